This is an optimization exercise on Yosys and OpenROAD, whose aim is small area and a short achievable clock period, not a production implementation. At most, simulation tests tie the RTL to the original design; equivalence was not proved. The runs stand in the order in which they began. Some may have run side by side, so a run need not build on the results above it, and the first need not be the original design. The series may have gaps, and a smaller design here may also do less where the tests do not look. No functional check of the RTL was part of runs 2 and 3. Power and IR drop assume default switching activity.

$ cat config.mk
export PLATFORM = sky130hd
export DESIGN_NAME = vga_unit
export DESIGN_NICKNAME = vga_unit
export VERILOG_FILES = /design/flow/design.v
export SDC_FILE = /design/flow/constraint.sdc
export NUM_CORES = 4
export LEC_CHECK = 0
export CAP_MARGIN = 20
export CORE_MARGIN = 2
export CORE_UTILIZATION = 45
export PLACE_DENSITY = 0.6
export SLEW_MARGIN = 20
$ cat constraint.sdc
create_clock -name core_clock -period 7.0 [get_ports {clk}]
set_input_delay 1.4000 -clock core_clock [delete_from_list [all_inputs] [get_ports {clk}]]
set_output_delay 1.4000 -clock core_clock [all_outputs]
set_load 0.01 [all_outputs]
$ cat design.v
module vga_core( 
   Hsync, Vsync, vgaRed, vgaGreen, vgaBlue, vg__stall,
   clk, rst_b, vg__color
   );
   parameter HOR_BITS = 11;
   parameter VER_BITS = 10;
   parameter HOR_ADDR = 800;
   parameter HOR_BLANK = 240;
   parameter HOR_TOTAL = HOR_ADDR + HOR_BLANK;
   parameter VER_ADDR = 600;
   parameter VER_BLANK = 66;
   parameter VER_TOTAL = VER_ADDR + VER_BLANK;
   parameter HSYNC_START = 856;
   parameter HSYNC_LENGTH = 120;
   parameter VSYNC_START = 637;
   parameter VSYNC_LENGTH = 6;
   output reg 	     Hsync;
   output reg 	     Vsync; 
   output [1:3]      vgaRed;
   output [1:3]      vgaGreen;
   output [2:3]      vgaBlue;
   output 	     vg__stall;
   input 	     clk;
   input 	     rst_b;
   input [7:0] 	     vg__color;
   reg [HOR_BITS-1:0] h_addr;
   reg [VER_BITS-1:0] v_addr;
   assign vg__stall = (h_addr >= HOR_ADDR || v_addr >= VER_ADDR);
   assign { vgaRed, vgaGreen, vgaBlue } = vg__stall ? 8'b0 : vg__color;
   always @(posedge clk or negedge rst_b) begin
      if (!rst_b) begin
	 Hsync <= 1'h0;
	 Vsync <= 1'h0;
	 h_addr <= {HOR_BITS{1'b0}};
	 v_addr <= {VER_BITS{1'b0}};
      end else begin
	 if (h_addr == (HOR_TOTAL - 1)) begin
	    h_addr <= {HOR_BITS{1'b0}};
	    if (v_addr == (VER_TOTAL - 1))
	      v_addr <= {VER_BITS{1'b0}};
	    else
	      v_addr <= v_addr + 1;
	 end else begin
	    h_addr <= h_addr + 1;
	 end
	 Hsync <= (HSYNC_START <= h_addr && h_addr < (HSYNC_START + HSYNC_LENGTH));
	 Vsync <= (VSYNC_START <= v_addr && v_addr < (VSYNC_START + VSYNC_LENGTH));
      end
   end
endmodule
module vga_stage_rectangle( 
   st__color_1a, st__x_1a, st__y_1a,
   clk, rst_b, st__color_0a, st__x_0a, st__y_0a, st__conf_multi_index,
   st__a0, st__data, vg__rect_write, vg__stall
   );
   parameter WIDTHBITS = 10;
   parameter HEIGHTBITS = 10;
   parameter COLORBITS = 8;
   parameter MULTIBITS = 5;
   output reg [COLORBITS-1:0]  st__color_1a;
   output reg [WIDTHBITS-1:0]  st__x_1a;
   output reg [HEIGHTBITS-1:0] st__y_1a;
   input 		       clk;
   input 		       rst_b;
   input [COLORBITS-1:0]       st__color_0a;
   input [WIDTHBITS-1:0]       st__x_0a;
   input [HEIGHTBITS-1:0]      st__y_0a;
   input [MULTIBITS-1:0]       st__conf_multi_index;
   input                       st__a0;
   input [31:0]                st__data;
   input 		       vg__rect_write;
   input 		       vg__stall;
   reg [COLORBITS-1:0] 	       color [0:2**MULTIBITS-1];
   reg 			       enabled[0:2**MULTIBITS-1];
   reg [WIDTHBITS-1:0] 	       rect_x1[0:2**MULTIBITS-1];
   reg [WIDTHBITS-1:0] 	       rect_x2[0:2**MULTIBITS-1];
   reg [HEIGHTBITS-1:0]        rect_y1[0:2**MULTIBITS-1];
   reg [HEIGHTBITS-1:0]        rect_y2[0:2**MULTIBITS-1];
   wire [0:2**MULTIBITS-1]     valid_bus;
   wire [COLORBITS-1:0]        color_bus[0:2**MULTIBITS];
   always @(posedge clk or negedge rst_b) begin
      if (!rst_b) begin
	 st__color_1a <= {COLORBITS{1'b0}};
	 st__x_1a <= {WIDTHBITS{1'b0}};
	 st__y_1a <= {HEIGHTBITS{1'b0}};
      end else begin
	 if (!vg__stall) begin
	    st__color_1a <= (|valid_bus) ? color_bus[2**MULTIBITS] : st__color_0a;
	    st__x_1a <= st__x_0a;
	    st__y_1a <= st__y_0a;
	 end
      end
   end
   assign color_bus[0] = {COLORBITS{1'b0}};
   generate
      genvar 		       i;
      for (i = 1; i <= 2**MULTIBITS; i = i + 1) begin : buses
	 assign valid_bus[i-1] = enabled[i-1] &&
				 rect_x1[i-1] <= st__x_0a && st__x_0a <= rect_x2[i-1] &&
				 rect_y1[i-1] <= st__y_0a && st__y_0a <= rect_y2[i-1];
	 assign color_bus[i] = valid_bus[i-1] ? (color[i-1] | color_bus[i-1]) : color_bus[i-1];
      end
      for (i = 0; i < 2**MULTIBITS; i = i + 1) begin : registers
	 always @(posedge clk or negedge rst_b) begin
	    if (!rst_b) begin
	       enabled[i] <= 1'h0;
	    end else begin
	       if (vg__rect_write && st__conf_multi_index == i) begin
                  if (st__a0 == 1'b0) begin
		     rect_x1[i] <= st__data[9:0];
		     rect_y1[i] <= st__data[19:10];
		     color[i] <= st__data[27:20];
		     enabled[i] <= st__data[28];
                  end else begin
		     rect_x2[i] <= st__data[9:0];
		     rect_y2[i] <= st__data[19:10];
                  end
	       end
	    end
	 end
      end
   endgenerate
endmodule
module vga_pipeline( 
   vg__color,
   clk, rst_b, st__data, vg__addr, vg__rect_write, vg__stall
   );
   parameter WIDTH = 800;
   parameter HEIGHT = 600;
   parameter WIDTHBITS = 10;
   parameter HEIGHTBITS = 10;
   parameter COLORBITS = 8;
   parameter RECTBITS = 6;
   output [COLORBITS-1:0] vg__color;
   input 		  clk, rst_b;
   input [31:0]           st__data;
   input [RECTBITS:0]     vg__addr;
   input 		  vg__rect_write;
   input 		  vg__stall;
   wire [COLORBITS-1:0]   color[0:1];
   wire [WIDTHBITS-1:0]   x[0:1];
   wire [HEIGHTBITS-1:0]  y[0:1];
   reg [WIDTHBITS-1:0] 	  x_counter;
   reg [HEIGHTBITS-1:0]   y_counter;
   assign color[0] = 8'h00;
   assign vg__color = color[1];
   assign x[0] = x_counter;
   assign y[0] = y_counter;
   always @(posedge clk or negedge rst_b) begin
      if (!rst_b) begin
	 x_counter <= {WIDTHBITS{1'b0}};
	 y_counter <= {HEIGHTBITS{1'b0}};
      end else begin
	 if (!vg__stall) begin
	    if (x_counter == (WIDTH - 1)) begin
	       x_counter <= 0;
	       if (y_counter == (HEIGHT - 1))
		 y_counter <= 0;
	       else
		 y_counter <= y_counter + 1;
	    end else begin
	       x_counter <= x_counter + 1;
	    end
	 end
      end
   end
   vga_stage_rectangle #(WIDTHBITS,HEIGHTBITS,COLORBITS,RECTBITS)
   RectangleStage(.st__conf_multi_index(vg__addr[RECTBITS:1]),
		  .st__a0		(vg__addr[0]),
		  .st__color_0a(color[0]),
		  .st__color_1a(color[1]),
		  .st__x_0a(x[0]),
		  .st__x_1a(x[1]),
		  .st__y_0a(y[0]),
		  .st__y_1a(y[1]),
		  .clk			(clk),
		  .rst_b		(rst_b),
		  .st__data		(st__data[31:0]),
		  .vg__rect_write	(vg__rect_write),
		  .vg__stall		(vg__stall));
endmodule
module vga_unit( 
   Hsync, Vsync, vgaRed, vgaGreen, vgaBlue,
   clk, rst_b, vg__data, vg__addr, vg__write
   );
   parameter WIDTH = 800;
   parameter HEIGHT = 600;
   parameter WIDTHBITS = 10;
   parameter HEIGHTBITS = 10;
   parameter COLORBITS = 8;
   parameter RECTBITS = 6;
   output 		Hsync;
   output 		Vsync; 
   output [1:3] 	vgaRed;
   output [1:3] 	vgaGreen;
   output [2:3] 	vgaBlue;
   input 		clk;
   input                rst_b;
   input [31:0]         vg__data;
   input [RECTBITS:0]   vg__addr;
   input                vg__write;
   wire [COLORBITS-1:0]	vg__color;		 
   wire			vg__stall;		 
   vga_core VGA( 
		.Hsync			(Hsync),
		.Vsync			(Vsync),
		.vgaRed			(vgaRed[1:3]),
		.vgaGreen		(vgaGreen[1:3]),
		.vgaBlue		(vgaBlue[2:3]),
		.vg__stall		(vg__stall),
		.clk			(clk),
		.rst_b			(rst_b),
		.vg__color		(vg__color[7:0]));
   vga_pipeline #(WIDTH, HEIGHT, WIDTHBITS, HEIGHTBITS, COLORBITS, RECTBITS)
   Video(.vg__rect_write		(vg__write),
	 .st__data			(vg__data),
	 .vg__color			(vg__color[COLORBITS-1:0]),
	 .clk				(clk),
	 .rst_b				(rst_b),
	 .vg__addr			(vg__addr[RECTBITS:0]),
	 .vg__stall			(vg__stall));
endmodule
$ cat run.sh
#!/bin/bash
# synth_recipe.tcl (not shown) runs the flow's synth.tcl, then flattens the netlist and writes it again
# the make line also repeats each setting of config.mk as NAME=value (left out here)
make -C /OpenROAD-flow-scripts/flow DESIGN_CONFIG=/design/flow/config.mk WORK_HOME=/design/flow/orfs CLKGATE_MAP_FILE= SYNTH_SCRIPT=/design/flow/synth_recipe.tcl finish
==> impl_metrics.json, run 1 <==
{
  "critPathMaxStageDelay_ps": 970,
  "fillers": 29400,
  "crit_cells": 14,
  "ioPinCount": 52,
  "syn_area_sq_um": 161000,
  "synth_enable_flop_cells": 3072,
  "gr-usage-all-layers_pct": 28.4,
  "cts_hold_buffers": 0,
  "hpwl_mm": 321,
  "cts_root_buffer": "clkbuf_16",
  "power_density_nw_per_um2": 221,
  "coreArea_sq_um": 356000,
  "r2r.worst_path.cells": 14,
  "avgSynthCellArea_sq_um": 13.4,
  "cts_tree": "yes",
  "synth.top_cell.area_share_pct": 57.1,
  "grt_max_degree": 92,
  "tightest_slew_ps": 1250,
  "synth-main-ff-cell": "edfxtp_1",
  "drt_first_pass_iters": 6,
  "critPathTopFamily": "compound AO/OA/AOI/OAI gates",
  "vdd_drop_max_uv": 191,
  "fin_nets": 15400,
  "r2r_slack_ps": 1520,
  "critPathKind": "reg2reg",
  "worstPathRequired_ps": 7840,
  "die_height_um": 603,
  "cts_resized": 0,
  "startpoint": "Video.y_counter[7]",
  "seqCellArea_sq_um": 95200,
  "drive_above_1_share_pct": 9.07,
  "core.rowCount": 219,
  "rsz0062_at_grt": "false",
  "post_drt_via_cell_ratio": 6.10,
  "grt_first_pass_wirelength_mm": 742,
  "slew_headroom_pct": 16.5,
  "synthArstFlopShare_pct": 3.61,
  "worstSetupEndpointType": "flop",
  "path_cells": "inv_4 -> ha_1 -> and3_1 -> nand3_1 -> a21o_1 -> a221oi_1 -> nor4_2 -> buf_4 -> a22o_1 -> a221oi_1 -> buf_4 -> nand4_1 -> or4_1 -> o32a_1",
  "cts_max_path_buffers": 4,
  "min_period_ps": 5480,
  "overflow": 0,
  "drt_iter0_drc": 13800,
  "route.final.wire_length_mm": 525,
  "cp-endpoint": "Video.RectangleStage.st__color_1a[5]",
  "detail-route-antenna-nets": 0,
  "placed_cells": 17200,
  "synth_cell_type_count": 77,
  "timing_hold_violations_final": 0,
  "final_cell_mix": "3072 x edfxtp_1, 2566 x ha_1, 1639 x inv_1, 584 x a21oi_1, 532 x nand4_1",
  "clk_pin_slew_worst_paths_ps": 60,
  "skew_ps": 60.4,
  "maxSlewViolCount": 0,
  "htree_levels": 5,
  "status": "no timing/DRC/antenna violations",
  "drc": 0,
  "period_share_pct": 78.3,
  "area_growth_pct": 13.6,
  "die_x_um": 603,
  "crit_arrival_ps": 6320,
  "cpMaxStageDelayCell": "dfrtp_4",
  "routabilityCongestion": 0.905,
  "post-cts-setup-buffers": 0,
  "netlist_top_cells_area": "edfxtp_1 57%, ha_1 20%, inv_1 3.9%",
  "max_freq_mhz": 182,
  "clkLatencyLatePin_ps": 960,
  "worstSetupStartpointType": "flop",
  "cts.sinks": 3187,
  "r2r_start": "Video.y_counter[7]",
  "ys.warnings.count": 9,
  "holdCritPathClass": "in2async",
  "post-synth-top-area-cell": "edfxtp_1",
  "wire_per_inst_um": 29.5,
  "multiInputGateArea_sq_um": 60800,
  "timing.critical_path.buf_inv": 3,
  "path_max_fanout": 29,
  "fin_tns_setup_ps": 0,
  "antenna_found_initial": 47,
  "dieArea_sq_um": 364000,
  "max_cap_viol_count": 0,
  "num_vias": 109000,
  "synth_cells": 12100,
  "r2r_end": "Video.RectangleStage.st__color_1a[5]",
  "synth-seq-cells": 3187,
  "numCtsBuffers": 352,
  "grt_pass1_vias": 107000,
  "power_leakage_nw": 73.4,
  "syn-num-nets": 14700,
  "layout_commonest_cell": "edfxtp_1",
  "ys_seq_area_share_pct": 58.9,
  "fin_cells": 17800,
  "portBuffers": 48,
  "start_util_pct": 45.3,
  "finalSetupViolations": 0
}
flip-flops by register name, indices dropped and copies added, names as in the netlist, 10 cells and up:
name	flops
Video.RectangleStage.color	512
VGA.v_addr	10
Video.y_counter	10
Video.RectangleStage.rect_x1	640
Video.RectangleStage.rect_x2	640
Video.RectangleStage.rect_y1	640
Video.x_counter	10
VGA.h_addr	11
Video.RectangleStage.rect_y2	640
Video.RectangleStage.enabled	64
cell families after synthesis:
logic type | count (synthesis) | synth area share (%)
and+or+nand+nor | 2136 | 6.86
DFF | 3187 | 58.9
xor gates and xnor gates | 28 | 0.152
muxes | 65 | 0.452
buffers and inverters | 1708 | 3.97
adders and majority gates | 2566 | 19.9
AOI/OAI and AO/OA | 2366 | 9.75
where the power goes:
part           internal (mW)  switching (mW)  leakage [nW]
Sequential              21.0          0.0448          29.1
Clock                   10.6            7.82          5.50
Combinational          0.203           0.947          38.7
Total                   31.8            8.81          73.4
synthesized netlist by cell type, drive strengths merged, types with 14 or more instances:
cell and count:
nor4 55, o211ai 61, o21a 81, a2111oi 108, nand3 173, a32oi 19
o31a 28, and2 23, nand4 532, a2bb2oi 17, nor2b 117, a22o 27
mux2 63, dfrtp 115, o32a 14, clkbuf 48, nor2 530, and3 26
a22oi 160, edfxtp 3072, o31ai 28, o311ai 25, o22ai 31, a31oi 58
o32ai 19, nand2b 146, ha 2566, o2111ai 17, a21oi 585, nor3 113
a211oi 340, xnor2 23, and4 51, o21ai 423, a221oi 43, inv 1659
a21o 183, o221ai 23, nand2 325
through the flow:
stage	hold WS (ps)	power, mW	setup slack [ps]	utilization (%)	instance area [sq um]
finish	422	40.6	1520	51.4	183000
global route	451	41.5	1340	51.4	183000
CTS	401	40.8	1460	51.4	183000
detailed placement	496	22.6	1580	48.2	172000
global placement	490	22.5	1440	48.2	172000
floorplan	465	21.6	876	-	161000
final cells by class:
type | count | area share [%]
Sequential cell | 3187 | 51.9
Multi-Input combinational cell | 7161 | 33.1
Clock buffer | 466 | 5.22
Inverter | 1659 | 3.42
Tap cell | 4751 | 3.24
Timing Repair Buffer | 412 | 2.12
Clock inverter | 178 | 0.943
Antenna cell | 14 | 0.0191
per-layer routing:
metal,wire [um],GRT usage (%),vias to the layer above
met1,212000,38.3,54700
li1,-,-,47700
met2,238000,45.7,5228
met5,81,0,-
met4,22700,11.0,12
met3,52200,5.02,1075
worst reg2reg max path: cells and delay by family (launching register included):
kind	cells	cell delay [ps]
AOI/OAI and AO/OA	5	1700
and+or+nand+nor	5	1230
DFF	1	970
buffers and inverters	3	910
adders and majority gates	1	540
how the worst min path moves through the flow:
stage	slack, ps	start	end	cells past startpoint
3_3_place_gp	490	VGA.h_addr[0]	VGA.h_addr[0]	1
3_5_place_dp	500	Video.RectangleStage.enabled[37]	Video.RectangleStage.enabled[37]	1
5_1_grt	450	rst_b	VGA.Hsync	1
2_1_floorplan	460	Video.RectangleStage.st__color_1a[1]	Video.RectangleStage.st__color_1a[1]	1
4_1_cts	400	rst_b	VGA.Hsync	1
6_report	420	rst_b	VGA.Hsync	1
==> run 2: changes to the inputs <==
==> design.v (replaced) <==
module vga_unit(
   Hsync, Vsync, vgaRed, vgaGreen, vgaBlue,
   clk, rst_b, vg__data, vg__addr, vg__write
   );
   output reg           Hsync;
   output reg           Vsync;
   output [1:3]         vgaRed;
   output [1:3]         vgaGreen;
   output [2:3]         vgaBlue;
   input                clk;
   input                rst_b;
   input [31:0]         vg__data;
   input [6:0]          vg__addr;
   input                vg__write;
   reg [10:0] h;
   reg [9:0]  v;
   reg        blank;             
   wire       h_end = (h == 11'd1039);
   wire       v_end = (v == 10'd665);
   wire [10:0] h_nx = h_end ? 11'd0 : h + 11'd1;
   wire [9:0]  v_nx = h_end ? (v_end ? 10'd0 : v + 10'd1) : v;
   wire        blank_nx = (h_nx >= 11'd800) || (v_nx >= 10'd600);
   always @(posedge clk or negedge rst_b) begin
      if (!rst_b) begin
         h <= 11'd0;
         v <= 10'd0;
         blank <= 1'b0;
         Hsync <= 1'b0;
         Vsync <= 1'b0;
      end else begin
         h <= h_nx;
         v <= v_nx;
         blank <= blank_nx;
         Hsync <= (h >= 11'd856) && (h < 11'd976);
         Vsync <= (v >= 10'd637) && (v < 10'd643);
      end
   end
   reg [9:0] x1 [0:63];
   reg [9:0] y1 [0:63];
   reg [9:0] x2 [0:63];
   reg [9:0] y2 [0:63];
   reg [7:0] col [0:63];
   reg       en [0:63];
   wire [9:0] px = h[9:0];
   wire [9:0] py = v;
   function le10(input [9:0] a, input [9:0] b);
      integer j;
      reg r;
      begin
         r = 1'b1;
         for (j = 0; j < 10; j = j + 1)
           r = (a[j] ^ b[j]) ? b[j] : r;
         le10 = r;
      end
   endfunction
   reg [7:0] newcol;
   integer k;
   always @(*) begin
      newcol = 8'd0;
      for (k = 0; k < 64; k = k + 1)
        if (en[k] && le10(x1[k], px) && le10(px, x2[k]) && le10(y1[k], py) && le10(py, y2[k]))
          newcol = newcol | col[k];
   end
   genvar i;
   generate
      for (i = 0; i < 64; i = i + 1) begin : rect
         always @(posedge clk or negedge rst_b) begin
            if (!rst_b) begin
               en[i] <= 1'b0;
            end else if (vg__write && vg__addr[6:1] == i && !vg__addr[0]) begin
               en[i] <= vg__data[28];
            end
         end
         always @(posedge clk) begin
            if (vg__write && vg__addr[6:1] == i) begin
               if (!vg__addr[0]) begin
                  x1[i]  <= vg__data[9:0];
                  y1[i]  <= vg__data[19:10];
                  col[i] <= vg__data[27:20];
               end else begin
                  x2[i] <= vg__data[9:0];
                  y2[i] <= vg__data[19:10];
               end
            end
         end
      end
   endgenerate
   reg [7:0] held;
   reg [7:0] rgb;
   always @(posedge clk or negedge rst_b) begin
      if (!rst_b) begin
         held <= 8'd0;
         rgb <= 8'd0;
      end else begin
         if (!blank)
           held <= newcol;
         rgb <= blank_nx ? 8'd0 : (blank ? held : newcol);
      end
   end
   assign {vgaRed, vgaGreen, vgaBlue} = rgb;
endmodule
==> run 2 against run 1 <==
  * Register-to-register slack got worse by 150 ps
  * Design area is 15% lower
  * Clock skew shrank 14 ps
  * Wire length is 8.0% lower
  * Combinational power decreased by 32%
  * Critical path type unchanged
  * Critical endpoint is now rgb[3]
  * Largest cell class unchanged
==> impl_metrics.json, run 2 <==
{
  "numCtsBuffers": 338,
  "drt_first_pass_iters": 9,
  "post-cts-setup-buffers": 0,
  "syn-num-nets": 9833,
  "cts_max_path_buffers": 4,
  "synth_cells": 9786,
  "maxSlewViolCount": 0,
  "synth_xor_xnor_area_share_pct": 0.0949,
  "layout_commonest_cell": "edfxtp_1",
  "finalPower_mw": 39.7,
  "synth-seq-cells": 3176,
  "drt_iter0_drc": 14200,
  "drc": 0,
  "r2r_slack_ps": 1370,
  "avgSynthCellArea_sq_um": 14.1,
  "synth_compound_area_share_pct": 14.2,
  "clk_pin_slew_worst_paths_ps": 60,
  "synthMuxAreaShare_pct": 0.536,
  "fin_tns_setup_ps": 0,
  "syn_area_sq_um": 138000,
  "synth_enable_flop_cells": 3072,
  "synth-main-ff-cell": "edfxtp_1",
  "grt_max_degree": 93,
  "fin_area_sq_um": 157000,
  "cts.sinks": 3176,
  "die_x_um": 559,
  "start_util_pct": 45.2,
  "synth.top_cell.area_share_pct": 66.7,
  "core.rowCount": 203,
  "fin_nets": 10000,
  "vdd_drop_max_uv": 208,
  "period_share_pct": 80.4,
  "netlist_top_cells_area": "edfxtp_1 67%, maj3_1 3.6%, nor2b_1 2.6%",
  "finalSetupViolations": 0,
  "worstSetupStartpointType": "flop",
  "num_vias": 95300,
  "route.final.wire_length_mm": 483,
  "status": "no timing/DRC/antenna violations",
  "portBuffers": 48,
  "htree_levels": 5,
  "synth_top_family_by_area": "compound AO/OA/AOI/OAI gates",
  "synth_cell_type_count": 106,
  "drive_above_1_share_pct": 12.5,
  "r2r_start": "h[1]",
  "synthArstFlopShare_pct": 3.27,
  "rsz0062_at_grt": "false",
  "coreArea_sq_um": 306000,
  "power_density_nw_per_um2": 254,
  "synthAdderAreaFrac_pct": 3.82,
  "path_max_fanout": 66,
  "cts_hold_buffers": 0,
  "worstSetupEndpointType": "flop",
  "die_height_um": 559,
  "ys.warnings.count": 7,
  "post_dp_cell_area_sq_um": 145000,
  "crit_arrival_ps": 6450,
  "worstHoldStart": "en[0]",
  "power_leakage_nw": 49.7,
  "yosysMostFrequentCell": "edfxtp_1",
  "yosys-top-cells-count": "3072 x edfxtp_1, 586 x nor2b_1, 567 x nand2b_1",
  "r2r.worst_path.cells": 12,
  "cts_tree": "yes",
  "cts_resized": 0,
  "grt_pass1_vias": 90700,
  "gr-usage-all-layers_pct": 30.3,
  "overflow": 0,
  "tightest_slew_ps": 1160,
  "grt_first_pass_wirelength_mm": 671,
  "final_util_pct": 51.2,
  "clkLatencyLatePin_ps": 960,
  "ioPinCount": 52,
  "hpwl_mm": 281,
  "antenna_found_initial": 29,
  "dieArea_sq_um": 312000,
  "post-synth-top-area-cell": "edfxtp_1",
  "routabilityCongestion": 0.896,
  "max_cap_viol_count": 0,
  "final_cell_mix": "3072 x edfxtp_1, 586 x nor2b_1, 567 x nand2b_1, 491 x maj3_1, 379 x inv_1",
  "holdCritPathClass": "reg2reg",
  "wire_per_inst_um": 33.6,
  "detail-route-antenna-nets": 0,
  "slew_headroom_pct": 21.9,
  "min_path_cells": 1,
  "cts_root_buffer": "clkbuf_16",
  "synth_simple_gate_area_share_pct": 9.69,
  "hold-path-endpoint": "en[0]",
  "post_drt_via_cell_ratio": 6.62,
  "skew_ps": 46.4,
  "timing_hold_violations_final": 0,
  "ys_seq_area_share_pct": 68.5,
  "max_freq_mhz": 178,
  "critPathKind": "reg2reg",
  "area_growth_pct": 13.1,
  "worstPathRequired_ps": 7820,
  "min_period_ps": 5630,
  "r2r_end": "rgb[3]"
}
-- run 2: logic make-up (layout without fill, tap and decap cells) --
family,Yosys count,count (layout)
other,0,12
buffers and inverters,959,1453
adder cells (fa/ha/maj),524,524
AND/OR/NAND/NOR,2418,2418
multiplexers,66,66
flip-flops,3176,3176
XOR/XNOR,15,15
AO/OA/AOI/OAI,2628,2628
-- run 2: layout make-up --
type                       count  area [sq um]
clock buffer                 455          9230
tap                         4100          5130
multi-input combinational   5651         39900
timing repair buffer         430          3930
antenna                       12          30.0
inverter                     399          1630
sequential                  3176         94900
clock inverter               169          1730
fill                       25200        149000
-- run 2: per-stage QoR --
| step | hold slack, ps | worst slack [ps] | cells |
|---|---|---|---|
| detailed placement | 485 | 1500 | 13800 |
| floorplan | 443 | 3180 | 9786 |
| global placement | 463 | 1550 | 13800 |
| CTS | 484 | 1490 | 14400 |
| global route | 491 | 1280 | 14400 |
| finish | 503 | 1370 | 14400 |
-- run 2: power by group --
part	internal [mW]	switching, mW	total, mW
clock network	10.3	7.66	17.9
registers	20.9	0.0435	21.0
logic	0.106	0.674	0.780
total	31.3	8.38	39.7
-- run 2: worst max-delay path, cell delays in order, from the launching register on --
cell and delay, ps:
dfrtp_2 820, inv_8 390, maj3_2 450, maj3_2 320, maj3_2 320, o2bb2ai_2 140
o221ai_1 170, and4b_1 540, a221oi_2 400, o2111ai_1 430, or4_1 640, or4b_1 590
and3_1 180
-- run 2: worst max path at each step --
stage,startpoint,end,slack (ps)
after floorplan,vg__write,en[12],3180
after global placement,h[1],rgb[3],1550
after detailed placement,h[1],rgb[3],1500
after CTS,h[1],rgb[3],1490
after global routing,h[0],rgb[4],1280
final,h[1],rgb[3],1370
-- run 2: layer usage --
metal / GRT usage (%) / routed length (um) / up-vias
li1: - / - / 39300
met1: 41.0 / 188000 / 48800
met2: 48.5 / 222000 / 6089
met3: 4.72 / 50300 / 1146
met4: 13.3 / 23000 / 4
met5: 0 / 27 / -
==> run 3: changes to the inputs <==
--- a/design.v
+++ b/design.v
@@ -14,33 +14,2 @@
    input                vg__write;
-   reg [10:0] h;
-   reg [9:0]  v;
-   reg        blank;             
-   wire       h_end = (h == 11'd1039);
-   wire       v_end = (v == 10'd665);
-   wire [10:0] h_nx = h_end ? 11'd0 : h + 11'd1;
-   wire [9:0]  v_nx = h_end ? (v_end ? 10'd0 : v + 10'd1) : v;
-   wire        blank_nx = (h_nx >= 11'd800) || (v_nx >= 10'd600);
-   always @(posedge clk or negedge rst_b) begin
-      if (!rst_b) begin
-         h <= 11'd0;
-         v <= 10'd0;
-         blank <= 1'b0;
-         Hsync <= 1'b0;
-         Vsync <= 1'b0;
-      end else begin
-         h <= h_nx;
-         v <= v_nx;
-         blank <= blank_nx;
-         Hsync <= (h >= 11'd856) && (h < 11'd976);
-         Vsync <= (v >= 10'd637) && (v < 10'd643);
-      end
-   end
-   reg [9:0] x1 [0:63];
-   reg [9:0] y1 [0:63];
-   reg [9:0] x2 [0:63];
-   reg [9:0] y2 [0:63];
-   reg [7:0] col [0:63];
-   reg       en [0:63];
-   wire [9:0] px = h[9:0];
-   wire [9:0] py = v;
    function le10(input [9:0] a, input [9:0] b);
@@ -55,9 +24,51 @@
    endfunction
-   reg [7:0] newcol;
-   integer k;
-   always @(*) begin
-      newcol = 8'd0;
-      for (k = 0; k < 64; k = k + 1)
-        if (en[k] && le10(x1[k], px) && le10(px, x2[k]) && le10(y1[k], py) && le10(py, y2[k]))
-          newcol = newcol | col[k];
+   reg [10:0] hn;
+   reg [9:0]  vn;
+   reg        blank;             
+   wire       hn_end = (hn == 11'd1039);
+   wire       vn_end = (vn == 10'd665);
+   wire       blank_nx = (hn >= 11'd800) || (vn >= 10'd600);
+   always @(posedge clk or negedge rst_b) begin
+      if (!rst_b) begin
+         hn <= 11'd1;
+         vn <= 10'd0;
+         blank <= 1'b0;
+         Hsync <= 1'b0;
+         Vsync <= 1'b0;
+      end else begin
+         hn <= hn_end ? 11'd0 : hn + 11'd1;
+         if (hn_end)
+           vn <= vn_end ? 10'd0 : vn + 10'd1;
+         blank <= blank_nx;
+         Hsync <= (hn >= 11'd857) && (hn < 11'd977);
+         Vsync <= (hn == 11'd0) ? ((vn >= 10'd638) && (vn < 10'd644))
+                                : ((vn >= 10'd637) && (vn < 10'd643));
+      end
+   end
+   wire [9:0] pxn = hn[9:0];
+   wire [9:0] pyn = vn;
+   reg [9:0] x1 [0:63];
+   reg [9:0] y1 [0:63];
+   reg [9:0] x2 [0:63];
+   reg [9:0] y2 [0:63];
+   reg [7:0] col [0:63];
+   reg       en [0:63];
+   reg       f1 [0:63];          
+   reg       f2 [0:63];          
+   reg       wr_r;
+   reg [5:0] idx_r;
+   reg       half_r;
+   reg       gge;                
+   reg       gle;                
+   always @(posedge clk or negedge rst_b) begin
+      if (!rst_b)
+        wr_r <= 1'b0;
+      else
+        wr_r <= vg__write;
+   end
+   always @(posedge clk) begin
+      idx_r <= vg__addr[6:1];
+      half_r <= vg__addr[0];
+      gge <= le10(vg__data[9:0], pxn) && le10(vg__data[19:10], pyn);
+      gle <= le10(pxn, vg__data[9:0]) && le10(pyn, vg__data[19:10]);
    end
@@ -84,2 +95,4 @@
             end
+            f1[i] <= le10(x1[i], pxn) && le10(y1[i], pyn);
+            f2[i] <= le10(pxn, x2[i]) && le10(pyn, y2[i]);
          end
@@ -87,2 +100,15 @@
    endgenerate
+   reg [7:0] newcol;
+   reg       hit, a1, a2;
+   integer k;
+   always @(*) begin
+      newcol = 8'd0;
+      for (k = 0; k < 64; k = k + 1) begin
+         hit = wr_r && idx_r == k;
+         a1 = (hit && !half_r) ? gge : f1[k];
+         a2 = (hit && half_r) ? gle : f2[k];
+         if (en[k] && a1 && a2)
+           newcol = newcol | col[k];
+      end
+   end
    reg [7:0] held;
--- a/config.mk
+++ b/config.mk
@@ -11,2 +11,3 @@
 export PLACE_DENSITY = 0.6
+export SETUP_SLACK_MARGIN = 4.5
 export SLEW_MARGIN = 20
==> run 3 against run 2 <==
  * Sequential share of layout area decreased by 5.8 points
  * Combinational power increased by 51%
  * Sequential cell count increased by 138
  * Via count increased by 1.1%
  * Still clean on timing, DRC and antenna
  * Largest power group unchanged
  * Design area increased by 14%
  * Clock-buffer cell count increased by 40
  * Critical path type unchanged
  * Register-to-register slack improved by 2100 ps
  * Largest cell class unchanged
  * Power increased by 6.0%
  * Fmax increased by 59%
==> impl_metrics.json, run 3 <==
{
  "tightest_slew_ps": 1250,
  "avgSynthCellArea_sq_um": 15.0,
  "netlist_top_cells_area": "edfxtp_1 66%, maj3_1 8.8%, nand2b_1 2.9%",
  "start_util_pct": 45.3,
  "power_density_nw_per_um2": 236,
  "power_leakage_nw": 56.7,
  "holdCritPathClass": "in2async",
  "yosys-top-cells-count": "3072 x edfxtp_1, 1232 x maj3_1, 641 x nand2b_1",
  "r2r_start": "wr_r",
  "skew_ps": 50.2,
  "status": "no timing/DRC/antenna violations",
  "min_period_ps": 3530,
  "wire_per_inst_um": 37.1,
  "synth-seq-cells": 3314,
  "path_max_fanout": 6,
  "r2r_slack_ps": 3470,
  "synthMuxAreaShare_pct": 0.542,
  "dieArea_sq_um": 315000,
  "yosysMostFrequentCell": "edfxtp_1",
  "layout_commonest_cell": "edfxtp_1",
  "vdd_drop_max_uv": 212,
  "slew_headroom_pct": 15.7,
  "synthAdderAreaFrac_pct": 9.01,
  "drt_first_pass_iters": 8,
  "syn_area_sq_um": 140000,
  "ioPinCount": 52,
  "critPathKind": "reg2reg",
  "antenna_found_initial": 39,
  "timing_hold_violations_final": 0,
  "core.rowCount": 204,
  "num_vias": 96400,
  "clkLatencyLatePin_ps": 970,
  "drc": 0,
  "crit_arrival_ps": 4330,
  "fin_ws_ps": 3470,
  "hpwl_mm": 262,
  "startpoint": "wr_r",
  "final_util_pct": 57.7,
  "gr-usage-all-layers_pct": 33.5,
  "post_drt_via_cell_ratio": 6.55,
  "max_cap_viol_count": 0,
  "detail-route-antenna-nets": 0,
  "maxSlewViolCount": 0,
  "clk_pin_slew_worst_paths_ps": 60,
  "synth_cells": 9315,
  "htree_levels": 5,
  "fin_area_sq_um": 178000,
  "synth_cell_type_count": 94,
  "p_sw_mw": 8.96,
  "fin_nets": 10300,
  "post-synth-top-area-cell": "edfxtp_1",
  "period_share_pct": 50.4,
  "synthArstFlopShare_pct": 3.17,
  "cts_hold_buffers": 0,
  "cts_root_buffer": "clkbuf_16",
  "synth_top_family_by_area": "compound AO/OA/AOI/OAI gates",
  "routabilityCongestion": 0.958,
  "ys.warnings.count": 9,
  "grt_first_pass_wirelength_mm": 737,
  "final_cell_mix": "3072 x edfxtp_1, 864 x maj3_2, 587 x nand2b_1, 454 x nor2b_1, 445 x buf_4",
  "synth_enable_flop_cells": 3072,
  "synth_compound_area_share_pct": 10.2,
  "rsz0062_at_grt": "true",
  "p_comb_share_pct": 2.8,
  "numCtsBuffers": 353,
  "die_height_um": 561,
  "worstSetupStartpointType": "flop",
  "drt_iter0_drc": 13800,
  "grt_pass1_vias": 93100,
  "clock_power_share_pct": 45.4,
  "p_int_mw": 33.1,
  "synth_simple_gate_area_share_pct": 7.84,
  "coreArea_sq_um": 309000,
  "route.final.wire_length_mm": 546,
  "area_growth_pct": 27.4,
  "overflow": 0,
  "pre_cts_ws_ps": 2130,
  "cts_max_path_buffers": 4,
  "pwr-share-seq_pct": 51.8,
  "post_dp_cell_area_sq_um": 148000,
  "finalSetupViolations": 0,
  "fin_tns_setup_ps": 0,
  "grt_max_degree": 113,
  "synth_xor_xnor_area_share_pct": 0.0940,
  "ys_seq_area_share_pct": 69.8,
  "cts_tree": "yes",
  "drive_above_1_share_pct": 34.5,
  "cts.sinks": 3314,
  "worstSetupEndpointType": "flop",
  "worstPathRequired_ps": 7800,
  "r2r.worst_path.cells": 9,
  "synth-main-ff-cell": "edfxtp_1",
  "switching_share_pct": 21.3,
  "r2r_end": "rgb[7]",
  "portBuffers": 48,
  "max_freq_mhz": 283,
  "syn-num-nets": 9364,
  "die_x_um": 561,
  "synth.top_cell.area_share_pct": 66.0
}
-- run 3: critical path, cell delays in order (launching register included) --
cell and delay, ps:
dfrtp_4 460, or4b_4 610, buf_6 200, o21ai_4 140
a22oi_2 150, a222oi_1 960, nand4_1 280, nor4_4 330
buf_4 180, a211oi_1 50
-- run 3: logic make-up (layout without fill, tap and decap cells) --
kind of cell,Yosys count,in the layout
other,0,16
xor gates and xnor gates,15,15
buffers and inverters,888,2050
AOI/OAI and AO/OA,1913,1913
DFF,3314,3314
and+or+nand+nor,1864,1969
muxes,67,67
adders and majority gates,1254,1254
-- run 3: layer usage --
layer / track usage [%] / wire length [um] / vias to the layer above
li1: - / - / 38700
met5: 0 / 68 / -
met2: 52.1 / 246000 / 6216
met4: 17.5 / 34300 / 10
met1: 44.4 / 204000 / 50100
met3: 7.10 / 62000 / 1460
-- run 3: worst max-delay path by stage --
| stage | slack [ps] | end | cells past startpoint |
|---|---|---|---|
| 2_1_floorplan | 3650 | en[63] | 4 |
| 6_report | 3470 | rgb[7] | 9 |
| 5_1_grt | 3470 | held[7] | 9 |
| 4_1_cts | 3450 | held[7] | 10 |
| 3_5_place_dp | 2130 | en[53] | 5 |
| 3_3_place_gp | 2230 | en[27] | 5 |
-- run 3: area by class of cell --
type | count | area, sq um
fill | 23500 | 131000
sequential | 3314 | 97700
multi-input combinational | 5218 | 48000
timing repair buffer | 1011 | 13900
clock buffer | 495 | 9860
tap | 4120 | 5150
clock inverter | 155 | 1810
inverter | 384 | 1610
timing repair inverter | 5 | 68.8
antenna | 16 | 40.0
-- run 3: what timing repair did --
action | in CTS | in global routing
gates cloned | 157 | 19
setup endpoints to repair | 3342 | 1401
buffers inserted | 579 | 124
resized for setup | 1374 | 466
pin swaps | 1023 | 742
-- run 3: power by group through the flow --
stage	Clock (mW)	Sequential (mW)	Combinational (mW)
6_report	19.1	21.8	1.18
5_1_grt	20.0	21.8	1.18
4_1_cts	19.2	21.8	1.11
3_5_place_dp	0	22.2	0.918
3_3_place_gp	0	22.2	0.908
2_1_floorplan	0	22.2	0.240
-- run 3: metrics by stage --
| step | hold WS, ps | power [mW] | cells |
|---|---|---|---|
| 2_1_floorplan | 472 | 22.4 | 9315 |
| 3_3_place_gp | 491 | 23.1 | 13200 |
| 3_5_place_dp | 498 | 23.1 | 13200 |
| 4_1_cts | 272 | 42.1 | 14600 |
| 5_1_grt | 314 | 42.9 | 14700 |
| 6_report | 316 | 42.1 | 14700 |
==> run 4: changes to the inputs <==
==> design.v (replaced) <==
module vga_unit(
   Hsync, Vsync, vgaRed, vgaGreen, vgaBlue,
   clk, rst_b, vg__data, vg__addr, vg__write
   );
   output reg           Hsync;
   output reg           Vsync;
   output [1:3]         vgaRed;
   output [1:3]         vgaGreen;
   output [2:3]         vgaBlue;
   input                clk;
   input                rst_b;
   input [31:0]         vg__data;
   input [6:0]          vg__addr;
   input                vg__write;
   function le10(input [9:0] a, input [9:0] b);
      integer j;
      reg r;
      begin
         r = 1'b1;
         for (j = 0; j < 10; j = j + 1)
           r = (a[j] ^ b[j]) ? b[j] : r;
         le10 = r;
      end
   endfunction
   reg [10:0] hn;
   reg [9:0]  vn;
   reg        blank;             
   wire       hn_end = (hn == 11'd1039);
   wire       vn_end = (vn == 10'd665);
   wire [10:0] hn_nx = hn_end ? 11'd0 : hn + 11'd1;
   wire [9:0]  vn_nx = hn_end ? (vn_end ? 10'd0 : vn + 10'd1) : vn;
   wire       blank_nx = (hn >= 11'd800) || (vn >= 10'd600);
   reg [9:0]  pxa, pya, pxb, pyb;
   always @(posedge clk or negedge rst_b) begin
      if (!rst_b) begin
         hn <= 11'd1;
         vn <= 10'd0;
         pxa <= 10'd1;
         pya <= 10'd0;
         pxb <= ~10'd1;
         pyb <= ~10'd0;
         blank <= 1'b0;
         Hsync <= 1'b0;
         Vsync <= 1'b0;
      end else begin
         hn <= hn_nx;
         vn <= vn_nx;
         pxa <= hn_nx[9:0];
         pya <= vn_nx;
         pxb <= ~hn_nx[9:0];
         pyb <= ~vn_nx;
         blank <= blank_nx;
         Hsync <= (hn >= 11'd857) && (hn < 11'd977);
         Vsync <= (hn == 11'd0) ? ((vn >= 10'd638) && (vn < 10'd644))
                                : ((vn >= 10'd637) && (vn < 10'd643));
      end
   end
   wire [9:0] dx = vg__data[9:0];
   wire [9:0] dy = vg__data[19:10];
   wire       gge = le10(dx, pxa) && le10(dy, pya);
   wire       gle = le10(pxa, dx) && le10(pya, dy);
   reg [9:0] x1 [0:63];
   reg [9:0] y1 [0:63];
   reg [9:0] x2 [0:63];
   reg [9:0] y2 [0:63];
   reg [7:0] col [0:63];
   reg       en [0:63];
   reg       f1 [0:63];          
   reg       f2 [0:63];          
   genvar i;
   generate
      for (i = 0; i < 64; i = i + 1) begin : rect
         wire w1 = vg__write && vg__addr[6:1] == i && !vg__addr[0];
         wire w2 = vg__write && vg__addr[6:1] == i && vg__addr[0];
         wire [9:0] qx = (i % 2 == 0) ? pxa : ~pxb;
         wire [9:0] qy = (i % 2 == 0) ? pya : ~pyb;
         always @(posedge clk or negedge rst_b) begin
            if (!rst_b)
              en[i] <= 1'b0;
            else if (w1)
              en[i] <= vg__data[28];
         end
         always @(posedge clk) begin
            if (w1) begin
               x1[i]  <= dx;
               y1[i]  <= dy;
               col[i] <= vg__data[27:20];
            end
            if (w2) begin
               x2[i] <= dx;
               y2[i] <= dy;
            end
            f1[i] <= w1 ? gge : (le10(x1[i], qx) && le10(y1[i], qy));
            f2[i] <= w2 ? gle : (le10(qx, x2[i]) && le10(qy, y2[i]));
         end
      end
   endgenerate
   reg [7:0] newcol;
   integer k;
   always @(*) begin
      newcol = 8'd0;
      for (k = 0; k < 64; k = k + 1)
        if (en[k] && f1[k] && f2[k])
          newcol = newcol | col[k];
   end
   reg [7:0] held;
   reg [7:0] rgb;
   always @(posedge clk or negedge rst_b) begin
      if (!rst_b) begin
         held <= 8'd0;
         rgb <= 8'd0;
      end else begin
         if (!blank)
           held <= newcol;
         rgb <= blank_nx ? 8'd0 : (blank ? held : newcol);
      end
   end
   assign {vgaRed, vgaGreen, vgaBlue} = rgb;
endmodule
==> run 4 against run 3 <==
  * Still clean
  * Sequential power barely moved
  * Register-to-register slack better by 830 ps
  * Final cell count grew 0.89%
  * Clock-buffer cell count down 4
  * Utilization fell by 3.7 points
  * Wire length up 0.45%
  * Power hardly changed
  * Non-clock buffer count is 376 lower
  * Critical path type is now reg2out
  * Critical endpoint is now Vsync
  * Largest power group unchanged
  * Highest routed layer unchanged
==> impl_metrics.json, run 4 <==
{
  "max_cap_viol_count": 0,
  "slew_headroom_pct": 28.6,
  "maxSlewViolCount": 0,
  "power_leakage_nw": 53.8,
  "holdCritPathClass": "in2async",
  "cts_tree": "yes",
  "wire_per_inst_um": 37.0,
  "synth_cells": 10000,
  "tightest_slew_ps": 1070,
  "detail-route-antenna-nets": 0,
  "avgSynthCellArea_sq_um": 13.9,
  "timing_hold_violations_final": 0,
  "netlist_top_cells_area": "edfxtp_1 66%, a22oi_1 2.7%, o22ai_1 2.2%",
  "die_height_um": 561,
  "htree_levels": 5,
  "dieArea_sq_um": 315000,
  "grt_pass1_vias": 96400,
  "final_util_pct": 53.9,
  "synth_enable_flop_cells": 3072,
  "ys.warnings.count": 9,
  "drt_iter0_drc": 19200,
  "syn-num-nets": 10100,
  "finalSetupViolations": 0,
  "routabilityCongestion": 0.949,
  "worstSetupStartpointType": "flop",
  "critPathKind": "reg2out",
  "grt_first_pass_wirelength_mm": 735,
  "worstPathRequired_ps": 5600,
  "post_drt_via_cell_ratio": 7.00,
  "rsz0062_at_grt": "true",
  "syn_area_sq_um": 140000,
  "synth-seq-cells": 3324,
  "placed_cells": 13700,
  "start_util_pct": 45.2,
  "synthArstFlopShare_pct": 3.73,
  "synth_cell_type_count": 86,
  "drt_first_pass_iters": 13,
  "path_max_fanout": 1,
  "fin_tns_setup_ps": 0,
  "fin_nets": 10500,
  "critPathTopFamily": "flip-flops",
  "hpwl_mm": 270,
  "cts_hold_buffers": 0,
  "coreArea_sq_um": 309000,
  "antenna_found_initial": 38,
  "ioPinCount": 52,
  "final_cell_mix": "3072 x edfxtp_1, 512 x a21oi_1, 492 x o22ai_1, 483 x a22oi_1, 477 x nor2_1",
  "cts_max_path_buffers": 4,
  "critPathMaxStageDelay_ps": 500,
  "clkLatencyLatePin_ps": 1000,
  "clk_pin_slew_worst_paths_ps": 60,
  "gr-usage-all-layers_pct": 33.0,
  "period_share_pct": 42.7,
  "numCtsBuffers": 351,
  "drive_above_1_share_pct": 17.1,
  "vdd_drop_max_uv": 235,
  "power_density_nw_per_um2": 253,
  "overflow": 0,
  "cts.sinks": 3324,
  "timing.critical_path.buf_inv": 1,
  "post-synth-top-area-cell": "edfxtp_1",
  "path_cells": "buf_6",
  "route.final.wire_length_mm": 549,
  "status": "no timing/DRC/antenna violations",
  "layout_commonest_cell": "edfxtp_1",
  "drc": 0,
  "ys_seq_area_share_pct": 70.2,
  "yosys-top-cells-count": "3072 x edfxtp_1, 611 x nor2_1, 565 x clkbuf_1",
  "synth-main-ff-cell": "edfxtp_1",
  "grt_max_degree": 121,
  "num_vias": 104000,
  "core.rowCount": 204,
  "min_period_ps": 2990,
  "skew_ps": 79.7,
  "area_growth_pct": 19.3,
  "worstSetupEndpointType": "output pin",
  "cpMaxStageDelayCell": "dfrtp_2",
  "crit_arrival_ps": 1590,
  "fin_cells": 14800,
  "die_x_um": 561,
  "max_freq_mhz": 335,
  "yosysMostFrequentCell": "edfxtp_1",
  "portBuffers": 48,
  "synth.top_cell.area_share_pct": 66.1,
  "cts_root_buffer": "clkbuf_16"
}
==> run 4: cell types whose count changed in the layout (fill, tap and decap cells not counted), moves of 144 or more <==
cell,previous run,this run
o21ai_0,147,372
nor2b_1,454,193
nand4_1,79,241
inv_1,366,153
a22oi_1,111,483
maj3_2,864,25
a21oi_1,112,512
nand2_1,126,425
buf_4,445,301
maj3_1,383,222
nand2b_1,587,157
o22ai_1,62,492
nor2_1,65,477
==> run 4: worst register-to-register path, cell delays in order, from the launching register on <==
cell      delay, ps
dfxtp_1         400
and3_4          310
a222oi_1        580
nand4_1         170
or4_4           540
nor3b_4         320
buf_6           150
a211oi_4         40
==> run 4: where the power goes <==
group / switching [mW] / internal [mW] / total (mW) / leakage (nW)
Clock: 8.10 / 11.1 / 19.2 / 5.79
Sequential: 0.0792 / 21.8 / 21.9 / 30.2
Combinational: 0.849 / 0.184 / 1.03 / 17.8
==> run 4: worst paths after layout <==
path,startpoint,endpoint,slack (ps),cells after the start
worst max-delay path,Vsync,Vsync,4010,1
worst min-delay path,rst_b,en[42],280,1
worst max register to register,f2[42],rgb[5],4300,7
worst min register to register,held[6],held[6],490,2
max in group asynchronous,rst_b,pya[2],5440,2
min in group core_clock,held[6],held[6],490,2
==> run 4: final cells by class <==
type / instances / area (sq um)
diodes: 23 / 57.6
fillers: 24700 / 142000
flip-flops and latches: 3324 / 98100
well taps: 4120 / 5150
clock buffers: 491 / 9860
clock inverters: 165 / 2030
multi-input cells: 5912 / 41700
repair buffers: 635 / 8710
inverters: 172 / 845
repair inverters: 7 / 61.3
==> run 4: metal layers <==
layer  vias up  part of all wire [%]  track usage [%]
li1      41700                     -                -
met1     52300                    36             43.6
met2      8209                    44             50.3
met3      1637                    14             8.01
met4        10                   6.4             18.2
met5         -                 0.012                0
==> run 4: logic make-up after synthesis <==
group                      after synthesis  synth area share (%)
and+or+nand+nor                       2091                  7.63
AOI/OAI and AO/OA                     3344                  17.1
muxes                                   97                 0.753
buffers and inverters                  883                  2.46
adders and majority gates              254                  1.84
xor gates and xnor gates                13                0.0816
DFF                                   3324                  70.2
==> run 4: per-stage QoR <==
| step | hold WS (ps) | setup slack [ps] | instance area (sq um) | power, mW |
|---|---|---|---|---|
| 2_1_floorplan | 447 | 3650 | 141000 | 22.4 |
| 3_3_place_gp | 460 | 2090 | 145000 | 23.1 |
| 3_5_place_dp | 479 | 2070 | 145000 | 23.1 |
| 4_1_cts | 260 | 4010 | 165000 | 42.1 |
| 5_1_grt | 278 | 3990 | 167000 | 42.9 |
| 6_report | 278 | 4010 | 167000 | 42.1 |
==> run 4: what timing repair did <==
item,CTS,global route
gates cloned,138,25
pin swaps,174,55
buffers inserted,297,60
resized for setup,565,209
setup endpoints to repair,3503,527
==> run 5: changes to the inputs <==
--- a/config.mk
+++ b/config.mk
@@ -9,5 +9,7 @@
 export CORE_MARGIN = 2
-export CORE_UTILIZATION = 45
-export PLACE_DENSITY = 0.6
-export SETUP_SLACK_MARGIN = 4.5
+export CORE_UTILIZATION = 65
+export CTS_CLUSTER_DIAMETER = 100
+export CTS_CLUSTER_SIZE = 25
+export PLACE_DENSITY = 0.8
+export SETUP_SLACK_MARGIN = 4.3
 export SLEW_MARGIN = 20
==> run 5 against run 4 <==
  * Critical path type unchanged
  * Critical path depth unchanged
  * Die area decreased by 31%
  * Design area shrank 6.6%
  * Synthesized area unchanged
  * Clock power shrank 45%
  * Non-clock buffer count decreased by 24
  * Sequential cell count unchanged
  * Hold slack better by 230 ps
==> impl_metrics.json, run 5 <==
{
  "status": "no timing/DRC/antenna violations",
  "area_growth_pct": 11.5,
  "post-synth-top-area-cell": "edfxtp_1",
  "layout_commonest_cell": "edfxtp_1",
  "core.rowCount": 170,
  "cts_tree": "yes",
  "crit_arrival_ps": 1560,
  "syn_area_sq_um": 140000,
  "synth_cells": 10000,
  "p_sw_mw": 7.03,
  "yosys-top-cells-count": "3072 x edfxtp_1, 611 x nor2_1, 565 x clkbuf_1",
  "slew_headroom_pct": 12.1,
  "finalSetupViolations": 0,
  "fillers": 12600,
  "clk_pin_slew_worst_paths_ps": 110,
  "ys.warnings.count": 9,
  "detail-route-antenna-nets": 0,
  "critPathMaxStageDelay_ps": 500,
  "worstSetupStartpointType": "flop",
  "min_period_ps": 2960,
  "cts_root_buffer": "clkbuf_16",
  "wire_per_inst_um": 37.6,
  "path_cells": "buf_6",
  "routabilityCongestion": 1.02,
  "synth_cell_type_count": 86,
  "start_util_pct": 65.2,
  "worstPathRequired_ps": 5600,
  "yosysMostFrequentCell": "edfxtp_1",
  "htree_levels": 4,
  "r2r_start": "f2[40]",
  "power_leakage_nw": 49.2,
  "final_cell_mix": "3072 x edfxtp_1, 528 x a21oi_1, 493 x o22ai_1, 488 x a22oi_1, 477 x nor2_1",
  "final_util_pct": 72.7,
  "pwr-share-seq_pct": 65.6,
  "r2r.worst_path.cells": 6,
  "drive_above_1_share_pct": 12.8,
  "dieArea_sq_um": 218000,
  "numCtsBuffers": 152,
  "cts_hold_buffers": 0,
  "fin_cells": 13200,
  "p_comb_share_pct": 2.9,
  "netlist_top_cells_area": "edfxtp_1 66%, a22oi_1 2.7%, o22ai_1 2.2%",
  "power_density_nw_per_um2": 214,
  "critPathKind": "reg2out",
  "critPathTopFamily": "flip-flops",
  "grt_pass1_vias": 98600,
  "grt_first_pass_wirelength_mm": 673,
  "num_vias": 106000,
  "avgSynthCellArea_sq_um": 13.9,
  "grt_max_degree": 112,
  "vdd_drop_max_uv": 310,
  "coreArea_sq_um": 214000,
  "fin_tns_setup_ps": 0,
  "startpoint": "Vsync",
  "timing.critical_path.buf_inv": 1,
  "clkLatencyLatePin_ps": 900,
  "r2r_slack_ps": 4050,
  "tightest_slew_ps": 1320,
  "gr-usage-all-layers_pct": 43.2,
  "syn-num-nets": 10100,
  "fin_nets": 10200,
  "die_height_um": 467,
  "period_share_pct": 42.2,
  "worstSetupEndpointType": "output pin",
  "seqCellArea_sq_um": 98100,
  "overflow": 0,
  "rsz0062_at_grt": "true",
  "placed_cells": 12400,
  "skew_ps": 37.1,
  "cpMaxStageDelayCell": "dfrtp_2",
  "path_max_fanout": 1,
  "maxSlewViolCount": 0,
  "antenna_found_initial": 32,
  "synth.top_cell.area_share_pct": 66.1,
  "die_x_um": 467,
  "holdCritPathClass": "in2async",
  "switching_share_pct": 21.1,
  "synth_enable_flop_cells": 3072,
  "max_cap_viol_count": 0,
  "multiInputGateArea_sq_um": 41200,
  "drc": 0,
  "route.final.wire_length_mm": 495,
  "synthArstFlopShare_pct": 3.73,
  "hpwl_mm": 251,
  "cts_max_path_buffers": 3,
  "timing_hold_violations_final": 0,
  "max_freq_mhz": 338,
  "drt_first_pass_iters": 14,
  "post_drt_via_cell_ratio": 8.01,
  "drt_iter0_drc": 24800,
  "r2r_end": "rgb[6]",
  "synth-seq-cells": 3324,
  "clock_power_share_pct": 31.5,
  "portBuffers": 48,
  "cts.sinks": 3324,
  "ioPinCount": 52,
  "ys_seq_area_share_pct": 70.2,
  "synth-main-ff-cell": "edfxtp_1",
  "p_int_mw": 26.3
}
## run 5: cell type report
cell class	count	area share, %
timing repair inverter	1	0.00563
sequential	3324	63.0
antenna	17	0.0273
clock buffer	270	2.81
multi-input combinational	5921	26.4
tap	2838	2.28
clock inverter	13	0.0965
inverter	172	0.507
timing repair buffer	611	4.81
## run 5: how the worst max path moves through the flow
stage | end | cells past startpoint
final | Vsync | 1
after global routing | Vsync | 1
after CTS | Hsync | 1
after detailed placement | en[21] | 4
after global placement | en[21] | 4
after floorplan | en[39] | 5
## run 5: logic make-up (layout without fill, tap and decap cells)
logic type / after synthesis / in the layout / share of synthesized area (%)
xor gates and xnor gates: 13 / 13 / 0.0816
and+or+nand+nor: 2091 / 2213 / 7.63
other: 0 / 17 / 0
muxes: 97 / 97 / 0.753
adders and majority gates: 254 / 254 / 1.84
DFF: 3324 / 3324 / 70.2
buffers and inverters: 883 / 1067 / 2.46
AOI/OAI and AO/OA: 3344 / 3344 / 17.1
## run 5: power by group through the flow
stage / Clock [mW] / Combinational [mW] / Sequential (mW)
final: 10.5 / 0.978 / 21.8
after global routing: 11.0 / 0.948 / 21.8
after CTS: 10.3 / 0.870 / 21.8
after detailed placement: 0 / 0.772 / 22.3
after global placement: 0 / 0.756 / 22.3
after floorplan: 0 / 0.189 / 22.2
## run 5: timing repair
action | in CTS | in global routing
gates cloned | 121 | 19
pin swaps | 170 | 40
setup endpoints to repair | 3313 | 1020
buffers inserted | 281 | 89
gates resized for setup | 352 | 147
## run 5: stage by stage
stage	total power, mW	hold slack [ps]	setup slack, ps	area [sq um]
after floorplan	22.4	447	3650	141000
after global placement	23.0	467	1990	144000
after detailed placement	23.1	482	1930	144000
after CTS	33.0	511	4020	154000
after global routing	33.8	540	4040	156000
final	33.3	511	4040	156000
## run 5: metal layers
metal,vias up,GRT usage (%),share of wire [%]
li1,41000,-,-
met1,50600,55.1,31
met2,11300,62.4,42
met3,2563,14.5,19
met4,28,30.9,8.7
met5,-,0.0220,0.044
==> run 6: changes to the inputs <==
--- a/design.v
+++ b/design.v
@@ -27,2 +27,3 @@
    reg        blank;             
+   reg        hs_pre, vs_pre;    
    wire       hn_end = (hn == 11'd1039);
@@ -42,2 +43,4 @@
          blank <= 1'b0;
+         hs_pre <= 1'b0;
+         vs_pre <= 1'b0;
          Hsync <= 1'b0;
@@ -52,5 +55,6 @@
          blank <= blank_nx;
-         Hsync <= (hn >= 11'd857) && (hn < 11'd977);
-         Vsync <= (hn == 11'd0) ? ((vn >= 10'd638) && (vn < 10'd644))
-                                : ((vn >= 10'd637) && (vn < 10'd643));
+         hs_pre <= (hn >= 11'd856) && (hn < 11'd976);
+         vs_pre <= (vn >= 10'd637) && (vn < 10'd643);
+         Hsync <= hs_pre;
+         Vsync <= vs_pre;
       end
--- a/config.mk
+++ b/config.mk
@@ -9,6 +9,6 @@
 export CORE_MARGIN = 2
-export CORE_UTILIZATION = 65
+export CORE_UTILIZATION = 55
 export CTS_CLUSTER_DIAMETER = 100
 export CTS_CLUSTER_SIZE = 25
-export PLACE_DENSITY = 0.8
+export PLACE_DENSITY = 0.7
 export SETUP_SLACK_MARGIN = 4.3
==> run 6 against run 5 <==
  * Clock skew rose by 22 ps
  * Still clean on timing, DRC and antenna
  * Combinational power rose by 15%
  * First-iteration DRC count fell by 25%
  * Clock power barely moved
  * Final cell count rose by 7.7%
  * Utilization fell by 9.7 points
  * Critical endpoint is now f1[51]
==> impl_metrics.json, run 6 <==
{
  "status": "no timing/DRC/antenna violations",
  "max_cap_viol_count": 0,
  "synthMuxAreaShare_pct": 0.508,
  "cts_tree": "yes",
  "seqCellArea_sq_um": 98200,
  "synth_simple_gate_area_share_pct": 9.76,
  "power_density_nw_per_um2": 206,
  "p_int_mw": 26.2,
  "yosys-top-cells-count": "3072 x edfxtp_1, 705 x nor2_1, 572 x nand2_1",
  "holdCritPathClass": "reg2reg",
  "detail-route-antenna-nets": 0,
  "max_freq_mhz": 307,
  "min_period_ps": 3260,
  "multiInputGateArea_sq_um": 44200,
  "overflow": 0,
  "drc": 0,
  "avgSynthCellArea_sq_um": 13.6,
  "post-synth-top-area-cell": "edfxtp_1",
  "critPathMaxStageDelay_ps": 790,
  "clk_pin_slew_worst_paths_ps": 110,
  "netlist_top_cells_area": "edfxtp_1 65%, maj3_1 3.6%, dfrtp_1 1.9%",
  "hold_slack_ps": 389,
  "syn-num-nets": 10500,
  "fin_ws_ps": 3740,
  "num_vias": 102000,
  "period_share_pct": 46.5,
  "post_drt_via_cell_ratio": 7.19,
  "power_leakage_nw": 51.4,
  "worstSetupEndpointType": "flop",
  "ys_seq_area_share_pct": 69.1,
  "routabilityCongestion": 0.947,
  "finalSetupViolations": 0,
  "final_cell_mix": "3072 x edfxtp_1, 607 x nor2_1, 557 x nand2_1, 442 x maj3_1, 371 x buf_4",
  "drt_first_pass_iters": 9,
  "clock_power_share_pct": 31.3,
  "synth_top_family_by_area": "compound AO/OA/AOI/OAI gates",
  "critPathKind": "in2reg",
  "cts.sinks": 3326,
  "route.final.wire_length_mm": 495,
  "coreArea_sq_um": 257000,
  "synth_xor_xnor_area_share_pct": 0.0556,
  "crit_arrival_ps": 4050,
  "cts_hold_buffers": 0,
  "synth-main-ff-cell": "edfxtp_1",
  "synthAdderAreaFrac_pct": 4.45,
  "cts_root_buffer": "clkbuf_16",
  "htree_levels": 4,
  "pwr-share-seq_pct": 65.3,
  "wire_per_inst_um": 34.9,
  "antenna_found_initial": 39,
  "path_max_fanout": 13,
  "numCtsBuffers": 151,
  "synthArstFlopShare_pct": 3.79,
  "slew_headroom_pct": 27.4,
  "area_growth_pct": 14.2,
  "core.rowCount": 186,
  "fin_nets": 10700,
  "start_util_pct": 55.2,
  "worstPathRequired_ps": 7800,
  "p_sw_mw": 7.15,
  "drive_above_1_share_pct": 17.1,
  "dieArea_sq_um": 262000,
  "cts_max_path_buffers": 3,
  "timing_hold_violations_final": 0,
  "synth_cells": 10400,
  "synth_compound_area_share_pct": 13.3,
  "grt_pass1_vias": 96900,
  "grt_first_pass_wirelength_mm": 689,
  "worstSetupStartpointType": "primary input",
  "synth-seq-cells": 3326,
  "pre_cts_ws_ps": 1780,
  "maxSlewViolCount": 0,
  "vdd_drop_max_uv": 368,
  "layout_commonest_cell": "edfxtp_1",
  "portBuffers": 48,
  "rsz0062_at_grt": "true",
  "tightest_slew_ps": 1090,
  "p_comb_share_pct": 3.4,
  "skew_ps": 58.6,
  "hpwl_mm": 251,
  "die_height_um": 512,
  "fin_tns_setup_ps": 0,
  "yosysMostFrequentCell": "edfxtp_1",
  "drt_iter0_drc": 18700,
  "cpMaxStageDelayCell": "nand3_2",
  "path_cells": "clkdlybuf4s15_2 -> nor2b_4 -> buf_12 -> nand3_2 -> nor3_2 -> nand4_1 -> o211ai_1",
  "grt_max_degree": 140,
  "synth.top_cell.area_share_pct": 65.1,
  "switching_share_pct": 21.4,
  "ioPinCount": 52,
  "gr-usage-all-layers_pct": 36.8,
  "die_x_um": 512,
  "syn_area_sq_um": 142000,
  "fillers": 18100,
  "clkLatencyLatePin_ps": 920,
  "ys.warnings.count": 9,
  "synth_cell_type_count": 74,
  "synth_enable_flop_cells": 3072
}
## run 6: changes by cell type after synthesis, sizes merged, moves of 94 or more
cell	delta
a22oi	-274
a21oi	-149
inv	+164
maj3	+363
o21ai	-153
nand2b	+201
nand2	+137
nor2	+94
a222oi	-148
o31ai	+101
a31oi	+136
o22ai	-289
## run 6: timing repair
item,4_1_cts,5_1_grt
pin swaps,279,181
buffers inserted,314,70
setup endpoints to repair,3453,922
gates cloned,114,5
gates resized for setup,807,258
## run 6: cell families (layout without fill, tap and decap cells)
family	after synthesis	count (layout)
AOI/OAI and AO/OA	2615	2615
and+or+nand+nor	2753	2803
adders and majority gates	616	616
xor gates and xnor gates	9	9
other	0	14
muxes	64	64
DFF	3326	3326
buffers and inverters	1028	1355
## run 6: cell type report
| type | instances | area share [%] |
|---|---|---|
| Inverter | 336 | 0.938 |
| Clock inverter | 17 | 0.144 |
| Multi-Input combinational cell | 6107 | 27.3 |
| Clock buffer | 263 | 2.62 |
| Timing Repair inverter | 22 | 0.0842 |
| Sequential cell | 3326 | 60.6 |
| Timing Repair Buffer | 717 | 5.61 |
| Antenna cell | 14 | 0.0216 |
| Tap cell | 3384 | 2.62 |
## run 6: path summary, 6_finish.rpt
kind                            startpoint  cells after the start  slack (ps)  endpoint
worst min register to register      hs_pre                      0         390     Hsync
min in group asynchronous            rst_b                      1         430    en[41]
worst min-delay path                hs_pre                      0         390     Hsync
worst max register to register       vn[1]                     17        3880    f1[23]
max in group asynchronous            rst_b                      2        5240    vs_pre
worst max-delay path             vg__write                      7        3740    f1[51]
## run 6: metal layers
layer	routed length [um]	up-vias	track usage, %
met1	169000	50500	47.5
met2	215000	8227	54.7
met5	141	-	0
met4	40800	20	26.1
li1	-	41300	-
met3	70200	1878	9.13
## run 6: power groups by stage
| stage | Combinational [mW] | Clock (mW) | Sequential, mW |
|---|---|---|---|
| after CTS | 1.03 | 10.4 | 21.8 |
| after global routing | 1.10 | 11.1 | 21.8 |
| final | 1.12 | 10.5 | 21.8 |
| after detailed placement | 0.853 | 0 | 22.3 |
| after global placement | 0.838 | 0 | 22.3 |
| after floorplan | 0.210 | 0 | 22.3 |
## run 6: critical path: cells and delay by family
family / cells / cell delay [ps]
buf+inv: 2 / 580
simple gates: 4 / 1900
compound gates: 1 / 150
## run 6: per-stage QoR
stage | util (%) | instances | cell area, sq um | power, mW
6_report | 63.1 | 14200 | 162000 | 33.4
4_1_cts | 62.2 | 14100 | 160000 | 33.2
3_5_place_dp | 57.4 | 13400 | 147000 | 23.1
3_3_place_gp | 57.3 | 13400 | 147000 | 23.1
5_1_grt | 63.1 | 14200 | 162000 | 34.0
2_1_floorplan | - | 10400 | 144000 | 22.5
==> run 7: changes to the inputs <==
--- a/config.mk
+++ b/config.mk
@@ -7,3 +7,3 @@
 export LEC_CHECK = 0
-export CAP_MARGIN = 20
+export CAP_MARGIN = 40
 export CORE_MARGIN = 2
@@ -14,2 +14,2 @@
 export SETUP_SLACK_MARGIN = 4.3
-export SLEW_MARGIN = 20
+export SLEW_MARGIN = 50
==> run 7 against run 6 <==
  * Clock power barely moved
  * Final cell count rose by 0.81%
  * Sequential power barely moved
  * Clock-buffer cell count rose by 6
  * Worst setup slack improved by 250 ps
  * Via count rose by 1.2%
  * Still clean on timing, DRC and antenna
  * Non-clock buffer count rose by 123
  * Combinational power barely moved
  * Power rose by 0.50%
  * Largest cell class unchanged
  * Global-route usage fell by 0.085 points
==> impl_metrics.json, run 7 <==
{
  "die_x_um": 512,
  "rsz0062_at_grt": "true",
  "max_cap_viol_count": 0,
  "vdd_drop_max_uv": 208,
  "drc": 0,
  "drt_first_pass_iters": 9,
  "crit_path_frequent_cell": "maj3_2",
  "status": "no timing/DRC/antenna violations",
  "routabilityCongestion": 0.947,
  "cts_root_buffer": "clkbuf_16",
  "max_freq_mhz": 333,
  "r2r_start": "pxa[0]",
  "maxSlewViolCount": 0,
  "coreArea_sq_um": 257000,
  "worstSetupEndpointType": "flop",
  "synth_cells": 10400,
  "clkLatencyLatePin_ps": 900,
  "ys_seq_area_share_pct": 69.1,
  "layout_commonest_cell": "edfxtp_1",
  "hold-path-endpoint": "Hsync",
  "detail-route-antenna-nets": 0,
  "synthArstFlopShare_pct": 3.79,
  "die_height_um": 512,
  "path_max_fanout": 5,
  "power_leakage_nw": 52.9,
  "timing.critical_path.buf_inv": 3,
  "cts_max_path_buffers": 3,
  "fin_nets": 10800,
  "synth-main-ff-cell": "edfxtp_1",
  "grt_first_pass_wirelength_mm": 688,
  "gr-usage-all-layers_pct": 36.7,
  "drive_above_1_share_pct": 20.1,
  "syn-num-nets": 10500,
  "dieArea_sq_um": 262000,
  "pwr-share-seq_pct": 65.0,
  "final_util_pct": 64.4,
  "cts.sinks": 3326,
  "numCtsBuffers": 152,
  "avgSynthCellArea_sq_um": 13.6,
  "holdCritPathClass": "reg2reg",
  "critPathTopFamily": "adder cells",
  "post_drt_via_cell_ratio": 7.21,
  "antenna_found_initial": 46,
  "cts_hold_buffers": 0,
  "core.rowCount": 186,
  "worstSetupStartpointType": "flop",
  "ioPinCount": 52,
  "synth-seq-cells": 3326,
  "area_growth_pct": 16.5,
  "power_density_nw_per_um2": 203,
  "min_path_cells": 0,
  "tightest_slew_ps": 812,
  "wire_per_inst_um": 35.5,
  "timing_hold_violations_final": 0,
  "p_comb_share_pct": 3.4,
  "period_share_pct": 42.9,
  "yosysMostFrequentCell": "edfxtp_1",
  "finalPower_mw": 33.6,
  "skew_ps": 41.7,
  "slew_headroom_pct": 45.9,
  "r2r_slack_ps": 4000,
  "htree_levels": 4,
  "overflow": 0,
  "post-synth-top-area-cell": "edfxtp_1",
  "netlist_top_cells_area": "edfxtp_1 65%, maj3_1 3.6%, dfrtp_1 1.9%",
  "route.final.wire_length_mm": 508,
  "p_sw_mw": 7.15,
  "min_period_ps": 3000,
  "num_vias": 103000,
  "worstHoldStart": "hs_pre",
  "crit_arrival_ps": 3780,
  "grt_max_degree": 77,
  "critPathMaxStageDelay_ps": 530,
  "synth.top_cell.area_share_pct": 65.1,
  "synth_enable_flop_cells": 3072,
  "drt_iter0_drc": 18200,
  "portBuffers": 48,
  "grt_pass1_vias": 96600,
  "clk_pin_slew_worst_paths_ps": 110,
  "worstPathRequired_ps": 7780,
  "p_int_mw": 26.4,
  "fin_tns_setup_ps": 0,
  "r2r_end": "f1[44]",
  "cpMaxStageDelayCell": "dfstp_4",
  "r2r.worst_path.cells": 11,
  "critPathKind": "reg2reg",
  "cts_tree": "yes",
  "syn_area_sq_um": 142000,
  "crit_cells": 11,
  "hpwl_mm": 256,
  "ys.warnings.count": 9,
  "path_cells": "buf_12 -> buf_16 -> buf_4 -> nand2b_1 -> maj3_2 -> a211oi_4 -> a311oi_2 -> maj3_2 -> maj3_2 -> o311ai_2 -> o211ai_1",
  "switching_share_pct": 21.3,
  "synth_cell_type_count": 74,
  "yosys-top-cells-count": "3072 x edfxtp_1, 705 x nor2_1, 572 x nand2_1",
  "final_cell_mix": "3072 x edfxtp_1, 606 x nor2_1, 558 x nand2_1, 374 x buf_4, 365 x maj3_1",
  "finalSetupViolations": 0,
  "start_util_pct": 55.2,
  "clock_power_share_pct": 31.6
}
[run 7: cell type report]
cell class	instances	area (sq um)
flip-flops and latches	3326	98200
fillers	17700	91500
multi-input cells	6090	45100
repair buffers	840	11400
clock buffers	269	4390
well taps	3384	4230
inverters	336	1520
clock inverters	11	165
repair inverters	24	153
diodes	21	52.6
[run 7: cells by family (layout without fill, tap and decap cells)]
family | Yosys count | count (layout) | share of synthesized area, %
multiplexers | 64 | 64 | 0.508
AO/OA/AOI/OAI | 2615 | 2615 | 13.3
XOR/XNOR | 9 | 9 | 0.0556
adder cells (fa/ha/maj) | 616 | 616 | 4.45
flip-flops | 3326 | 3326 | 69.1
buffers and inverters | 1028 | 1480 | 2.81
AND/OR/NAND/NOR | 2753 | 2786 | 9.76
other | 0 | 21 | 0
[run 7: per-layer routing]
layer,wire length [um],global-route usage [%]
met1,172000,47.6
met2,219000,55.0
met3,73300,8.83
met4,43900,25.2
met5,138,0
[run 7: how the worst max path moves through the flow]
stage / from / end / slack, ps
after floorplan: vg__addr[3] / f1[47] / 3750
after global placement: vg__addr[3] / f1[19] / 1750
after detailed placement: vg__addr[1] / en[13] / 2070
after CTS: Hsync / Hsync / 4030
after global routing: pxa[0] / f1[30] / 3970
final: pxa[0] / f1[44] / 4000
[run 7: timing repair]
action / CTS / global route
cloned: 98 / 45
resized for setup: 816 / 494
pin swaps: 339 / 278
buffers inserted: 269 / 122
endpoints found under the setup margin: 3351 / 688
[run 7: power by group through the flow]
stage	registers [mW]	logic (mW)	clock network [mW]
2_1_floorplan	22.3	0.210	0
3_3_place_gp	22.3	0.838	0
3_5_place_dp	22.3	0.869	0
4_1_cts	21.8	1.00	10.6
5_1_grt	21.8	1.12	11.2
6_report	21.8	1.14	10.6
[run 7: stage by stage]
stage / setup WS, ps / hold WS (ps) / instance area (sq um) / cells
floorplan: 3750 / 331 / 144000 / 10400
global placement: 1750 / 344 / 147000 / 13400
detailed placement: 2070 / 342 / 149000 / 13500
CTS: 4030 / 383 / 161000 / 14100
global route: 3970 / 390 / 165000 / 14300
finish: 4000 / 381 / 165000 / 14300
==> run 8: changes to the inputs <==
--- a/design.v
+++ b/design.v
@@ -27,3 +27,2 @@
    reg        blank;             
-   reg        hs_pre, vs_pre;    
    wire       hn_end = (hn == 11'd1039);
@@ -43,4 +42,2 @@
          blank <= 1'b0;
-         hs_pre <= 1'b0;
-         vs_pre <= 1'b0;
          Hsync <= 1'b0;
@@ -55,6 +52,5 @@
          blank <= blank_nx;
-         hs_pre <= (hn >= 11'd856) && (hn < 11'd976);
-         vs_pre <= (vn >= 10'd637) && (vn < 10'd643);
-         Hsync <= hs_pre;
-         Vsync <= vs_pre;
+         Hsync <= (hn >= 11'd857) && (hn < 11'd977);
+         Vsync <= (hn == 11'd0) ? ((vn >= 10'd638) && (vn < 10'd644))
+                                : ((vn >= 10'd637) && (vn < 10'd643));
       end
--- a/config.mk
+++ b/config.mk
@@ -7,3 +7,3 @@
 export LEC_CHECK = 0
-export CAP_MARGIN = 40
+export CAP_MARGIN = 20
 export CORE_MARGIN = 2
@@ -14,2 +14,2 @@
 export SETUP_SLACK_MARGIN = 4.3
-export SLEW_MARGIN = 50
+export SLEW_MARGIN = 20
==> run 8 against run 7 <==
  * Fmax increased by 2.9%
  * First-iteration DRC count up 9.6%
  * Utilization fell by 2.5 points
  * Sequential cell count fell by 2
  * Final cell count decreased by 4.6%
  * Critical path type is now reg2out
  * Highest routed layer unchanged
==> impl_metrics.json, run 8 <==
{
  "max_cap_viol_count": 0,
  "path_cells": "buf_6",
  "synth_cells": 10000,
  "critPathTopFamily": "flip-flops",
  "netlist_top_cells_area": "edfxtp_1 66%, a22oi_1 2.7%, o22ai_1 2.2%",
  "maxSlewViolCount": 0,
  "post-synth-top-area-cell": "edfxtp_1",
  "finalSetupViolations": 0,
  "grt_first_pass_wirelength_mm": 667,
  "pwr-share-seq_pct": 65.8,
  "period_share_pct": 41.7,
  "path_max_fanout": 1,
  "num_vias": 101000,
  "synth-seq-cells": 3324,
  "skew_ps": 65.9,
  "finalPower_mw": 33.2,
  "drive_above_1_share_pct": 12.7,
  "holdCritPathClass": "reg2reg",
  "yosys-top-cells-count": "3072 x edfxtp_1, 611 x nor2_1, 565 x clkbuf_1",
  "final_cell_mix": "3072 x edfxtp_1, 528 x a21oi_1, 492 x o22ai_1, 491 x a22oi_1, 477 x nor2_1",
  "cts_tree": "yes",
  "cpMaxStageDelayCell": "dfrtp_2",
  "routabilityCongestion": 0.966,
  "post_dp_cell_area_sq_um": 144000,
  "synth.top_cell.area_share_pct": 66.1,
  "p_int_mw": 26.1,
  "critPathKind": "reg2out",
  "fin_tns_setup_ps": 0,
  "max_freq_mhz": 342,
  "gr-usage-all-layers_pct": 36.1,
  "fin_nets": 10200,
  "synth-main-ff-cell": "edfxtp_1",
  "portBuffers": 48,
  "yosysMostFrequentCell": "edfxtp_1",
  "clock_power_share_pct": 31.3,
  "cts_max_path_buffers": 3,
  "fin_area_sq_um": 156000,
  "worstSetupStartpointType": "flop",
  "worstPathRequired_ps": 5600,
  "worstSetupEndpointType": "output pin",
  "die_x_um": 508,
  "wire_per_inst_um": 35.6,
  "detail-route-antenna-nets": 0,
  "drt_iter0_drc": 19900,
  "clk_pin_slew_worst_paths_ps": 100,
  "timing_hold_violations_final": 0,
  "crit_arrival_ps": 1520,
  "critPathMaxStageDelay_ps": 480,
  "coreArea_sq_um": 252000,
  "tightest_slew_ps": 1170,
  "synth_enable_flop_cells": 3072,
  "power_leakage_nw": 48.9,
  "drt_first_pass_iters": 9,
  "htree_levels": 4,
  "ys.warnings.count": 9,
  "syn-num-nets": 10100,
  "dieArea_sq_um": 258000,
  "start_util_pct": 55.4,
  "ioPinCount": 52,
  "rsz0062_at_grt": "true",
  "overflow": 0,
  "final_util_pct": 61.9,
  "grt_max_degree": 143,
  "hpwl_mm": 258,
  "core.rowCount": 184,
  "route.final.wire_length_mm": 486,
  "cts_root_buffer": "clkbuf_16",
  "clkLatencyLatePin_ps": 910,
  "p_comb_share_pct": 2.9,
  "ys_seq_area_share_pct": 70.2,
  "synthArstFlopShare_pct": 3.73,
  "drc": 0,
  "numCtsBuffers": 151,
  "layout_commonest_cell": "edfxtp_1",
  "min_period_ps": 2920,
  "p_sw_mw": 7.06,
  "timing.critical_path.buf_inv": 1,
  "die_height_um": 508,
  "area_growth_pct": 11.7,
  "cts.sinks": 3324,
  "switching_share_pct": 21.3,
  "antenna_found_initial": 29,
  "avgSynthCellArea_sq_um": 13.9,
  "vdd_drop_max_uv": 200,
  "slew_headroom_pct": 21.5,
  "syn_area_sq_um": 140000,
  "post_drt_via_cell_ratio": 7.42,
  "grt_pass1_vias": 94400,
  "synth_cell_type_count": 86,
  "status": "no timing/DRC/antenna violations",
  "power_density_nw_per_um2": 213
}
-- run 8: cells by family (layout without fill, tap and decap cells) --
group,count (synthesis),after routing,synth area share [%]
buf+inv,883,1032,2.46
mux,97,97,0.753
xor+xnor,13,13,0.0816
compound gates,3344,3344,17.1
simple gates,2091,2217,7.63
other cells,0,16,0
fa+ha+maj,254,254,1.84
flops,3324,3324,70.2
-- run 8: area by class of cell --
cell class | count | area [sq um]
fillers | 18200 | 96000
inverters | 172 | 787
clock buffers | 258 | 4210
repair inverters | 2 | 17.5
multi-input cells | 5925 | 41300
clock inverters | 16 | 239
well taps | 3348 | 4190
repair buffers | 584 | 7000
flip-flops and latches | 3324 | 98100
diodes | 16 | 40.0
-- run 8: metrics by stage --
stage / worst slack, ps / cells / hold WS (ps)
2_1_floorplan: 3650 / 10000 / 447
3_3_place_gp: 2060 / 12900 / 460
3_5_place_dp: 2020 / 12900 / 482
4_1_cts: 3650 / 13500 / 505
5_1_grt: 4050 / 13600 / 526
6_report: 4080 / 13600 / 506
-- run 8: routing by layer --
layer | wire [um] | GRT usage, % | vias up | share of wire (%)
li1 | - | - | 41000 | -
met1 | 166000 | 47.4 | 50300 | 34
met2 | 218000 | 55.6 | 8513 | 45
met3 | 71800 | 8.46 | 1498 | 15
met4 | 30300 | 20.5 | 18 | 6.2
met5 | 115 | 0 | - | 0.024
-- run 8: worst register-to-register path, stage by stage (launching register included) --
cell and delay (ps):
dfxtp_1 690, nand4_1 610, and4_1 480, nand4_1 200
or4_1 210, nor3b_4 80, a211oi_1 470
-- run 8: what timing repair did --
item	in CTS	in global routing
gates cloned	121	19
gates resized for setup	352	187
setup buffers	220	118
hold buffers	0	0
pin swaps	129	47
setup endpoints to repair	3413	1529
-- run 8: final timing paths --
check,start,end,slack [ps],cells after the start
worst min register to register,held[2],held[2],510,2
worst max-delay path,Vsync,Vsync,4080,1
worst max register to register,f2[43],rgb[5],4110,6
min in group asynchronous,rst_b,en[56],530,1
worst min-delay path,held[2],held[2],510,2
max in group asynchronous,rst_b,pya[8],5220,2
-- run 8: power by group through the flow --
stage | clock (mW) | sequential [mW] | combinational [mW]
after floorplan | 0 | 22.2 | 0.189
after CTS | 10.4 | 21.8 | 0.877
final | 10.4 | 21.8 | 0.956
after global placement | 0 | 22.3 | 0.780
after detailed placement | 0 | 22.3 | 0.792
after global routing | 11.0 | 21.8 | 0.946
==> run 9: changes to the inputs <==
--- a/config.mk
+++ b/config.mk
@@ -9,6 +9,6 @@
 export CORE_MARGIN = 2
-export CORE_UTILIZATION = 55
+export CORE_UTILIZATION = 60
 export CTS_CLUSTER_DIAMETER = 100
 export CTS_CLUSTER_SIZE = 25
-export PLACE_DENSITY = 0.7
+export PLACE_DENSITY = 0.75
 export SETUP_SLACK_MARGIN = 4.3
==> run 9 against run 8 <==
  * Still clean
  * Synthesized cell count unchanged
  * Die area shrank 8.3%
  * Power rose by 0.41%
  * Utilization is 5.1 points higher
  * Worst setup slack better by 6.2 ps
  * Synthesized area is the same
  * Register-to-register slack gained 70 ps
  * Via count is 2.3% higher
  * Wire length is 2.4% higher
  * Clock-buffer cell count is 13 higher
  * First-iteration DRC count grew 13%
  * Critical endpoint unchanged
  * Largest power group unchanged
==> impl_metrics.json, run 9 <==
{
  "layout_commonest_cell": "edfxtp_1",
  "synth_cell_type_count": 86,
  "syn-num-nets": 10100,
  "fin_nets": 10200,
  "wire_per_inst_um": 37.4,
  "critPathKind": "reg2out",
  "critPathTopFamily": "flip-flops",
  "numCtsBuffers": 152,
  "maxSlewViolCount": 0,
  "syn_area_sq_um": 140000,
  "final_cell_mix": "3072 x edfxtp_1, 529 x a21oi_1, 492 x o22ai_1, 488 x a22oi_1, 477 x nor2_1",
  "ioPinCount": 52,
  "dieArea_sq_um": 237000,
  "min_period_ps": 2910,
  "cts_max_path_buffers": 3,
  "synth_cells": 10000,
  "finalPower_mw": 33.3,
  "rsz0062_at_grt": "true",
  "yosysMostFrequentCell": "edfxtp_1",
  "synthArstFlopShare_pct": 3.73,
  "vdd_drop_max_uv": 251,
  "grt_pass1_vias": 95600,
  "crit_arrival_ps": 1510,
  "power_leakage_nw": 48.9,
  "synth.top_cell.area_share_pct": 66.1,
  "finalSetupViolations": 0,
  "avgSynthCellArea_sq_um": 13.9,
  "cpMaxStageDelayCell": "dfrtp_2",
  "drt_iter0_drc": 22500,
  "num_vias": 104000,
  "period_share_pct": 41.6,
  "status": "no timing/DRC/antenna violations",
  "portBuffers": 48,
  "route.final.wire_length_mm": 498,
  "path_cells": "buf_6",
  "grt_first_pass_wirelength_mm": 673,
  "critPathMaxStageDelay_ps": 500,
  "core.rowCount": 177,
  "gr-usage-all-layers_pct": 39.9,
  "drt_first_pass_iters": 13,
  "yosys-top-cells-count": "3072 x edfxtp_1, 611 x nor2_1, 565 x clkbuf_1",
  "max_cap_viol_count": 0,
  "overflow": 0,
  "cts_root_buffer": "clkbuf_16",
  "worstPathRequired_ps": 5600,
  "die_height_um": 486,
  "fillers": 15300,
  "tightest_slew_ps": 1050,
  "detail-route-antenna-nets": 0,
  "power_density_nw_per_um2": 214,
  "netlist_top_cells_area": "edfxtp_1 66%, a22oi_1 2.7%, o22ai_1 2.2%",
  "hpwl_mm": 257,
  "cts_tree": "yes",
  "fin_tns_setup_ps": 0,
  "synth_enable_flop_cells": 3072,
  "path_max_fanout": 1,
  "start_util_pct": 60.2,
  "drc": 0,
  "routabilityCongestion": 0.976,
  "post_drt_via_cell_ratio": 7.79,
  "post-synth-top-area-cell": "edfxtp_1",
  "cts_hold_buffers": 0,
  "antenna_found_initial": 47,
  "clkLatencyLatePin_ps": 880,
  "ys_seq_area_share_pct": 70.2,
  "cts.sinks": 3324,
  "htree_levels": 4,
  "post_dp_cell_area_sq_um": 144000,
  "timing_hold_violations_final": 0,
  "slew_headroom_pct": 29.9,
  "area_growth_pct": 11.3,
  "hold_slack_ps": 504,
  "fin_area_sq_um": 155000,
  "holdCritPathClass": "in2async",
  "clk_pin_slew_worst_paths_ps": 100,
  "die_x_um": 486,
  "grt_max_degree": 97,
  "worstSetupStartpointType": "flop",
  "timing.critical_path.buf_inv": 1,
  "ys.warnings.count": 9,
  "max_freq_mhz": 343,
  "skew_ps": 44.5,
  "coreArea_sq_um": 232000,
  "worstSetupEndpointType": "output pin",
  "drive_above_1_share_pct": 12.4,
  "synth-main-ff-cell": "edfxtp_1",
  "synth-seq-cells": 3324
}
[run 9: what timing repair did]
item / in CTS / in global routing
pin swaps: 159 / 19
resized for setup: 396 / 143
endpoints found under the setup margin: 3432 / 380
cloned: 126 / 18
setup buffers: 259 / 28
[run 9: area by class of cell]
class / count / area (sq um) / share of cell area [%]
repair inverters: 6 / 52.6 / 0.0338
diodes: 28 / 70.1 / 0.0451
inverters: 172 / 835 / 0.537
clock buffers: 271 / 4420 / 2.84
clock inverters: 9 / 143 / 0.0918
well taps: 3043 / 3810 / 2.45
flip-flops and latches: 3324 / 98100 / 63.1
repair buffers: 533 / 6810 / 4.38
multi-input cells: 5918 / 41200 / 26.5
[run 9: metal layers]
metal | GRT usage [%] | vias up | wire length, um
met2 | 58.5 | 10100 | 213000
met3 | 12.0 | 2131 | 85800
li1 | - | 40900 | -
met5 | 0 | - | 385
met1 | 51.8 | 50500 | 160000
met4 | 26.2 | 28 | 38900
[run 9: worst paths after layout]
kind                         start  slack [ps]  endpoint  cells past startpoint
max                          Vsync        4090     Vsync                      1
min in group core_clock    held[2]         510   held[2]                      2
min                          rst_b         500    en[60]                      1
max reg2reg                  f2[6]        4180    rgb[2]                      6
max in group asynchronous    rst_b        4990    pxb[0]                      2
min reg2reg                held[2]         510   held[2]                      2
[run 9: stage by stage]
stage          utilization (%)  instances  setup slack [ps]
3_5_place_dp              62.1      12600              2020
3_3_place_gp              62.1      12600              2060
6_report                  67.0      13300              4090
4_1_cts                   66.5      13200              4070
5_1_grt                   67.0      13300              4080
2_1_floorplan                -      10000              3650
[run 9: logic make-up (layout without fill, tap and decap cells)]
| group | count (synthesis) | in the layout | share of synthesized area, % |
|---|---|---|---|
| adder cells (fa/ha/maj) | 254 | 254 | 1.84 |
| AND/OR/NAND/NOR | 2091 | 2210 | 7.63 |
| flip-flops | 3324 | 3324 | 70.2 |
| XOR/XNOR | 13 | 13 | 0.0816 |
| buffers and inverters | 883 | 991 | 2.46 |
| multiplexers | 97 | 97 | 0.753 |
| other | 0 | 28 | 0 |
| AO/OA/AOI/OAI | 3344 | 3344 | 17.1 |
[run 9: report_power, final]
group | internal [mW] | switching, mW | leakage, nW
clock network | 4.38 | 6.16 | 2.17
logic | 0.165 | 0.794 | 16.5
registers | 21.8 | 0.0812 | 30.2
==> run 10: changes to the inputs <==
--- a/config.mk
+++ b/config.mk
@@ -9,7 +9,7 @@
 export CORE_MARGIN = 2
-export CORE_UTILIZATION = 60
+export CORE_UTILIZATION = 55
 export CTS_CLUSTER_DIAMETER = 100
 export CTS_CLUSTER_SIZE = 25
-export PLACE_DENSITY = 0.75
-export SETUP_SLACK_MARGIN = 4.3
+export PLACE_DENSITY = 0.7
+export SETUP_SLACK_MARGIN = 4.5
 export SLEW_MARGIN = 20
==> run 10 against run 9 <==
  * Fmax fell by 1.3%
  * Wire length grew 6.1%
  * Global-route usage shrank 0.80 points
  * Clock skew is 6.2 ps lower
  * Design area rose by 3.1%
  * Critical endpoint unchanged
  * Non-clock buffer count grew 157
  * Power up 0.40%
  * Die area rose by 9.0%
  * Synthesized area stayed put
  * First-iteration DRC count down 1.2%
==> impl_metrics.json, run 10 <==
{
  "status": "no timing/DRC/antenna violations",
  "detail-route-antenna-nets": 0,
  "clk_pin_slew_worst_paths_ps": 100,
  "synth-seq-cells": 3324,
  "coreArea_sq_um": 252000,
  "seqCellArea_sq_um": 98100,
  "area_growth_pct": 14.8,
  "timing_hold_violations_final": 0,
  "power_leakage_nw": 51.1,
  "die_height_um": 508,
  "fin_tns_setup_ps": 0,
  "layout_commonest_cell": "edfxtp_1",
  "drt_iter0_drc": 22200,
  "overflow": 0,
  "ys_seq_area_share_pct": 70.2,
  "cpMaxStageDelayCell": "dfrtp_2",
  "final_cell_mix": "3072 x edfxtp_1, 499 x a21oi_1, 490 x o22ai_1, 482 x a22oi_1, 476 x nor2_1",
  "route.final.wire_length_mm": 528,
  "ioPinCount": 52,
  "clkLatencyLatePin_ps": 940,
  "fin_cells": 13800,
  "drt_first_pass_iters": 13,
  "grt_pass1_vias": 96400,
  "yosys-top-cells-count": "3072 x edfxtp_1, 611 x nor2_1, 565 x clkbuf_1",
  "tightest_slew_ps": 1140,
  "multiInputGateArea_sq_um": 42800,
  "routabilityCongestion": 0.969,
  "path_max_fanout": 1,
  "gr-usage-all-layers_pct": 39.1,
  "core.rowCount": 184,
  "timing.critical_path.buf_inv": 1,
  "period_share_pct": 42.2,
  "grt_max_degree": 130,
  "rsz0062_at_grt": "true",
  "num_vias": 105000,
  "skew_ps": 38.3,
  "syn_area_sq_um": 140000,
  "netlist_top_cells_area": "edfxtp_1 66%, a22oi_1 2.7%, o22ai_1 2.2%",
  "path_cells": "buf_6",
  "hold_slack_ps": 383,
  "ys.warnings.count": 9,
  "numCtsBuffers": 152,
  "critPathKind": "reg2out",
  "fillers": 17700,
  "htree_levels": 4,
  "start_util_pct": 55.4,
  "maxSlewViolCount": 0,
  "power_density_nw_per_um2": 209,
  "worstPathRequired_ps": 5600,
  "min_period_ps": 2950,
  "worstSetupEndpointType": "output pin",
  "max_cap_viol_count": 0,
  "cts_tree": "yes",
  "holdCritPathClass": "in2async",
  "drc": 0,
  "yosysMostFrequentCell": "edfxtp_1",
  "worstSetupStartpointType": "flop",
  "synth-main-ff-cell": "edfxtp_1",
  "crit_arrival_ps": 1550,
  "portBuffers": 48,
  "cts_hold_buffers": 0,
  "synth.top_cell.area_share_pct": 66.1,
  "critPathMaxStageDelay_ps": 490,
  "critPathTopFamily": "flip-flops",
  "hpwl_mm": 259,
  "vdd_drop_max_uv": 334,
  "post-synth-top-area-cell": "edfxtp_1",
  "grt_first_pass_wirelength_mm": 711,
  "avgSynthCellArea_sq_um": 13.9,
  "post_drt_via_cell_ratio": 7.60,
  "antenna_found_initial": 36,
  "wire_per_inst_um": 38.4,
  "synth_cell_type_count": 86,
  "placed_cells": 12900,
  "slew_headroom_pct": 24.0,
  "synthArstFlopShare_pct": 3.73,
  "drive_above_1_share_pct": 16.1,
  "die_x_um": 508,
  "fin_nets": 10300,
  "synth_cells": 10000,
  "cts_max_path_buffers": 3,
  "dieArea_sq_um": 258000,
  "finalSetupViolations": 0,
  "finalPower_mw": 33.5,
  "cts_root_buffer": "clkbuf_16",
  "max_freq_mhz": 339,
  "synth_enable_flop_cells": 3072,
  "syn-num-nets": 10100,
  "cts.sinks": 3324
}
-- run 10: final timing paths --
path                         from      to  slack, ps  cells after the start
setup / recovery            Vsync   Vsync       4050                      1
hold / removal              rst_b  en[42]        380                      1
setup reg to reg           f2[61]  rgb[5]       4290                      7
hold reg to reg            en[31]  en[31]        520                      1
max in group asynchronous   rst_b  pya[4]       5370                      2
min in group core_clock    en[31]  en[31]        520                      1
-- run 10: area by class of cell --
type | instances | share of cell area [%]
multi-input combinational | 5922 | 26.7
antenna | 27 | 0.0422
inverter | 172 | 0.518
timing repair buffer | 690 | 6.05
tap | 3348 | 2.62
sequential | 3324 | 61.2
clock inverter | 18 | 0.163
timing repair inverter | 5 | 0.0273
clock buffer | 267 | 2.66
-- run 10: power breakdown --
group | internal, mW | switching (mW)
logic | 0.213 | 0.839
clock network | 4.26 | 6.32
registers | 21.8 | 0.0814
total | 26.2 | 7.24
-- run 10: timing repair --
action	4_1_cts	5_1_grt
setup buffers	300	115
pin swaps	186	139
setup endpoints to repair	3594	1385
gates resized for setup	635	334
endpoints found under the hold margin	0	0
gates cloned	166	15
-- run 10: cells by family after synthesis --
group,count (synthesis),share of synthesized area [%]
xor gates and xnor gates,13,0.0816
muxes,97,0.753
DFF,3324,70.2
AOI/OAI and AO/OA,3344,17.1
adders and majority gates,254,1.84
and+or+nand+nor,2091,7.63
buffers and inverters,883,2.46
-- run 10: per-layer routing --
layer  GRT usage (%)  share of wire (%)  up-vias
met4            24.8                7.5       22
met5               0              0.031        -
met3            11.8                 16     1933
met2            57.3                 43     9739
li1                -                  -    41200
met1            51.0                 33    51800
-- run 10: worst register-to-register path, cell delays in order (launching register included) --
cell and delay [ps]:
dfxtp_1 440, and3_2 380, a22oi_2 460, nand3_2 200, or4_4 630, nor3b_4 220, buf_6 150, a211oi_4 50
-- run 10: stage by stage --
step	util [%]	worst slack, ps	cell area (sq um)
after global placement	57.3	2160	144000
after global routing	63.6	4020	160000
after floorplan	-	3650	141000
after CTS	62.4	4050	157000
final	63.6	4050	160000
after detailed placement	57.3	2070	144000

re-timing with driven ports:
How much do the figures lean on ideal ports? The routed layouts below were timed once more, with nothing changed but the port constraints. Step 1, drivers: a clkbuf_16 drives clk and a buf_2 each remaining input, both assumed. Step 2 moves the port delays by t, midway between the first and last clock arrival at a register: inputs arrive t later, outputs are due t later. That takes back most of the time a late clock gives input paths. Slacks: ideal ports / drivers / drivers and shift; pairs: ideal ports / drivers.
run	t (ns)	setup WS [ns]	worst setup path after step 2
run 1	1.050	1.519 / 1.519 / 1.519	register to register
run 2	1.034	1.373 / 1.373 / 1.373	register to register
run 3	1.035	3.469 / 3.469 / 2.826	input to register
run 4	1.071	4.014 / 3.899 / 2.853	input to register
run 5	0.980	4.044 / 3.948 / 3.089	input to register
run 6	1.000	3.743 / 3.754 / 2.754	input to register
run 7	0.983	3.997 / 3.860 / 2.877	input to register
run 8	0.957	4.080 / 3.996 / 3.091	input to register
run 9	0.943	4.086 / 3.925 / 2.983	input to register
run 10	1.002	4.048 / 3.963 / 3.152	input to register
After both steps every run listed still meets setup and hold. The setup slack of run 4, which loses most, moves by -0.115 ns with the drivers and by -1.161 ns with both steps.
